Source: an optimization exercise on an open RTL-to-GDS flow (aim: small area). Production flows keep margins and buffers that such runs may drop. In this exercise RTL edits were held to simulation tests only and were not proved equivalent to the original. Order is by start time. A run may have started before the one above it ended, and the first run may already hold edits. Not every run is shown, and edits may drop behaviour that the tests do not exercise. The clock port is modelled as an ideal driver; clocking choices that lean on that would not hold on a real chip.

--- design/flow/run.sh ---
#!/bin/bash
# synth_recipe.tcl (not shown) runs the flow's synth.tcl, then flattens the netlist and writes it again
# the make line also repeats each setting of config.mk as NAME=value (left out here)
make -C /OpenROAD-flow-scripts/flow DESIGN_CONFIG=/design/flow/config.mk WORK_HOME=/design/flow/orfs CLKGATE_MAP_FILE= SYNTH_SCRIPT=/design/flow/synth_recipe.tcl finish
--- design/flow/config.mk ---
export PLATFORM = sky130hd
export DESIGN_NAME = top
export DESIGN_NICKNAME = top
export VERILOG_FILES = /design/flow/design.v
export SDC_FILE = /design/flow/constraint.sdc
export NUM_CORES = 4
export LEC_CHECK = 0
export CAP_MARGIN = 20
export CORE_MARGIN = 2
export CORE_UTILIZATION = 40
export SLEW_MARGIN = 20
--- design/flow/constraint.sdc ---
create_clock -name core_clock -period 20.0 [get_ports {clk_50MHz}]
set_input_delay 4.0000 -clock core_clock [delete_from_list [all_inputs] [get_ports {clk_50MHz}]]
set_output_delay 4.0000 -clock core_clock [all_outputs]
set_load 0.01 [all_outputs]
--- design/flow/design.v ---
module ttl_74162(CLK, CE, ENP, ENT, CLRN, QA, QB, QC, QD);
input CLK, CE, ENP, ENT, CLRN;
output QA, QB, QC, QD;
reg [3:0] q;
assign {QD, QC, QB, QA} = q;
always @(posedge CLK)
	if (CE)
	begin
		if (!CLRN)
			q <= 4'd0;
		else if (ENP && ENT)
			q <= (q == 4'd9) ? 4'd0 : q + 4'd1;
	end
endmodule
module ttl_74138(A, B, C, G1, G2AN, G2BN, Y0N, Y1N, Y2N, Y3N, Y4N, Y5N, Y6N, Y7N);
input A, B, C, G1, G2AN, G2BN;
output Y0N, Y1N, Y2N, Y3N, Y4N, Y5N, Y6N, Y7N;
wire en = G1 & ~G2AN & ~G2BN;
wire [2:0] s = {C, B, A};
assign Y0N = ~(en && s == 3'd0);
assign Y1N = ~(en && s == 3'd1);
assign Y2N = ~(en && s == 3'd2);
assign Y3N = ~(en && s == 3'd3);
assign Y4N = ~(en && s == 3'd4);
assign Y5N = ~(en && s == 3'd5);
assign Y6N = ~(en && s == 3'd6);
assign Y7N = ~(en && s == 3'd7);
endmodule
module f_divider(clk_50MHz, rst, clk_1kHz, tick_1kHz);
input clk_50MHz, rst;
output reg clk_1kHz;
output tick_1kHz;
reg [31:0] count_1k;
assign tick_1kHz = rst && !(count_1k<=50000/2-1) && !clk_1kHz;
always@(posedge clk_50MHz)
begin
	if(!rst)
		begin
			count_1k<=0;
			clk_1kHz<=0;
		end
	else
		begin
			if(count_1k<=50000/2-1)
				count_1k<=count_1k+1;
			else
				begin
					count_1k<=0;
					clk_1kHz<=~clk_1kHz;
				end
		end
end
endmodule
module keyboard(clk, rst, ce, SWC, SWR0, SWR1, SWR2, SWR3, key);
	input clk, rst, ce;
	input [3:0] SWC;
	output reg SWR0, SWR1, SWR2, SWR3;
	output reg [3:0] key;
	reg [1:0] state;
	always@(state)
		case(state)
			0:{SWR0, SWR1, SWR2, SWR3}=4'b0111;
			1:{SWR0, SWR1, SWR2, SWR3}=4'b1011;
			2:{SWR0, SWR1, SWR2, SWR3}=4'b1101;
			3:{SWR0, SWR1, SWR2, SWR3}=4'b1110;
		endcase
	always@(posedge clk)
	if (!rst)
	begin
		state<=0;
		key<=0;
	end
	else if (ce)
	begin
		case(state)
			0:state<=1;
			1:state<=2;
			2:state<=3;
			3:state<=0;
		endcase
		case({SWR0, SWR1, SWR2, SWR3, SWC})
				8'b01110111:key<=4'b0000;
				8'b01111011:key<=4'b0001;
				8'b01111101:key<=4'b0010;
				8'b01111110:key<=4'b0011;
				8'b10110111:key<=4'b0100;
				8'b10111011:key<=4'b0101;
				8'b10111101:key<=4'b0110;
				8'b10111110:key<=4'b0111;
				8'b11010111:key<=4'b1000;
				8'b11011011:key<=4'b1001;
				8'b11011101:key<=4'b1010;
				8'b11011110:key<=4'b1011;
				8'b11100111:key<=4'b1100;
				8'b11101011:key<=4'b1101;
				8'b11101101:key<=4'b1110;
				8'b11101110:key<=4'b1111;
				default:key<=key;
		endcase
	end
endmodule
module detector(clk, ce, x, z, rise, reset);
	input clk, ce, reset;
	input [3:0] x;
	output reg z;
	output rise;
	reg[3:0] cur_state, next_state;
	reg sx;
	assign rise = ce && !z && (cur_state != 8);
	always@(posedge clk)
		begin
			if(!reset)
				begin
					cur_state <= 8;
					z <= 0;
					sx <= 0;
				end
			else if (ce)
				begin
					cur_state <= next_state;
					if (cur_state == 8) z <= 0;
					else z <= 1;
					sx <= (~x[0] | ~x[1] | ~x[2] | ~x[3]);
				end
		end
	always@(cur_state or sx)
		begin
			case(cur_state)
				0: if(!sx) next_state=1; else next_state=0;
				1: if(!sx) next_state=2; else next_state=0;
				2: if(!sx) next_state=3; else next_state=0;
				3: if(!sx) next_state=4; else next_state=0;
				4: if(!sx) next_state=5; else next_state=0;
				5: if(!sx) next_state=6; else next_state=0;
				6: if(!sx) next_state=7; else next_state=0;
				7: if(!sx) next_state=8; else next_state=0;
				8: if(!sx) next_state=8; else next_state=0;
				default: next_state=0;
			endcase
		end
endmodule
module buffer32(clk, rst, k, input4, output32, passed, notpassed, opened);
	input clk, rst;
	input [3:0] input4;
	input k;
	output reg [31:0] output32;
	reg [31:0] password;
	output reg notpassed, passed, opened;
	reg pressClear;
	always@(posedge clk)
	if (!rst)
	begin
		output32 = 32'hFFFFFFFF;
		password = 32'h15071025;
		pressClear = 1'b0;
		passed = 0;
		notpassed = 0;
		opened = 0;
	end
	else if (k)
	begin
		if (input4=='hb && passed) 
			begin
				opened = 1;
				output32 = 'hCC0bedCC; 
				pressClear = 1;
			end
		else if (input4=='hc || pressClear)	
			begin
				output32=32'hFFFFFFFF; 
				pressClear = 0;
				passed = 0;
				notpassed = 0;
				opened = 0;
			end
		else if (input4=='hd)
			begin
				output32=output32>>4;
				output32=output32 + 32'hF0000000; 
			end
		else if (input4=='hf)
			begin
				pressClear = 1;
				if(output32 == password)
					begin
						passed = 1;
						notpassed = 0;
						opened = 0;
					end
				else
					begin
						passed = 0;
						opened = 0;
						notpassed = 1;
					end
				if (passed) output32 = 'hccba55cc;  
				if (notpassed) output32 = 'hccceeccc;  
			end
		else if (input4=='he) 
			begin
				if (output32[3:0]<'ha && output32[7:4]<'ha && output32[11:8]<'ha
					&& output32[15:12]<'ha && output32[19:16]<'ha && output32[23:20]<'ha
					&& output32[27:24]<'ha && output32[31:28]<'ha)
					begin
						password = output32;
						notpassed = 0;
						passed=1;
						pressClear = 1;  
					end
				else
					begin
						notpassed = 1;
						pressClear = 1;
						passed = 0;
					end
				if (pressClear)
					begin
						if(notpassed) 	output32 = 'hc5eccd0c;  
						if(passed) output32 = 'hcc5ecbcc; 
					end
			end
		else if (input4>='h0 && input4<='h9)
			begin
				output32=output32<<4;
				output32=output32 + input4;
			end
	end
endmodule
module multiplexer(input32, sel, output4);
	input [31:0] input32;
	input [2:0] sel;
	output reg [3:0] output4;
	always@(*)
		output4 = input32 >> ((7-sel)*4);
endmodule
module scanner(rst, clock, ce, ds, sel);
input wire	rst;
input wire	clock;
input wire	ce;
output wire	[7:0] ds;
output wire	[2:0] sel;
wire rst_t, rst_o, rst_c;
wire qd;
assign	rst_c = sel[0] & sel[1] & sel[2];
assign	rst_o = ~rst;
assign	rst_t = ~(rst_c | rst_o);
ttl_74162 u_counter (
	.CLK(clock),
	.CE(ce | rst_o),
	.ENP(1'b1),
	.ENT(1'b1),
	.CLRN(rst_t),
	.QA(sel[0]),
	.QB(sel[1]),
	.QC(sel[2]),
	.QD(qd)
);
ttl_74138 u_decoder	(
	.A(sel[0]),
	.B(sel[1]),
	.C(sel[2]),
	.G1(1'b1),
	.G2AN(1'b0),
	.G2BN(1'b0),
	.Y0N(ds[7]),
	.Y1N(ds[6]),
	.Y2N(ds[5]),
	.Y3N(ds[4]),
	.Y4N(ds[3]),
	.Y5N(ds[2]),
	.Y6N(ds[1]),
	.Y7N(ds[0])
);
endmodule
module led(data, a, b, c, d, e, f, g);
input [3:0] data;
output a,b,c,d,e,f,g;
reg  a,b,c,d,e,f,g;
always @(data)
begin
case(data)
	4'b0000:{a,b,c,d,e,f,g}=7'b1111110;
	4'b0001:{a,b,c,d,e,f,g}=7'b0110000;
	4'b0010:{a,b,c,d,e,f,g}=7'b1101101;
	4'b0011:{a,b,c,d,e,f,g}=7'b1111001;
	4'b0100:{a,b,c,d,e,f,g}=7'b0110011;
	4'b0101:{a,b,c,d,e,f,g}=7'b1011011;
	4'b0110:{a,b,c,d,e,f,g}=7'b1011111;
	4'b0111:{a,b,c,d,e,f,g}=7'b1110000;
	4'b1000:{a,b,c,d,e,f,g}=7'b1111111;
	4'b1001:{a,b,c,d,e,f,g}=7'b1111011;
	4'b1010:{a,b,c,d,e,f,g}=7'b1110111; 
	4'b1011:{a,b,c,d,e,f,g}=7'b1100111; 
	4'b1100:{a,b,c,d,e,f,g}=7'b0000001; 
	4'b1101:{a,b,c,d,e,f,g}=7'b0010101; 
	4'b1110:{a,b,c,d,e,f,g}=7'b1001111; 
	4'b1111:{a,b,c,d,e,f,g}=7'b0000000; 
	default:{a,b,c,d,e,f,g}=7'b0000001;
endcase
end
endmodule
module top(
	clk_50MHz,
	rst,
	SWC,
	SWR0,
	SWR1,
	SWR2,
	SWR3,
	a,
	b,
	c,
	d,
	e,
	f,
	g,
	ds,
	vpassed,
	vnotpassed,
	vopened
);
input clk_50MHz, rst;
input [3:0] SWC;
output SWR0, SWR1, SWR2, SWR3;
output a, b, c, d, e, f, g;
output [7:0] ds;
output vpassed, vnotpassed, vopened;
wire passed, notpassed, opened;
wire key_pulse, key_rise, clk_1k, tick_1k;
wire [3:0] key_data;
wire [31:0] led_data;
wire [2:0] led_sel;
wire [3:0] led_display;
assign vpassed=~passed;
assign vnotpassed=~notpassed;
assign vopened=~opened;
f_divider u_f_divider (
	.clk_50MHz(clk_50MHz),
	.rst(rst),
	.clk_1kHz(clk_1k),
	.tick_1kHz(tick_1k)
);
keyboard u_keyboard	(
	.clk(clk_50MHz),
	.rst(rst),
	.ce(tick_1k),
	.SWC(SWC),
	.SWR0(SWR0),
	.SWR1(SWR1),
	.SWR2(SWR2),
	.SWR3(SWR3),
	.key(key_data)
);
detector u_detector	(
	.clk(clk_50MHz),
	.ce(tick_1k),
	.reset(rst),
	.x(SWC),
	.z(key_pulse),
	.rise(key_rise)
);
buffer32 u_buffer32	(
	.clk(clk_50MHz),
	.rst(rst),
	.k(key_rise),
	.input4(key_data),
	.output32(led_data),
	.passed(passed),
	.notpassed(notpassed),
	.opened(opened)
);
multiplexer u_multiplexer	(
	.input32(led_data),
	.sel(led_sel),
	.output4(led_display)
);
scanner u_scanner (
	.rst(rst),
	.clock(clk_50MHz),
	.ce(tick_1k),
	.ds(ds),
	.sel(led_sel)
);
led u_led (
	.data(led_display),
	.a(a),
	.b(b),
	.c(c),
	.d(d),
	.e(e),
	.f(f),
	.g(g)
);
endmodule
==> metrics.md, run 1 <==
| Metric | Value |
|---|---|
| FF+latch area | 0.002382 sq mm |
| Post-synthesis sequential area ratio | 0.3874 |
| Most common flop cell mapped by yosys | dfxtp_1 |
| CTS root buf | clkbuf_16 |
| Drt total wl | 15760 microns |
| End of the critical path | a |
| Peak Freq | 0.1326 GHz |
| Setup Skew | about 0.011 ns |
| Grt ovf | 0 |
| IO Count | 28 |
| R2R setup slack | 16.84 ns |
| Global-route wire length before repair | approximately 25000 microns |
| Initial Utilization | 0.4075 |
| Port Buf Inserts | 27 |
| Multi-input logic area | 0.003433 sq mm |
| Clk slew on worst S/H paths | 0.06 ns |
| Setup violations, final | 0 |
| Mapped Avg Cell Area | around 8.9 sq um |
| Share of layout cells above drive strength 1 | 0.07692 |
| TritonCTS Buffers | 17 |
| CTS tree | built |
| Slowest cell on the critical path | edfxtp_1 |
| Cell Chain, Critical Path | mux4_2 -> mux2i_1 -> nor2_1 -> a21oi_1 -> nor2_1 -> a21oi_1 -> clkdlybuf4s50_1 |
| Largest net degree at the start of global routing | 50 |
| RR Endpoint | u_buffer32.output32[11] |
| Post-Synthesis Cells | 689 |
| Most frequent cell after synthesis | dfxtp_1 |
| Vias in the first global route | about 4900 |
| CP delay by family, top | multiplexers |
| Dpl hpwl | 10480 microns |
| TNS Setup | 0 ns |
| RePlAce Congestion | 0.9664 |
| FP Rows | between 40 and 50 |
| Crit start category | flop |
| Max cap viols | 0 |
| Measured slew at the worst slew-check pin | 1.048 ns |
| Yosys cell types | 65 |
| Number of synthesized register bits | 117 |
| Initial antenna violation count | 0 |
| Total global-route track usage | 0.1977 |
| Routed vias/inst | 5.695 |
| Outcome | finished clean |
| Clk sinks | roughly 120 |
| Worst hold path type | reg2reg |
| # DRC | 0 |
| Vias post-DR | just over 5000 |
| Die Wd | 128.0 microns |
| Nets | between 700 and 800 |
| Post-synth top cells | dfxtp_1, nor2_1, nand2_1 |
| Post_cts resized | 0 |
| Worst r2r src | u_f_divider.count_1k[19] |
| Wire length per cell | 17.45 microns |
| Post-synth EDFFs | 4 |
| Mapped Area | a little over 0.006 sq mm |
| N_diodes | 0 |
| Htree depth | 4 |
| Hold_buf cts | 0 |
| Initial DRC count | about 430 |
| Total die area | 0.01638 sq mm |
| R2R cell count | 6 |
| Final period util | 0.3772 |
| Final Hold Vio Count | 0 |
| WP data required | 16.00 ns |
| # fillers | 1427 |
| Syn. warnings | 7 |
| Layout area overhead | 15.06% |
| Worst Path Max Fanout | 13 |
| Crit path launch | u_scanner.u_counter.q[0] |
| RSZ-0062 raised after global routing | false |
| Rel. slew slack | 0.2990 |
| Max Root-Sink Buffers | 2 |
| Post-CTS setup buffers | 0 |
| Max Transition Viols Final | 0 |
| Core Box Area | 0.01509 sq mm |
| Critical path arrival | 3.54 ns |
| Die height | 128.0 microns |
| Kind of critical path | reg2out |
| Area contributors post-synth | dfxtp_1, mux2i_1, xor2_1 |
| Async SR Flop Fraction | 0 |
| Routed Antenna Nets | 0 |
| Synth top area share | 0.3679 |
| CP bufs+invs | 1 |
| Largest stage delay, worst path | 0.71 ns |
| Cell taking the most area after synthesis | dfxtp_1 |
| Clock latency on the worst-skew pair | 0.42 ns |
| Final min period | approximately 7.5 ns |
| Worst path depth | 7 |
| Drt first pass iters | 5 |
| CP endpoint kind | primary output |
how the worst min path moves through the flow:
| stage | startpoint | to | slack (ns) | depth (start not counted) |
|---|---|---|---|---|
| floorplan | u_f_divider.count_1k[0] | u_f_divider.count_1k[0] | 0.43 | 1 |
| global placement | u_f_divider.count_1k[0] | u_f_divider.count_1k[0] | 0.44 | 1 |
| detailed placement | u_f_divider.count_1k[0] | u_f_divider.count_1k[0] | 0.45 | 1 |
| CTS | u_f_divider.count_1k[0] | u_f_divider.count_1k[0] | 0.46 | 1 |
| global route | u_keyboard.key[0] | u_keyboard.key[0] | 0.50 | 1 |
| finish | u_f_divider.count_1k[0] | u_f_divider.count_1k[0] | 0.46 | 1 |
registers in the layout, summed over array words and instances (netlist names):
| name | flops |
|---|---|
| u_buffer32.output32 | 32 |
| u_detector.cur_state | 4 |
| u_buffer32.passed | 1 |
| u_f_divider.count_1k | 32 |
| u_scanner.u_counter.q | 4 |
| u_buffer32.pressClear | 1 |
| u_detector.z | 1 |
| u_buffer32.notpassed | 1 |
| u_keyboard.state | 2 |
| u_f_divider.clk_1kHz | 1 |
| u_buffer32.opened | 1 |
| u_detector.sx | 1 |
| u_buffer32.password | 32 |
| u_keyboard.key | 4 |
layout by cell type (no fill, tap or decap), types with 15 or more instances in the layout:
| cell type | Yosys | routed |
|---|---|---|
| dfxtp_1 | 113 | 113 |
| ha_1 | 20 | 20 |
| inv_1 | 23 | 23 |
| o21ai_0 | 34 | 34 |
| clkdlybuf4s50_1 | 0 | 27 |
| clkbuf_16 | 0 | 17 |
| nand2_1 | 53 | 53 |
| xor2_1 | 42 | 42 |
| nor2_1 | 77 | 77 |
| a21oi_1 | 42 | 42 |
| conb_1 | 1 | 17 |
| nand3_1 | 15 | 15 |
| mux2i_1 | 41 | 41 |
routing by layer:
layer,up-vias,track usage,wire length [microns]
met1,2429,0.2501,6818
met4,0,0.08985,504
met2,190,0.3174,7383
li1,2481,-,-
met5,-,0,0
met3,43,0.05134,1049
cell type report:
class	count	area share
multi-input combinational	508	0.4852
sequential	117	0.3367
clock buffer	17	0.06012
timing repair buffer	33	0.04456
tap	188	0.03324
clock inverter	15	0.02688
inverter	25	0.01326
per-stage QoR:
step                      area, sq um  cells  worst slack, ns    util  hold slack (ns)
after global routing             7076    903            12.21  0.4689           0.4953
after global placement           6460    871            13.06  0.4281           0.4403
final                            7076    903            12.46  0.4689           0.4599
after CTS                        7076    903            12.45  0.4689           0.4633
after floorplan                  6210    705            13.70       -           0.4265
after detailed placement         6460    871            12.90  0.4281           0.4493
logic make-up (layout without fill, tap and decap cells):
| family | after synthesis | in the layout | share of synthesized area |
|---|---|---|---|
| other cells | 1 | 17 | 0.0006098 |
| xor+xnor | 48 | 48 | 0.06836 |
| flops | 117 | 117 | 0.3874 |
| compound gates | 164 | 164 | 0.1815 |
| mux | 49 | 49 | 0.09603 |
| simple gates | 210 | 210 | 0.1613 |
| buf+inv | 80 | 90 | 0.06409 |
| fa+ha+maj | 20 | 20 | 0.04069 |
Power of run 1 is not shown: the default activity estimate is doubtful for this run.
==> run 2, diff against run 1 <==
==> design/flow/design.v (replaced) <==
module top(
	clk_50MHz,
	rst,
	SWC,
	SWR0,
	SWR1,
	SWR2,
	SWR3,
	a,
	b,
	c,
	d,
	e,
	f,
	g,
	ds,
	vpassed,
	vnotpassed,
	vopened
);
input clk_50MHz, rst;
input [3:0] SWC;
output SWR0, SWR1, SWR2, SWR3;
output a, b, c, d, e, f, g;
output [7:0] ds;
output vpassed, vnotpassed, vopened;
reg [15:0] lf;
wire tick = (lf == 16'h71c8);
wire lf_fb = lf[15] ^ lf[14] ^ lf[12] ^ lf[3];
always @(posedge clk_50MHz)
	if (!rst)
		lf <= 16'hcc6b;
	else if (tick)
		lf <= 16'h4c6b;
	else
		lf <= {~lf[14:0], lf_fb};
reg [2:0] sel;
always @(posedge clk_50MHz)
	if (!rst)
		sel <= 3'd0;
	else if (tick)
		sel <= sel + 3'd1;
assign {SWR0, SWR1, SWR2, SWR3} = ~(4'b1000 >> sel[1:0]);
wire [7:0] dsel = 8'b10000000 >> sel;    
assign ds = ~dsel;
wire pressed = ~&SWC;
reg sx;
reg [3:0] st;
always @(posedge clk_50MHz)
	if (!rst) begin
		sx <= 1'b0;
		st <= 4'd9;
	end else if (tick) begin
		sx <= pressed;
		if (sx)
			st <= (st[3] & ~st[1]) ? 4'd10 : 4'd0;    
		else if (st == 4'd10)
			st <= 4'd1;
		else if (st != 4'd9)
			st <= st + 4'd1;
	end
wire rise = tick & (st == 4'd10);
reg [1:0] col;
always @(posedge clk_50MHz)
	if (tick & pressed)
		col <= {~SWC[1] | ~SWC[0], ~SWC[2] | ~SWC[0]};
wire [1:0] row = sx ? {sel[1] ~^ sel[0], ~sel[0]} : {~sel[1], sel[0]};
wire [3:0] key = {row, col};
reg [31:0] buf32;
reg P, N, O, s;
wire msg = P | N;
wire valid = ~(buf32[31] & buf32[30]);
wire is_digit = ~key[3] | (key[2:1] == 2'b00);
wire k_c = key == 4'hc, k_d = key == 4'hd, k_e = key == 4'he, k_f = key == 4'hf;
wire act = rise & ~msg;
wire set = ~rst | (rise & (msg ? ~(key == 4'hb && P) : k_c));
wire shl = act & is_digit;
wire shr = act & k_d;
wire hold = ~(set | shl | shr);
always @(posedge clk_50MHz)
	buf32 <= {32{set}} | ({32{shl}} & {buf32[27:0], key}) |
		({32{shr}} & {4'hF, buf32[31:4]}) | ({32{hold}} & buf32);
reg [31:0] pw;
reg [2:0] ph;
reg mm, dflt;
wire at = (ph == sel);
wire ld = P & s & ~O;                   
wire [3:0] dig;
reg [3:0] pw0;
always @(*)
	case (sel)
	3'd0: pw0 = 4'h1;
	3'd1: pw0 = 4'h5;
	3'd2: pw0 = 4'h0;
	3'd3: pw0 = 4'h7;
	3'd4: pw0 = 4'h1;
	3'd5: pw0 = 4'h0;
	3'd6: pw0 = 4'h2;
	default: pw0 = 4'h5;
	endcase
wire [3:0] pwd = dflt ? pw0 : pw[31:28];
wire match = ~mm;
always @(posedge clk_50MHz) begin
	ph <= ph + 3'd1;
	pw <= {pw[27:0], (ld & at) ? dig : pw[31:28]};
end
always @(posedge clk_50MHz)
	if (!rst) begin
		mm <= 1'b1;
		dflt <= 1'b1;
	end else begin
		if (rise)
			mm <= 1'b0;
		else if (at & (pwd != dig))
			mm <= 1'b1;
		if (act & k_e & valid)
			dflt <= 1'b0;
	end
always @(posedge clk_50MHz)
	if (!rst) begin
		P <= 1'b0;
		N <= 1'b0;
		O <= 1'b0;
	end else if (rise) begin
		if (msg) begin
			if (key == 4'hb && P)
				O <= 1'b1;
			else begin
				P <= 1'b0;
				N <= 1'b0;
				O <= 1'b0;
			end
		end else if (k_f) begin
			P <= match;
			N <= ~match;
		end else if (k_e) begin
			P <= valid;
			N <= ~valid;
		end
	end
always @(posedge clk_50MHz)
	if (act)
		s <= ~key[0];
assign vpassed = ~P;
assign vnotpassed = ~N;
assign vopened = ~O;
reg [3:0] digm;
integer i;
always @(*) begin
	digm = 4'h0;
	for (i = 0; i < 8; i = i + 1)
		digm = digm | ({4{dsel[7 - i]}} & buf32[4 * (7 - i) +: 4]);
end
assign dig = digm;
reg [3:0] mch;
always @(*)
	case ({O, N, s})
	3'b100, 3'b101: mch = 32'hCC0BEDCC >> (4 * (7 - sel));  
	3'b000: mch = 32'hCCBA55CC >> (4 * (7 - sel));          
	3'b001: mch = 32'hCC5ECBCC >> (4 * (7 - sel));          
	3'b010: mch = 32'hCCCEECCC >> (4 * (7 - sel));          
	default: mch = 32'hC5ECCD0C >> (4 * (7 - sel));         
	endcase
wire [3:0] nib = msg ? mch : dig;
reg [6:0] seg;
always @(*)
	case (nib)
	4'h0: seg = 7'b1111110;
	4'h1: seg = 7'b0110000;
	4'h2: seg = 7'b1101101;
	4'h3: seg = 7'b1111001;
	4'h4: seg = 7'b0110011;
	4'h5: seg = 7'b1011011;
	4'h6: seg = 7'b1011111;
	4'h7: seg = 7'b1110000;
	4'h8: seg = 7'b1111111;
	4'h9: seg = 7'b1111011;
	4'ha: seg = 7'b1110111;
	4'hb: seg = 7'b1100111;
	4'hc: seg = 7'b0000001;
	4'hd: seg = 7'b0010101;
	4'he: seg = 7'b1001111;
	default: seg = 7'b0000000;
	endcase
assign {a, b, c, d, e, f, g} = seg;
endmodule
==> design/flow/flow/run.sh (new file) <==
#!/bin/bash
# Own layout flow: the standard synthesis, then the combinational logic
# between the (unchanged) flip-flops is re-mapped by ABC for area, then
# the standard layout from floorplan to finish.
set -euo pipefail
W=$(pwd)
R=$W/orfs/results/$FLOW_PLATFORM/top/base
LIB=$FLOW_HOME/platforms/$FLOW_PLATFORM/lib/sky130_fd_sc_hd__tt_025C_1v80.lib

bash standard.sh synth > $W/flow_synth.log 2>&1

cp $R/1_2_yosys.v $W/standard_synth.v
sed -e "s#@LIB@#$LIB#g" -e "s#@IN@#$W/standard_synth.v#g" -e "s#@OUT@#$W/resyn.v#g" \
	flow/resyn.ys > $W/resyn.ys
yosys -l $W/flow_resyn.log -q $W/resyn.ys > /dev/null 2>&1

ff() { grep -oE '^ +sky130_fd_sc_hd__[a-z]*df[a-z0-9_]* +[^ ]+' "$1" | sort; }
if [[ "$(ff $W/standard_synth.v)" != "$(ff $W/resyn.v)" ]]; then
	echo "flip-flops differ after re-mapping" >&2
	exit 1
fi

cp $W/resyn.v $R/1_2_yosys.v
rm -f $R/1_synth.odb $R/1_synth.sdc
bash standard.sh finish > $W/flow_finish.log 2>&1
==> design/flow/flow/resyn.ys (new file) <==
read_liberty -ignore_miss_func @LIB@
read_verilog @IN@
hierarchy -top top
setattr -mod -set keep_hierarchy 1 sky130_fd_sc_hd__df* sky130_fd_sc_hd__edf*
flatten top
opt -purge top
abc -liberty @LIB@ -dont_use *probe_p* -dont_use *lpflow* -script +strash;&get,-n;&deepsyn,-J,500;&put;dch,-f;amap top
opt_clean -purge top
hilomap -singleton -hicell sky130_fd_sc_hd__conb_1 HI -locell sky130_fd_sc_hd__conb_1 LO top
opt_clean -purge top
stat -liberty @LIB@ top
select top
write_verilog -noattr -noexpr -nohex -nodec -selected @OUT@
==> design/flow/standard.sh (new file) <==
#!/bin/bash
# synth_recipe.tcl (not shown) runs the flow's synth.tcl, then flattens the netlist and writes it again
# the make line also repeats each setting of config.mk as NAME=value (left out here)
make -C /OpenROAD-flow-scripts/flow DESIGN_CONFIG=/design/flow/config.mk WORK_HOME=/design/flow/orfs CLKGATE_MAP_FILE= SYNTH_SCRIPT=/design/flow/synth_recipe.tcl "${@:-finish}"
removed: design/flow/run.sh
==> run 2 against run 1 <==
Against the previous run:
- worst setup slack worse by 0.85 ns
- worst hold slack got worse by 0.13 ns
- area after synthesis is 42% lower
- die area shrank 41%
- non-clock buffer count shrank 2
- critical endpoint is now f
- cell count shrank 40%
- critical path depth rose by 7
- critical path type unchanged
- via count shrank 40%
- highest routed layer unchanged
- first-iteration DRC count fell by 41%
- largest cell class is now registers
- still clean
- flip-flop and latch count is 18 lower
==> metrics.md, run 2 <==
| Metric | Value |
|---|---|
| Outcome | finished clean |
| Global-route wire length before repair | 14210 microns |
| Hold_buf cts | 0 |
| Clock latency on the worst-skew pair | 0.36 ns |
| IO Count | 28 |
| Layout area overhead | 18.79% |
| Initial antenna violation count | 0 |
| Vias in the first global route | 2913 |
| WP data required | 16.00 ns |
| Routed vias/inst | 5.619 |
| CP endpoint kind | primary output |
| Peak Freq | 0.1192 GHz |
| Largest net degree at the start of global routing | 33 |
| N_diodes | 0 |
| Share of layout cells above drive strength 1 | 0.05023 |
| Vias post-DR | 3068 |
| Crit path launch | sel[2] |
| Critical path arrival | between 4 and 5 ns |
| CTS tree | built |
| Nets | ~440 |
| # fillers | 845 |
| Total global-route track usage | 0.1837 |
| Highest-count cells in the layout ignoring fill and taps | dfxtp_1, clkinv_1, nor2_1 |
| Most common cell after layout, fill and taps aside | dfxtp_1 |
| Worst Path Max Fanout | 12 |
| Max Transition Viols Final | 0 |
| FF+latch area | 0.002012 sq mm |
| RePlAce Congestion | 0.9946 |
| Die Wd | 98.45 microns |
| Port Buf Inserts | 27 |
| Drt total wl | 8446 microns |
| TritonCTS Buffers | 9 |
| Measured slew at the worst slew-check pin | a little over 0.8 ns |
| Initial DRC count | roughly 250 |
| # DRC | 0 |
| Setup Skew | 0.009311 ns |
| Grt ovf | 0 |
| Max Root-Sink Buffers | 2 |
| Post-CTS setup buffers | 0 |
| Core Box Area | 0.008678 sq mm |
| HP Start | pw[11] |
| Htree depth | 3 |
| Routed Antenna Nets | 0 |
| Crit start category | flop |
| Die height | approximately 98 microns |
| RSZ-0062 raised after global routing | false |
| Final min period | 8.390 ns |
| Worst hold path type | reg2reg |
| FP Rows | 34 |
| Clk slew on worst S/H paths | 0.09 ns |
| CTS root buf | clkbuf_8 |
| Total die area | 0.009692 sq mm |
| Drt first pass iters | 7 |
| Final period util | 0.4195 |
| Rel. slew slack | 0.4521 |
| Mapped Avg Cell Area | 9.126 sq um |
| Initial Utilization | 0.4112 |
| Post-Synthesis Cells | ~400 |
| Post_cts resized | 0 |
| Worst r2r src | sel[1] |
| Kind of critical path | reg2out |
| Syn. warnings | 1 |
| Wire length per cell | between 15 and 20 microns |
| Clk sinks | 99 |
| Multi-input logic area | 0.001284 sq mm |
| Max cap viols | 0 |
| Final Hold Vio Count | 0 |
| Mapped Area | 0.003568 sq mm |
| TNS Setup | 0 ns |
| Dpl hpwl | 6135 microns |
| Setup violations, final | 0 |
[run 2: final cells by class]
| cell class | instances | area share |
|---|---|---|
| Clock inverter | 5 | 0.01505 |
| Tap cell | 108 | 0.03188 |
| Timing Repair Buffer | 31 | 0.07084 |
| Clock buffer | 11 | 0.03837 |
| Multi-Input combinational cell | 217 | 0.3028 |
| Inverter | 75 | 0.06641 |
| Sequential cell | 99 | 0.4746 |
[run 2: worst paths after layout]
path / to / slack, ns / cells past startpoint
worst max-delay path: f / 11.61 / 14
worst min-delay path: pw[15] / 0.33 / 0
worst max register to register: mm / 16.88 / 13
worst min register to register: pw[15] / 0.33 / 0
[run 2: stage by stage]
step                      hold WS (ns)  std cells  utilization  instance area (sq um)  worst slack [ns]
after floorplan                 0.3096        391            -                   3568             13.02
after global placement          0.3100        530       0.4624                   4013             12.26
after detailed placement        0.3132        530       0.4624                   4013             12.11
after CTS                       0.3340        546       0.4885                   4239             11.69
after global routing            0.3435        546       0.4885                   4239             11.24
final                           0.3319        546       0.4885                   4239             11.61
[run 2: metal layers]
metal  up-vias  track usage  share of wire
met4         0      0.06955          0.023
met5         -            0              0
met2       119       0.2637           0.44
met3        19      0.06028          0.080
met1      1416       0.2580           0.46
li1       1514            -              -
[run 2: critical path: stages, from the launching register on]
cell and delay [ns]:
dfxtp_1 0.47, clkinv_1 0.34, nand3_1 0.27, o22ai_1 0.10, nor4_1 0.73, clkinv_1 0.21
o32a_1 0.24, o21ai_0 0.24, clkinv_1 0.20, a22oi_1 0.20, nor2_1 0.08, a21oi_1 0.17
clkinv_1 0.09, o32ai_1 0.11, clkdlybuf4s50_1 0.58
Power of run 2 is not shown: the default activity estimate is doubtful for this run.
==> run 3, diff against run 2 <==
--- a/design/flow/design.v
+++ b/design/flow/design.v
@@ -68,5 +68,5 @@
 wire [3:0] key = {row, col};
 reg [31:0] buf32;
-reg P, N, O, s;
+reg P, N, s;
 wire msg = P | N;
 wire valid = ~(buf32[31] & buf32[30]);
@@ -85,5 +85,5 @@
 reg mm, dflt;
 wire at = (ph == sel);
-wire ld = P & s & ~O;                   
+wire ld = P & s & ~N;                   
 wire [3:0] dig;
 reg [3:0] pw0;
@@ -99,9 +99,9 @@
 	default: pw0 = 4'h5;
 	endcase
-wire [3:0] pwd = dflt ? pw0 : pw[31:28];
+wire [3:0] pwd = pw[31:28];
 wire match = ~mm;
 always @(posedge clk_50MHz) begin
 	ph <= ph + 3'd1;
-	pw <= {pw[27:0], (ld & at) ? dig : pw[31:28]};
+	pw <= {pw[27:0], ((ld | dflt) & at) ? (dflt ? pw0 : dig) : pw[31:28]};
 end
 always @(posedge clk_50MHz)
@@ -121,13 +121,11 @@
 		P <= 1'b0;
 		N <= 1'b0;
-		O <= 1'b0;
 	end else if (rise) begin
 		if (msg) begin
 			if (key == 4'hb && P)
-				O <= 1'b1;
+				N <= 1'b1;
 			else begin
 				P <= 1'b0;
 				N <= 1'b0;
-				O <= 1'b0;
 			end
 		end else if (k_f) begin
@@ -143,6 +141,6 @@
 		s <= ~key[0];
 assign vpassed = ~P;
-assign vnotpassed = ~N;
-assign vopened = ~O;
+assign vnotpassed = ~(N & ~P);
+assign vopened = ~(P & N);
 reg [3:0] digm;
 integer i;
@@ -155,8 +153,8 @@
 reg [3:0] mch;
 always @(*)
-	case ({O, N, s})
-	3'b100, 3'b101: mch = 32'hCC0BEDCC >> (4 * (7 - sel));  
-	3'b000: mch = 32'hCCBA55CC >> (4 * (7 - sel));          
-	3'b001: mch = 32'hCC5ECBCC >> (4 * (7 - sel));          
+	case ({P, N, s})
+	3'b110, 3'b111: mch = 32'hCC0BEDCC >> (4 * (7 - sel));  
+	3'b100: mch = 32'hCCBA55CC >> (4 * (7 - sel));          
+	3'b101: mch = 32'hCC5ECBCC >> (4 * (7 - sel));          
 	3'b010: mch = 32'hCCCEECCC >> (4 * (7 - sel));          
 	default: mch = 32'hC5ECCD0C >> (4 * (7 - sel));         
==> design/flow/flow/run.sh (replaced) <==
#!/bin/bash
# Own layout flow:
#  1. the standard synthesis (standard.sh synth), unchanged;
#  2. the combinational logic between the flip-flops is re-mapped by ABC for
#     area, with a few ABC scripts in parallel; the smallest netlist is kept.
#     Every flip-flop instance (name and cell) stays as the standard synthesis
#     made it;
#  3. the standard layout from floorplan to finish, with the ports
#     buffered by buf_1 cells and a clock tree of clkbuf_4 and clkbuf_8 cells without
#     dummy loads.
# Each tool's output goes to a flow_*.log file in the work folder.
set -euo pipefail
W=$(pwd)
R=$W/orfs/results/$FLOW_PLATFORM/top/base
LIB=$FLOW_HOME/platforms/$FLOW_PLATFORM/lib/sky130_fd_sc_hd__tt_025C_1v80.lib

bash standard.sh synth > $W/flow_synth.log 2>&1
cp $R/1_2_yosys.v $W/standard_synth.v

SCRIPTS=(
	'+strash;&get,-n;&deepsyn,-J,500;&put;dch,-f;amap'
	'+strash;&get,-n;&deepsyn,-J,500,-S,1;&put;dch,-f;amap'
	'+strash;&get,-n;&deepsyn,-J,500,-S,3;&put;dch,-f;amap'
	'+strash;&get,-n;&deepsyn,-J,500;&dch,-f;&nf,-R,1000;&put'
)
for i in "${!SCRIPTS[@]}"; do
	sed -e "s#@LIB@#$LIB#g" -e "s#@IN@#$W/standard_synth.v#g" -e "s#@OUT@#$W/resyn_$i.v#g" \
		flow/resyn.ys > $W/resyn_$i.ys
	printf '%s\n' "${SCRIPTS[$i]#+}" | tr ';,' '\n ' > $W/resyn_$i.abc
	sed -i "s#@SCRIPT@#$W/resyn_$i.abc#" $W/resyn_$i.ys
	( yosys -l $W/flow_resyn_$i.log -q $W/resyn_$i.ys > /dev/null 2>&1 || true ) &
done
wait

# keep the smallest netlist that has every flip-flop of the standard synthesis
ff() { grep -oE '^ +sky130_fd_sc_hd__[a-z]*df[a-z0-9_]* +[^ ]+' "$1" | sort; }
best=""
best_area=""
for i in "${!SCRIPTS[@]}"; do
	[[ -s $W/resyn_$i.v ]] || continue
	[[ "$(ff $W/standard_synth.v)" == "$(ff $W/resyn_$i.v)" ]] || continue
	a=$(grep "Chip area" $W/flow_resyn_$i.log | tail -1 | awk '{print $NF}')
	if [[ -z "$best" ]] || awk -v a="$a" -v b="$best_area" 'BEGIN{exit !(a < b)}'; then
		best=$i
		best_area=$a
	fi
done
echo "re-mapped netlists: best is $best with area $best_area" > $W/flow_pick.log
if [[ -n "$best" ]]; then
	cp $W/resyn_$best.v $R/1_2_yosys.v
	rm -f $R/1_synth.odb $R/1_synth.sdc
fi

bash standard.sh finish \
	"BUFFER_PORTS_ARGS=-buffer_cell sky130_fd_sc_hd__buf_1" \
	"CTS_ARGS=-sink_clustering_enable -repair_clock_nets -dont_use_dummy_load -buf_list {sky130_fd_sc_hd__clkbuf_4 sky130_fd_sc_hd__clkbuf_8}" \
	> $W/flow_finish.log 2>&1
--- a/design/flow/flow/resyn.ys
+++ b/design/flow/flow/resyn.ys
@@ -5,5 +5,5 @@
 flatten top
 opt -purge top
-abc -liberty @LIB@ -dont_use *probe_p* -dont_use *lpflow* -script +strash;&get,-n;&deepsyn,-J,500;&put;dch,-f;amap top
+abc -liberty @LIB@ -dont_use *probe_p* -dont_use *lpflow* -script @SCRIPT@ top
 opt_clean -purge top
 hilomap -singleton -hicell sky130_fd_sc_hd__conb_1 HI -locell sky130_fd_sc_hd__conb_1 LO top
==> run 3 against run 2 <==
Against the previous run:
- highest routed layer unchanged
- area after synthesis down 1.3%
- synthesized cell count is 0.77% higher
- largest cell class unchanged
- still clean on timing, DRC and antenna
- worst setup slack worse by 0.12 ns
- first-iteration DRC count decreased by 6.7%
- design area decreased by 7.7%
==> metrics.md, run 3 <==
| Metric | Value |
|---|---|
| Outcome | finished clean |
| Final period util | 0.4256 |
| Mapped Area | 0.003521 sq mm |
| Setup violations, final | 0 |
| RSZ-0062 raised after global routing | false |
| Post-Synthesis Cells | 394 |
| Share of layout cells above drive strength 1 | 0.03233 |
| Die height | 97.82 microns |
| Dpl hpwl | 6045 microns |
| Routed vias/inst | 5.534 |
| Mapped Avg Cell Area | 8.936 sq um |
| Max Transition Viols Final | 0 |
| Hold_buf cts | 0 |
| Largest net degree at the start of global routing | 24 |
| RR Endpoint | mm |
| Clk slew on worst S/H paths | around 0.090 ns |
| Critical path arrival | 4.51 ns |
| Global-route wire length before repair | 13870 microns |
| Kind of critical path | reg2out |
| Syn. warnings | 1 |
| Grt ovf | 0 |
| Final min period | roughly 8.5 ns |
| Rel. slew slack | 0.5154 |
| IO Count | 28 |
| Total die area | 0.009569 sq mm |
| Core Box Area | 0.008636 sq mm |
| RePlAce Congestion | 0.9423 |
| Initial antenna violation count | 0 |
| Pre-CTS setup slack | 12.01 ns |
| Placed cell count | 532 |
| CTS tree | built |
| Port Buf Inserts | 27 |
| Final Hold Vio Count | 0 |
| Htree depth | 3 |
| Wire length per cell | about 15 microns |
| Die Wd | 97.82 microns |
| HP Start | pw[18] |
| Initial DRC count | 237 |
| Routed Antenna Nets | 0 |
| Final cell count without fillers | 541 |
| Max cap viols | 0 |
| Initial Utilization | 0.4077 |
| Final worst setup slack | 11.49 ns |
| TritonCTS Buffers | 9 |
| Clock latency on the worst-skew pair | between 0.3 and 0.4 ns |
| Clk sinks | 98 |
| Vias post-DR | 2994 |
| R2R setup slack | 16.78 ns |
| Highest-count cells in the layout ignoring fill and taps | dfxtp_1, clkinv_1, nor2_1 |
| Peak Freq | ~0.12 GHz |
| Drt total wl | 8322 microns |
| Max Root-Sink Buffers | 2 |
| Layout area overhead | 11.16% |
| Worst r2r src | sel[1] |
| Nets | 441 |
| R2R cell count | 12 |
| Post_cts resized | 0 |
| Hold EP | pw[22] |
| Crit start category | flop |
| WP data required | 16.00 ns |
| Vias in the first global route | between 2000 and 3000 |
| Hold depth | 0 |
| TNS Setup | 0 ns |
| Hold_ws | 0.3097 ns |
| Post-CTS setup buffers | 0 |
| Drt first pass iters | 7 |
| Worst Path Max Fanout | 9 |
| # DRC | 0 |
| FP Rows | 34 |
| Measured slew at the worst slew-check pin | between 0.7 and 0.8 ns |
| N_diodes | 0 |
| Most common cell after layout, fill and taps aside | dfxtp_1 |
| Setup Skew | 0.03223 ns |
| Total global-route track usage | 0.1806 |
| Worst hold path type | reg2reg |
| CTS root buf | clkbuf_8 |
| CP endpoint kind | primary output |
## run 3: layout make-up
class,count,area (sq um)
sequential,98,1992
fill,880,4722
clock buffer,9,123.9
timing repair buffer,30,123.9
tap,108,135.1
inverter,64,240.2
multi-input combinational,232,1299
## run 3: metrics by stage
step | cell area (sq um) | utilization
after floorplan | 3521 | -
after global placement | 3790 | 0.4389
after detailed placement | 3790 | 0.4389
after CTS | 3914 | 0.4532
after global routing | 3914 | 0.4532
final | 3914 | 0.4532
## run 3: how the worst max path moves through the flow
stage	start	endpoint	slack (ns)	cells after the start
after floorplan	sel[1]	e	12.65	14
after global placement	sel[1]	e	12.10	15
after detailed placement	sel[1]	e	12.01	15
after CTS	sel[1]	e	11.59	15
after global routing	sel[1]	e	11.12	16
final	sel[1]	e	11.49	16
## run 3: critical path: stages (launching register included)
cell      delay, ns
dfxtp_1        0.46
clkinv_1       0.28
nand2_1        0.23
nor2_1         0.13
clkinv_1       0.15
o22ai_1        0.11
nor4_1         0.59
clkinv_1       0.21
o221ai_1       0.40
a21oi_1        0.15
o21ai_0        0.19
o221ai_1       0.16
or2_0          0.28
a21oi_1        0.25
clkinv_1       0.13
o32ai_1        0.27
buf_1          0.18
## run 3: per-layer routing
layer	track usage	wire [microns]
met2	0.2682	3638
met4	0.05342	129
met1	0.2591	4107
met5	0	0
met3	0.04724	445
Power of run 3 is not shown: the default activity estimate is doubtful for this run.
==> run 4, diff against run 3 <==
--- a/design/flow/design.v
+++ b/design/flow/design.v
@@ -26,13 +26,12 @@
 output vpassed, vnotpassed, vopened;
 reg [15:0] lf;
-wire tick = (lf == 16'h71c8);
-wire lf_fb = lf[15] ^ lf[14] ^ lf[12] ^ lf[3];
+wire tick = (lf == 16'h3ccc);
 always @(posedge clk_50MHz)
 	if (!rst)
-		lf <= 16'hcc6b;
+		lf <= 16'hcf7c;
 	else if (tick)
-		lf <= 16'h4c6b;
+		lf <= 16'hcffc;
 	else
-		lf <= {~lf[14:0], lf_fb};
+		lf <= {~lf[14:0], lf[15] ^ lf[6]};
 reg [2:0] sel;
 always @(posedge clk_50MHz)
==> design/flow/flow/run.sh (replaced) <==
#!/bin/bash
# Own layout flow:
#  1. the standard synthesis (standard.sh synth), unchanged;
#  2. the combinational logic between the flip-flops is re-mapped by ABC for
#     area with several ABC scripts, four at a time; the smallest netlist that
#     keeps every flip-flop instance (name and cell) of the standard synthesis
#     is used;
#  3. the standard layout up to CTS, with the ports buffered by buf_1
#     cells and a clock tree of clkbuf_4 cells without dummy loads;
#  4. clock-tree buffers are upsized to clkbuf_8 where a flip-flop clock pin's
#     estimated slew is over 110 ps (clkfix.tcl);
#  5. the standard layout from global route to finish.
# Each tool's output goes to a flow_*.log file in the work folder.
set -euo pipefail
W=$(pwd)
R=$W/orfs/results/$FLOW_PLATFORM/top/base
PLAT=$FLOW_HOME/platforms/$FLOW_PLATFORM
LIB=$PLAT/lib/sky130_fd_sc_hd__tt_025C_1v80.lib
ARGS=(
	"BUFFER_PORTS_ARGS=-buffer_cell sky130_fd_sc_hd__buf_1"
	"CTS_ARGS=-sink_clustering_enable -repair_clock_nets -dont_use_dummy_load -buf_list {sky130_fd_sc_hd__clkbuf_4}"
)

bash standard.sh synth > $W/flow_synth.log 2>&1
cp $R/1_2_yosys.v $W/standard_synth.v

SCRIPTS=(
	'+strash;&get,-n;&deepsyn,-J,500;&put;dch,-f;amap'
	'+strash;&get,-n;&deepsyn,-J,500,-S,1;&put;dch,-f;amap'
	'+strash;&get,-n;&deepsyn,-J,500,-S,2;&put;dch,-f;amap'
	'+strash;&get,-n;&deepsyn,-J,500,-S,3;&put;dch,-f;amap'
	'+strash;&get,-n;&deepsyn,-J,500,-S,4;&put;dch,-f;amap'
	'+strash;&get,-n;&deepsyn,-J,500,-S,5;&put;dch,-f;amap'
	'+strash;&get,-n;&deepsyn,-J,500;&dch,-f;&nf,-R,1000;&put'
	'+strash;&get,-n;&deepsyn,-J,500,-S,1;&dch,-f;&nf,-R,1000;&put'
)
run_one() {
	local i=$1
	sed -e "s#@LIB@#$LIB#g" -e "s#@IN@#$W/standard_synth.v#g" -e "s#@OUT@#$W/resyn_$i.v#g" \
		-e "s#@SCRIPT@#$W/resyn_$i.abc#" flow/resyn.ys > $W/resyn_$i.ys
	printf '%s\n' "${SCRIPTS[$i]#+}" | tr ';,' '\n ' > $W/resyn_$i.abc
	yosys -l $W/flow_resyn_$i.log -q $W/resyn_$i.ys > /dev/null 2>&1 || true
}
for i in "${!SCRIPTS[@]}"; do
	run_one $i &
	if (( i % 4 == 3 )); then wait; fi
done
wait

# keep the smallest netlist that has every flip-flop of the standard synthesis
ff() { grep -oE '^ +sky130_fd_sc_hd__[a-z]*df[a-z0-9_]* +[^ ]+' "$1" | sort; }
best=""
best_area=""
for i in "${!SCRIPTS[@]}"; do
	[[ -s $W/resyn_$i.v ]] || continue
	[[ "$(ff $W/standard_synth.v)" == "$(ff $W/resyn_$i.v)" ]] || continue
	a=$(grep "Chip area" $W/flow_resyn_$i.log | tail -1 | awk '{print $NF}')
	echo "netlist $i: area $a" >> $W/flow_pick.log
	if [[ -z "$best" ]] || awk -v a="$a" -v b="$best_area" 'BEGIN{exit !(a < b)}'; then
		best=$i
		best_area=$a
	fi
done
echo "best is $best with area $best_area" >> $W/flow_pick.log
if [[ -n "$best" ]]; then
	cp $W/resyn_$best.v $R/1_2_yosys.v
	rm -f $R/1_synth.odb $R/1_synth.sdc
fi

bash standard.sh cts "${ARGS[@]}" > $W/flow_cts.log 2>&1

cp $R/4_cts.odb $W/cts_before_clkfix.odb
if ! CTS_ODB=$R/4_cts.odb CTS_SDC=$R/4_cts.sdc LIB=$LIB PLATFORM_DIR=$PLAT CLK_SLEW_TARGET=0.11 \
	openroad -no_init -exit flow/clkfix.tcl > $W/flow_clkfix.log 2>&1; then
	echo "clkfix failed; keeping the clock tree as CTS made it" >> $W/flow_clkfix.log
	cp $W/cts_before_clkfix.odb $R/4_cts.odb
fi

bash standard.sh finish "${ARGS[@]}" > $W/flow_finish.log 2>&1
==> design/flow/flow/clkfix.tcl (new file) <==
# After CTS: upsize clock-tree buffers (clkbuf_4 -> clkbuf_8) until every
# flip-flop clock pin's estimated slew is under the target, then legalize.
# Reads and rewrites $::env(CTS_ODB).
set lib $::env(LIB)
read_db $::env(CTS_ODB)
read_liberty $lib
read_sdc $::env(CTS_SDC)
source $::env(PLATFORM_DIR)/setRC.tcl
set_propagated_clock [all_clocks]
set target $::env(CLK_SLEW_TARGET)
set big sky130_fd_sc_hd__clkbuf_8

proc worst_sink {} {
  set worst 0
  set wp ""
  foreach p [get_pins -of_objects [all_registers] -filter "is_clock==1"] {
    set s [get_property $p slew_max]
    if { $s > $worst } { set worst $s; set wp $p }
  }
  return [list $worst $wp]
}

for { set it 0 } { $it < 40 } { incr it } {
  estimate_parasitics -placement
  lassign [worst_sink] worst wp
  puts "iteration $it: worst clock pin slew [format %.4f $worst] at [get_full_name $wp]"
  if { $worst <= $target } { break }
  # the buffer driving the worst pin; if it is already big, its driver
  set net [get_nets -of_objects $wp]
  set drv [get_cells -of_objects [get_pins -of_objects $net -filter "direction==output"]]
  set done 0
  while { $drv != "" && !$done } {
    set ref [get_property $drv ref_name]
    if { [string match "*clkbuf*" $ref] && $ref != $big } {
      puts "  upsize [get_full_name $drv] $ref -> $big"
      replace_cell $drv $big
      set done 1
    } else {
      set in [get_pins -of_objects $drv -filter "direction==input"]
      if { [llength $in] != 1 } { break }
      set drvnet [get_nets -of_objects $in]
      set drv [get_cells -quiet -of_objects [get_pins -quiet -of_objects $drvnet -filter "direction==output"]]
    }
  }
  if { !$done } { break }
}
detailed_placement
check_placement
write_db $::env(CTS_ODB)
--- a/design/flow/config.mk
+++ b/design/flow/config.mk
@@ -8,4 +8,4 @@
 export CAP_MARGIN = 20
 export CORE_MARGIN = 2
-export CORE_UTILIZATION = 40
+export CORE_UTILIZATION = 55
 export SLEW_MARGIN = 20
==> run 4 against run 3 <==
Against the previous run:
- core utilization is 16 points higher
- clock skew is 0.0042 ns higher
- global-route usage is 5.3 points higher
- clock-buffer cell count stayed put
- register-to-register slack better by 0.18 ns
- design area is 2.0% lower
- largest cell class unchanged
- first-iteration DRC count is 6.8% lower
- routed wire length is 3.0% lower
==> metrics.md, run 4 <==
| Metric | Value |
|---|---|
| Outcome | finished clean |
| Initial Utilization | 0.5623 |
| CP bufs+invs | 2 |
| Cell Chain, Critical Path | nand2b_1 -> or2_0 -> o22ai_1 -> or4_1 -> a21oi_1 -> a21boi_0 -> clkinv_1 -> a31oi_1 -> a22oi_1 -> o21ai_0 -> a21boi_0 -> a211o_1 -> buf_1 |
| Initial antenna violation count | 0 |
| Initial DRC count | 221 |
| Wire length per cell | around 16 microns |
| Setup Skew | 0.03643 ns |
| Measured slew at the worst slew-check pin | 0.8756 ns |
| Post_cts resized | 0 |
| Post-CTS setup buffers | 0 |
| Routed vias/inst | slightly below 6 |
| Largest stage delay, worst path | 0.72 ns |
| CTS root buf | clkbuf_4 |
| Routed Antenna Nets | 0 |
| Max Transition Viols Final | 0 |
| IO Count | 28 |
| FP Rows | 29 |
| Clk slew on worst S/H paths | between 0.1 and 0.15 ns |
| Die height | 84.11 microns |
| Drt first pass iters | 5 |
| Port Buf Inserts | 27 |
| Highest-count cells in the layout ignoring fill and taps | dfxtp_1, nor2_1, o22ai_1 |
| Rel. slew slack | 0.4109 |
| Critical path arrival | 4.49 ns |
| N_diodes | 0 |
| TNS Setup | 0 ns |
| CTS tree | built |
| Clock latency on the worst-skew pair | 0.45 ns |
| Total die area | just over 0.007 sq mm |
| RSZ-0062 raised after global routing | false |
| Peak Freq | 0.1177 GHz |
| Vias in the first global route | 2655 |
| Global-route wire length before repair | 12980 microns |
| Total global-route track usage | 0.2334 |
| Final period util | 0.4247 |
| CP endpoint kind | primary output |
| Layout area overhead | 8.685% |
| Max cap viols | 0 |
| Slowest cell on the critical path | dfxtp_1 |
| Top cell by count, worst path | a21boi_0 |
| Die Wd | 84.11 microns |
| Mapped Area | between 0.003 and 0.004 sq mm |
| Most common cell after layout, fill and taps aside | dfxtp_1 |
| Htree depth | 3 |
| # DRC | 0 |
| RePlAce Congestion | 0.9638 |
| Drt total wl | 8076 microns |
| Grt ovf | 0 |
| Mapped Avg Cell Area | 8.981 sq um |
| Max Root-Sink Buffers | 2 |
| Vias post-DR | about 3000 |
| WP data required | 16.00 ns |
| CP delay by family, top | compound AO/OA/AOI/OAI gates |
| Setup violations, final | 0 |
| Core Box Area | 0.006277 sq mm |
| Worst Path Max Fanout | 18 |
| Kind of critical path | reg2out |
| Syn. warnings | 1 |
| Post-Synthesis Cells | just under 400 |
| Crit start category | flop |
| R2R setup slack | 16.96 ns |
| Largest net degree at the start of global routing | 33 |
| Clk sinks | 98 |
| Worst hold path type | reg2reg |
| TritonCTS Buffers | 9 |
| Final Hold Vio Count | 0 |
| Nets | 438 |
| Share of layout cells above drive strength 1 | 0.02558 |
| Hold_buf cts | 0 |
| Dpl hpwl | 5690 microns |
| Final min period | 8.495 ns |
[run 4: changes by cell type in the layout (fill, tap and decap cells not counted), sizes merged, moves of 6 or more]
cell	delta
a21oi	-7
a222oi	-16
clkinv	-52
nand2	+8
nand2b	+6
nor2	+28
o22ai	+12
xnor2	+7
[run 4: worst paths after layout]
| kind | cells past startpoint | endpoint | start |
|---|---|---|---|
| worst max-delay path | 13 | a | sel[0] |
| worst min-delay path | 0 | pw[16] | pw[12] |
| worst max register to register | 8 | mm | sel[0] |
| worst min register to register | 0 | pw[16] | pw[12] |
[run 4: routing by layer]
layer | track usage | part of all wire | wire (microns)
met2 | 0.3543 | 0.46 | 3710
met1 | 0.3154 | 0.46 | 3709
met4 | 0.09384 | 0.021 | 169
met3 | 0.06726 | 0.060 | 486
met5 | 0 | 0 | 0
[run 4: layout make-up]
type | count | area (sq um)
clock buffers | 9 | 98.84
fillers | 571 | 2441
inverters | 12 | 45.04
multi-input cells | 283 | 1495
flip-flops and latches | 98 | 1992
well taps | 77 | 96.34
repair buffers | 28 | 108.9
[run 4: through the flow]
stage / setup slack [ns] / std cells / utilization / hold WS, ns / area (sq um)
final: 11.51 / 507 / 0.6111 / 0.3131 / 3836
after global routing: 10.96 / 507 / 0.6111 / 0.3168 / 3836
after CTS: 11.59 / 507 / 0.6061 / 0.3134 / 3805
after detailed placement: 12.07 / 498 / 0.5954 / 0.3121 / 3737
after global placement: 12.36 / 498 / 0.5950 / 0.3118 / 3735
after floorplan: 12.50 / 393 / - / 0.3096 / 3530
Power of run 4 is not shown: the default activity estimate is doubtful for this run.
==> run 5, diff against run 4 <==
--- a/design/flow/design.v
+++ b/design/flow/design.v
@@ -101,5 +101,5 @@
 wire match = ~mm;
 always @(posedge clk_50MHz) begin
-	ph <= ph + 3'd1;
+	ph <= rst ? ph + 3'd1 : 3'd0;
 	pw <= {pw[27:0], ((ld | dflt) & at) ? (dflt ? pw0 : dig) : pw[31:28]};
 end
--- a/design/flow/flow/run.sh
+++ b/design/flow/flow/run.sh
@@ -9,5 +9,5 @@
 #     cells and a clock tree of clkbuf_4 cells without dummy loads;
 #  4. clock-tree buffers are upsized to clkbuf_8 where a flip-flop clock pin's
-#     estimated slew is over 110 ps (clkfix.tcl);
+#     estimated slew is over 100 ps (clkfix.tcl);
 #  5. the standard layout from global route to finish.
 # Each tool's output goes to a flow_*.log file in the work folder.
@@ -71,5 +71,5 @@
 
 cp $R/4_cts.odb $W/cts_before_clkfix.odb
-if ! CTS_ODB=$R/4_cts.odb CTS_SDC=$R/4_cts.sdc LIB=$LIB PLATFORM_DIR=$PLAT CLK_SLEW_TARGET=0.11 \
+if ! CTS_ODB=$R/4_cts.odb CTS_SDC=$R/4_cts.sdc LIB=$LIB PLATFORM_DIR=$PLAT CLK_SLEW_TARGET=0.10 \
 	openroad -no_init -exit flow/clkfix.tcl > $W/flow_clkfix.log 2>&1; then
 	echo "clkfix failed; keeping the clock tree as CTS made it" >> $W/flow_clkfix.log
==> run 5 against run 4 <==
Against the previous run:
- still clean on timing, DRC and antenna
- non-clock buffer count grew 1
- via count shrank 0.84%
- global-route usage grew 0.27 points
- routed wire length shrank 0.41%
- synthesized cell count shrank 2.0%
- design area grew 0.39%
- area after synthesis shrank 0.25%
- first-iteration DRC count grew 15%
- clock skew shrank 0.0035 ns
- sequential share of layout area shrank 0.20 points
==> metrics.md, run 5 <==
| Metric | Value |
|---|---|
| Outcome | finished clean |
| R2R cell count | 8 |
| Most common cell after layout, fill and taps aside | dfxtp_1 |
| Worst r2r src | lf[0] |
| Grt ovf | 0 |
| RePlAce Congestion | 0.9347 |
| Syn. warnings | 1 |
| Vias in the first global route | approximately 2700 |
| Max cap viols | 0 |
| Routed Antenna Nets | 0 |
| # fillers | 570 |
| RR Endpoint | buf32[8] |
| Total die area | between 0.007 and 0.008 sq mm |
| Nets | ~430 |
| WP data required | 16.00 ns |
| Rel. slew slack | 0.4692 |
| Drt total wl | between 8000 and 9000 microns |
| Mapped Area | 0.003521 sq mm |
| Clock latency on the worst-skew pair | 0.43 ns |
| Measured slew at the worst slew-check pin | 0.7913 ns |
| Core Box Area | 0.006277 sq mm |
| Final period util | 0.4117 |
| Vias post-DR | 2968 |
| End of the critical path | c |
| Hold_buf cts | 0 |
| Total global-route track usage | 0.2361 |
| N_diodes | 0 |
| Clk sinks | 98 |
| TritonCTS Buffers | 9 |
| Layout area overhead | 9.382% |
| Dpl hpwl | 5851 microns |
| CTS root buf | clkbuf_4 |
| Highest-count cells in the layout ignoring fill and taps | dfxtp_1, clkinv_1, nor2_1 |
| # DRC | 0 |
| Drt first pass iters | 7 |
| Initial Utilization | 0.5609 |
| Max Transition Viols Final | 0 |
| Share of layout cells above drive strength 1 | 0.02837 |
| Setup Skew | approximately 0.033 ns |
| Die height | 84.01 microns |
| CP endpoint kind | primary output |
| Initial DRC count | 254 |
| Worst Path Max Fanout | 9 |
| Initial antenna violation count | 0 |
| IO Count | 28 |
| Crit start category | flop |
| Final Hold Vio Count | 0 |
| Crit path launch | sel[1] |
| Clk slew on worst S/H paths | 0.09 ns |
| TNS Setup | 0 ns |
| Global-route wire length before repair | about 13000 microns |
| Critical path arrival | 4.23 ns |
| Largest net degree at the start of global routing | 30 |
| Kind of critical path | reg2out |
| Worst hold path type | reg2reg |
| Die Wd | 84.01 microns |
| Htree depth | 3 |
| FF+latch area | ~0.002 sq mm |
| CTS tree | built |
| Wire length per cell | 16.09 microns |
| Post-CTS setup buffers | 0 |
| Final min period | 8.235 ns |
| R2R setup slack | 15.95 ns |
| Port Buf Inserts | 27 |
| Mapped Avg Cell Area | about 9 sq um |
| Setup violations, final | 0 |
| FP Rows | 29 |
| Multi-input logic area | 0.001269 sq mm |
| Max Root-Sink Buffers | 2 |
| RSZ-0062 raised after global routing | false |
| Peak Freq | 0.1214 GHz |
| Post-Synthesis Cells | around 390 |
| Routed vias/inst | just under 6 |
| Hold_ws | 0.3154 ns |
| Post_cts resized | 0 |
-- run 5: per-stage QoR --
step	cells	worst slack, ns	util	cell area, sq um
floorplan	385	12.86	-	3521
global placement	491	12.61	0.5958	3740
detailed placement	491	12.28	0.5958	3740
CTS	500	11.78	0.6065	3807
global route	500	11.23	0.6135	3851
finish	500	11.77	0.6135	3851
-- run 5: worst max-delay path, stage by stage (launching register included) --
cell and delay (ns):
dfxtp_1 0.50, clkinv_1 0.30, nor2_1 0.31, clkinv_1 0.16, o22ai_1 0.17, a2111oi_0 0.07
nor3_1 0.41, clkinv_1 0.16, o221ai_1 0.52, clkinv_1 0.25, o311ai_0 0.58, nand2_1 0.11
o221ai_1 0.09, buf_1 0.17
-- run 5: how the worst min path moves through the flow --
stage               endpoint  slack (ns)   start  depth (start not counted)
floorplan             pw[10]        0.31   pw[6]                          0
finish                 pw[5]        0.32   pw[1]                          0
global placement      pw[24]        0.31  pw[20]                          0
CTS                    pw[5]        0.31   pw[1]                          0
detailed placement    pw[13]        0.31   pw[9]                          0
global route          pw[20]        0.32  pw[16]                          0
-- run 5: area by class of cell --
cell class                      count  area share
Tap cell                           77     0.02502
Timing Repair Buffer               29     0.03021
Inverter                           71     0.06920
Multi-Input combinational cell    216      0.3294
Clock buffer                        9     0.02891
Sequential cell                    98      0.5172
-- run 5: layer usage --
layer	share of wire	global-route usage
met2	0.44	0.3527
met4	0.019	0.07331
met1	0.48	0.3346
met3	0.064	0.06429
met5	0	0
Power of run 5 is not shown: the default activity estimate is doubtful for this run.
==> run 6, diff against run 5 <==
--- a/design/flow/flow/run.sh
+++ b/design/flow/flow/run.sh
@@ -9,5 +9,5 @@
 #     cells and a clock tree of clkbuf_4 cells without dummy loads;
 #  4. clock-tree buffers are upsized to clkbuf_8 where a flip-flop clock pin's
-#     estimated slew is over 100 ps (clkfix.tcl);
+#     estimated slew is over 105 ps (clkfix.tcl);
 #  5. the standard layout from global route to finish.
 # Each tool's output goes to a flow_*.log file in the work folder.
@@ -32,6 +32,10 @@
 	'+strash;&get,-n;&deepsyn,-J,500,-S,4;&put;dch,-f;amap'
 	'+strash;&get,-n;&deepsyn,-J,500,-S,5;&put;dch,-f;amap'
+	'+strash;&get,-n;&deepsyn,-J,500,-S,6;&put;dch,-f;amap'
+	'+strash;&get,-n;&deepsyn,-J,500,-S,7;&put;dch,-f;amap'
 	'+strash;&get,-n;&deepsyn,-J,500;&dch,-f;&nf,-R,1000;&put'
 	'+strash;&get,-n;&deepsyn,-J,500,-S,1;&dch,-f;&nf,-R,1000;&put'
+	'+strash;dc2;&get,-n;&deepsyn,-J,500;&put;dch,-f;amap'
+	'+strash;dc2;&get,-n;&deepsyn,-J,500,-S,1;&put;dch,-f;amap'
 )
 run_one() {
@@ -71,5 +75,5 @@
 
 cp $R/4_cts.odb $W/cts_before_clkfix.odb
-if ! CTS_ODB=$R/4_cts.odb CTS_SDC=$R/4_cts.sdc LIB=$LIB PLATFORM_DIR=$PLAT CLK_SLEW_TARGET=0.10 \
+if ! CTS_ODB=$R/4_cts.odb CTS_SDC=$R/4_cts.sdc LIB=$LIB PLATFORM_DIR=$PLAT CLK_SLEW_TARGET=0.105 \
 	openroad -no_init -exit flow/clkfix.tcl > $W/flow_clkfix.log 2>&1; then
 	echo "clkfix failed; keeping the clock tree as CTS made it" >> $W/flow_clkfix.log
==> run 6 against run 5 <==
Against the previous run:
- global-route usage stayed put
- flip-flop and latch count unchanged
- highest routed layer unchanged
- non-clock buffer count did not move
- worst hold slack worse by 0.016 ns
- critical endpoint unchanged
- clock skew is 0.0025 ns lower
- cell count stayed put
- core utilization shrank 0.10 points
- first-iteration DRC count shrank 1.2%
- still clean
- synthesized cell count unchanged
- design area down 0.16%
- register-to-register slack about the same
==> metrics.md, run 6 <==
| Metric | Value |
|---|---|
| Syn. warnings | 1 |
| Largest net degree at the start of global routing | 30 |
| Post-CTS setup buffers | 0 |
| FP Rows | 29 |
| Routed Antenna Nets | 0 |
| Crit start category | flop |
| Final min period | 8.231 ns |
| N_diodes | 0 |
| Clk sinks | 98 |
| Total die area | about 0.0071 sq mm |
| Post-Synthesis Cells | 385 |
| Vias post-DR | 2991 |
| Total global-route track usage | 0.2361 |
| # DRC | 0 |
| Initial antenna violation count | 0 |
| Rel. slew slack | 0.4883 |
| Final period util | 0.4115 |
| Setup violations, final | 0 |
| TritonCTS Buffers | 9 |
| Grt ovf | 0 |
| Nets | 431 |
| Max Root-Sink Buffers | 2 |
| Core Box Area | approximately 0.0063 sq mm |
| Worst Path Max Fanout | 9 |
| Routed vias/inst | 5.982 |
| Setup Skew | about 0.030 ns |
| Mapped Avg Cell Area | 9.145 sq um |
| Outcome | finished clean |
| Max cap viols | 0 |
| Mapped Area | 0.003521 sq mm |
| Hold_buf cts | 0 |
| Port Buf Inserts | 27 |
| IO Count | 28 |
| Peak Freq | 0.1215 GHz |
| Kind of critical path | reg2out |
| Drt first pass iters | 7 |
| RePlAce Congestion | 0.9347 |
| Layout area overhead | 9.204% |
| Worst hold path type | reg2reg |
| Die Wd | about 84 microns |
| TNS Setup | 0 ns |
| Die height | ~84 microns |
| Vias in the first global route | ~2700 |
| Dpl hpwl | 5851 microns |
| CP endpoint kind | primary output |
| Max Transition Viols Final | 0 |
| Wire length per cell | 16.09 microns |
| Final Hold Vio Count | 0 |
| Global-route wire length before repair | 13300 microns |
| Critical path arrival | 4.23 ns |
| Drt total wl | just over 8000 microns |
| Initial DRC count | roughly 250 |
| Initial Utilization | 0.5609 |
| Post_cts resized | 0 |
| CTS root buf | clkbuf_4 |
| RSZ-0062 raised after global routing | false |
| CTS tree | built |
| Highest-count cells in the layout ignoring fill and taps | dfxtp_1, clkinv_1, nor2_1 |
| WP data required | 16.00 ns |
| Clk slew on worst S/H paths | 0.10 ns |
| Share of layout cells above drive strength 1 | 0.02837 |
| Most common cell after layout, fill and taps aside | dfxtp_1 |
| Htree depth | 3 |
| Clock latency on the worst-skew pair | 0.43 ns |
| Measured slew at the worst slew-check pin | 0.7628 ns |
run 6: final timing paths:
kind         slack [ns]        to  startpoint  cells after the start
max               11.77         c      sel[1]                     13
min reg2reg        0.30    pw[30]      pw[26]                      0
min                0.30    pw[30]      pw[26]                      0
max reg2reg       15.96  buf32[8]       lf[0]                      8
run 6: critical path: stages, from the launching register on:
cell and delay [ns]:
dfxtp_1 0.50, clkinv_1 0.30, nor2_1 0.32, clkinv_1 0.16
o22ai_1 0.17, a2111oi_0 0.07, nor3_1 0.40, clkinv_1 0.16
o221ai_1 0.52, clkinv_1 0.25, o311ai_0 0.58, nand2_1 0.11
o221ai_1 0.09, buf_1 0.17
run 6: metrics by stage:
stage	area, sq um	util	cells	hold slack, ns	worst slack [ns]
2_1_floorplan	3521	-	385	0.3096	12.86
3_3_place_gp	3740	0.5958	491	0.3106	12.61
3_5_place_dp	3740	0.5958	491	0.3121	12.28
4_1_cts	3807	0.6065	500	0.3123	11.78
5_1_grt	3845	0.6125	500	0.3196	11.24
6_report	3845	0.6125	500	0.2996	11.77
run 6: final cells by class:
type / instances / area (sq um)
Clock buffer: 9 / 105.1
Fill cell: 571 / 2432
Inverter: 71 / 266.5
Multi-Input combinational cell: 216 / 1269
Sequential cell: 98 / 1992
Tap cell: 77 / 96.34
Timing Repair Buffer: 29 / 116.4
run 6: routing by layer:
metal | wire, microns | GRT usage | part of all wire | vias up
met5 | 0 | 0 | 0 | -
met4 | 177 | 0.07331 | 0.022 | 0
met3 | 464 | 0.06429 | 0.058 | 15
met2 | 3512 | 0.3527 | 0.44 | 112
met1 | 3892 | 0.3346 | 0.48 | 1389
li1 | - | - | - | 1475
Power of run 6 is not shown: the default activity estimate is doubtful for this run.
==> run 7, diff against run 6 <==
--- a/design/flow/flow/run.sh
+++ b/design/flow/flow/run.sh
@@ -9,5 +9,5 @@
 #     cells and a clock tree of clkbuf_4 cells without dummy loads;
 #  4. clock-tree buffers are upsized to clkbuf_8 where a flip-flop clock pin's
-#     estimated slew is over 105 ps (clkfix.tcl);
+#     estimated slew is over 110 ps (clkfix.tcl);
 #  5. the standard layout from global route to finish.
 # Each tool's output goes to a flow_*.log file in the work folder.
@@ -75,5 +75,5 @@
 
 cp $R/4_cts.odb $W/cts_before_clkfix.odb
-if ! CTS_ODB=$R/4_cts.odb CTS_SDC=$R/4_cts.sdc LIB=$LIB PLATFORM_DIR=$PLAT CLK_SLEW_TARGET=0.105 \
+if ! CTS_ODB=$R/4_cts.odb CTS_SDC=$R/4_cts.sdc LIB=$LIB PLATFORM_DIR=$PLAT CLK_SLEW_TARGET=0.11 \
 	openroad -no_init -exit flow/clkfix.tcl > $W/flow_clkfix.log 2>&1; then
 	echo "clkfix failed; keeping the clock tree as CTS made it" >> $W/flow_clkfix.log
==> run 7 against run 6 <==
Against the previous run:
- still clean on timing, DRC and antenna
- critical path depth unchanged
- worst hold slack unchanged
- flip-flop and latch count unchanged
- sequential share of layout area unchanged
- design area unchanged
- worst setup slack unchanged
- clock skew unchanged
- critical endpoint unchanged
- largest cell class unchanged
- highest routed layer unchanged
==> metrics.md, run 7 <==
| Metric | Value |
|---|---|
| Vias post-DR | roughly 3000 |
| Max cap viols | 0 |
| Outcome | finished clean |
| Top cell by count, worst path | clkinv_1 |
| Initial antenna violation count | 0 |
| Drt total wl | 8045 microns |
| Max Transition Viols Final | 0 |
| WP data required | 16.00 ns |
| HP Start | pw[26] |
| Total die area | slightly above 0.007 sq mm |
| TNS Setup | 0 ns |
| Critical path arrival | approximately 4.2 ns |
| Nets | 431 |
| IO Count | 28 |
| Routed vias/inst | 5.982 |
| Post-CTS setup buffers | 0 |
| Post-Synthesis Cells | 385 |
| Largest net degree at the start of global routing | 30 |
| CTS root buf | clkbuf_4 |
| Htree depth | 3 |
| Most common cell after layout, fill and taps aside | dfxtp_1 |
| Layout area overhead | 9.204% |
| N_diodes | 0 |
| CP endpoint kind | primary output |
| TritonCTS Buffers | 9 |
| Highest-count cells in the layout ignoring fill and taps | dfxtp_1, clkinv_1, nor2_1 |
| Die height | 84.01 microns |
| Hold depth | 0 |
| FP Rows | 29 |
| CTS tree | built |
| Pre-CTS setup slack | 12.28 ns |
| Largest stage delay, worst path | 0.58 ns |
| Initial DRC count | 251 |
| Setup Skew | 0.03044 ns |
| Worst r2r src | lf[0] |
| Vias in the first global route | 2690 |
| Die Wd | 84.01 microns |
| Worst hold path type | reg2reg |
| Cell Chain, Critical Path | clkinv_1 -> nor2_1 -> clkinv_1 -> o22ai_1 -> a2111oi_0 -> nor3_1 -> clkinv_1 -> o221ai_1 -> clkinv_1 -> o311ai_0 -> nand2_1 -> o221ai_1 -> buf_1 |
| Final period util | 0.4115 |
| Slowest cell on the critical path | o311ai_0 |
| R2R cell count | 8 |
| Rel. slew slack | 0.4883 |
| Max Root-Sink Buffers | 2 |
| Worst Path Max Fanout | 9 |
| Initial Utilization | 0.5609 |
| Final worst setup slack | 11.77 ns |
| RR Endpoint | buf32[8] |
| Drt first pass iters | 7 |
| Syn. warnings | 1 |
| Routed Antenna Nets | 0 |
| Hold EP | pw[30] |
| Kind of critical path | reg2out |
| Clk sinks | 98 |
| Global-route wire length before repair | 13300 microns |
| R2R setup slack | roughly 16 ns |
| Clock latency on the worst-skew pair | 0.43 ns |
| Crit start category | flop |
| Peak Freq | 0.1215 GHz |
| Post_cts resized | 0 |
| Port Buf Inserts | 27 |
| Mapped Avg Cell Area | 9.145 sq um |
| Hold_buf cts | 0 |
| Final min period | 8.231 ns |
| Share of layout cells above drive strength 1 | 0.02837 |
| Setup violations, final | 0 |
| Core Box Area | 0.006277 sq mm |
| Total global-route track usage | 0.2361 |
| Clk slew on worst S/H paths | approximately 0.10 ns |
| Grt ovf | 0 |
| Wire length per cell | 16.09 microns |
| Measured slew at the worst slew-check pin | ~0.76 ns |
| Dpl hpwl | just under 6000 microns |
| Mapped Area | 0.003521 sq mm |
| RSZ-0062 raised after global routing | false |
| RePlAce Congestion | 0.9347 |
| Final Hold Vio Count | 0 |
| # DRC | 0 |
-- run 7: how the worst max path moves through the flow --
| stage | from | end | slack [ns] | cells after the start |
|---|---|---|---|---|
| final | sel[1] | c | 11.77 | 13 |
| after global routing | sel[1] | c | 11.24 | 13 |
| after CTS | sel[1] | c | 11.78 | 13 |
| after detailed placement | sel[1] | c | 12.28 | 13 |
| after global placement | sel[1] | c | 12.61 | 13 |
| after floorplan | rst | buf32[20] | 12.86 | 6 |
-- run 7: worst max-delay path: cells and delay by family (launching register included) --
family / cells / cell delay [ns]
AOI/OAI and AO/OA: 5 / 1.43
buffers and inverters: 5 / 1.04
and+or+nand+nor: 3 / 0.83
DFF: 1 / 0.50
-- run 7: layer usage --
metal	vias up	share of wire	global-route usage
met2	112	0.44	0.3527
met4	0	0.022	0.07331
met5	-	0	0
met1	1389	0.48	0.3346
met3	15	0.058	0.06429
li1	1475	-	-
-- run 7: cell type report --
cell class / instances / area, sq um
clock buffers: 9 / 105.1
fillers: 571 / 2432
inverters: 71 / 266.5
multi-input cells: 216 / 1269
flip-flops and latches: 98 / 1992
well taps: 77 / 96.34
repair buffers: 29 / 116.4
-- run 7: stage by stage --
stage | std cells | cell area, sq um | util | hold WS [ns]
after global placement | 491 | 3740 | 0.5958 | 0.3106
after CTS | 500 | 3807 | 0.6065 | 0.3123
after floorplan | 385 | 3521 | - | 0.3096
after detailed placement | 491 | 3740 | 0.5958 | 0.3121
final | 500 | 3845 | 0.6125 | 0.2996
after global routing | 500 | 3845 | 0.6125 | 0.3196
Power of run 7 is not shown: the default activity estimate is doubtful for this run.

-- what the ideal ports hide --
No port has a modelled driver above. Below, the same layouts with a new extraction and two added sets of constraints.
Step 1, drivers: a clkbuf_16 drives clk_50MHz and a buf_2 each remaining input, both assumed.
Step 2 also shifts input and output timing later by t, the mid clock arrival at the registers, as if the neighbouring blocks saw the same clock.
Three values: no drivers, after step 1, after step 2; two values: the first two.
| run | t, ns | setup slack, ns | worst setup path after step 2 | worst register clock-pin slew, ns | worst data-port slew with drivers (ns) |
|---|---|---|---|---|---|
| run 1 | 0.458 | 12.456 / 12.417 / 12.874 | register to output | 0.06 / 0.06 | 0.03 |
| run 2 | 0.387 | 11.611 / 11.579 / 11.966 | register to output | 0.10 / 0.10 | 0.03 |
| run 3 | 0.378 | 11.488 / 11.454 / 11.831 | register to output | 0.10 / 0.10 | 0.03 |
| run 4 | 0.461 | 11.505 / 11.475 / 11.936 | register to output | 0.11 / 0.11 | 0.03 |
| run 5 | 0.446 | 11.765 / 11.737 / 12.183 | register to output | 0.10 / 0.10 | 0.03 |
| run 6 | 0.443 | 11.770 / 11.742 / 12.184 | register to output | 0.10 / 0.10 | 0.03 |
| run 7 | 0.443 | 11.770 / 11.742 / 12.184 | register to output | 0.10 / 0.10 | 0.03 |
After both steps setup and hold are still met in every run listed.
